Source: an optimization exercise on an open RTL-to-GDS flow (aim: small area). Production flows keep margins and buffers that such runs may drop.
Function was checked by simulation only, so behaviour that the tests miss may differ from the original.
Runs are listed by start time; runs that overlapped did not see each other's results, and the first one shown may already differ from the original design.
The series may have gaps, and a smaller design here may also do less where the tests do not look.
No driver is modelled on the clock port, so clocking that relies on it looks cheaper here than on a real chip.

### design/flow/run.sh
#!/bin/bash
# synth_recipe.tcl (not shown) runs the flow's synth.tcl, then flattens the netlist and writes it again
# the make line also repeats each setting of config.mk as NAME=value (left out here)
make -C /OpenROAD-flow-scripts/flow DESIGN_CONFIG=/design/flow/config.mk WORK_HOME=/design/flow/orfs CLKGATE_MAP_FILE= SYNTH_SCRIPT=/design/flow/synth_recipe.tcl finish
### design/flow/config.mk
export PLATFORM = sky130hd
export DESIGN_NAME = drac
export DESIGN_NICKNAME = drac
export VERILOG_FILES = /design/flow/design.v
export SDC_FILE = /design/flow/constraint.sdc
export NUM_CORES = 4
export LEC_CHECK = 0
export CAP_MARGIN = 20
export CORE_MARGIN = 2
export CORE_UTILIZATION = 40
export SLEW_MARGIN = 20
### design/flow/constraint.sdc
create_clock -name core_clock -period 4.0 [get_ports {clk}]
set_input_delay 0.8000 -clock core_clock [delete_from_list [all_inputs] [get_ports {clk}]]
set_output_delay 0.8000 -clock core_clock [all_outputs]
set_load 0.01 [all_outputs]
### design/flow/design.v
module spi
	(
	input SCK,
	input CS,
	input MOSI,
	output MISO,
	input clk,
	input rst,
	input ready,
	input [7:0]datar,
	output [7:0]dataw,
	output reg valid
		);
	genvar i;
	reg [1:0]CS_sync;
	always @(posedge clk)begin
		CS_sync[0]<=CS;
		CS_sync[1]<=CS_sync[0];
	end
	reg [1:0]SCK_sync;
	always @(posedge clk)begin
		if(rst)
			SCK_sync<=0;  
		else
			SCK_sync[0]<=SCK;
			SCK_sync[1]<=SCK_sync[0];
	end
	reg late_SCK;
	always @(posedge clk)begin
		if(rst)
			late_SCK<=0;  
		else
			late_SCK<=SCK_sync[1];
	end
	wire SCK_RE;
	wire SCK_FE;
	assign SCK_RE=~late_SCK & SCK_sync[1] & ~CS_sync[1];
	assign SCK_FE= late_SCK &~SCK_sync[1] & ~CS_sync[1];
	reg [2:0]counter;
	always @(posedge clk)begin
		if(rst)
			counter<=0;
		else if(SCK_FE)
			counter<=counter+1;
	end
	always @(posedge clk)begin
		if(rst)
			valid <=0;
		else
		 	valid <= counter==7 & SCK_RE;
	end
	reg [1:0]MOSI_sync;
	always @(posedge clk)begin
		if(rst)
			MOSI_sync<=2'b11;  
		else
			MOSI_sync[0]<=MOSI;
			MOSI_sync[1]<=MOSI_sync[0];
	end
	reg [7:0] MOSI_SR;
	always @(posedge clk)begin
		if(rst)
			MOSI_SR<=8'hFF;  
		else if(SCK_RE) begin
			MOSI_SR[0]	<=MOSI_sync[1];
			MOSI_SR[7:1]<=MOSI_SR[6:0];
		end
	end
	assign dataw=MOSI_SR;
	reg [7:0] MISO_SR;
	reg sending;
	always @(posedge clk)begin
		if( CS_sync[1] | rst)begin
			MISO_SR<=8'hFF;  
			sending<=0;
		end
		else if( SCK_FE & ready & ~sending)begin
			MISO_SR<=datar;
			sending<=1;
		end
		else if( SCK_FE & ready & sending)
			MISO_SR[7:1]<=MISO_SR[6:0];		
	end
	assign MISO = MISO_SR[7];
endmodule
module access_controler #(parameter nregwr = 41,parameter nregr = 6)
	(
	input clk,
	input rst,
	output we,
	output reg [7:0]data_out,
	output reg [$clog2(nregwr+nregr)-1:0]addr,
	input [7:0]data_in,
	output reg ready,
	output reg [7:0]datar,
	input [7:0]dataw,
	input valid
		);
	localparam adrr_s=0;
	localparam write=1;
	localparam read=2;
	localparam burst=3;
	reg [$clog2(nregwr)-1:0]burst_cnt;
	reg [1:0] state;
	always @(posedge clk) begin
		if(rst)begin
			state<=adrr_s;
		end
		else if( state==adrr_s & dataw==8'hFF & valid)begin
			state<=burst;
		end
		else if( state==adrr_s & dataw[7] & valid)begin
			state<=write;
		end
		else if( state==adrr_s & ~dataw[7] & valid)begin
			state<=read;
		end
		else if( state==write & valid )begin
			state<=adrr_s;			
		end
		else if( state==read & valid )
			state<=adrr_s;
		else if( state==burst & burst_cnt==(nregwr+1) )
			state<=adrr_s;
	end
	reg single_we;
	reg burst_we;
	assign we = single_we | burst_we;
	always @(posedge clk) begin
		if(rst)
			addr<=0;
		else if( state==adrr_s & valid)
			addr<=dataw[$clog2(nregwr+nregr)-1:0];
		else if(state==burst)
			addr<=burst_cnt;
		if(rst)begin
			data_out<=0;
			single_we<=0;
		end
		else if(state==write & valid )begin
			single_we<=1;
			data_out<=dataw;
		end
		else 
			single_we<=0;
		if(rst)begin
			datar<=0;
			ready<=0;
		end 
		else if(state==read)begin
			datar<=data_in;
			ready<=1;
		end
		else
			ready<=0;
		if(rst | state==burst & burst_cnt==(nregwr+1) )begin
			burst_cnt<=0;
			data_out<=0;
			burst_we<=0;
		end
		else if(state==burst & valid )begin
			burst_cnt <= burst_cnt+1;
			burst_we  <= 1 ;
			data_out  <=dataw;
		end
		else 
			burst_we  <=0;
	end
endmodule
module registers(
  input        clk,
  input        rst,
  input        we,
  input  [7:0] dataw,
  input  [5:0] addr,
  output [7:0] datar,
  input  [3:0] regr_0,
  input  [6:0] regr_1,
  input  [7:0] regr_2,
  input  [7:0] regr_3,
  input  [7:0] regr_4,
  input  [7:0] regr_5,
  output [7:0] regwr_0,
  output [7:0] regwr_1,
  output [7:0] regwr_2,
  output [7:0] regwr_3,
  output [2:0] regwr_4,
  output [7:0] regwr_5,
  output [3:0] regwr_6,
  output [1:0] regwr_7,
  output [4:0] regwr_8,
  output [4:0] regwr_9,
  output [4:0] regwr_10,
  output [4:0] regwr_11,
  output       regwr_12,
  output       regwr_13,
  output       regwr_14,
  output [2:0] regwr_15,
  output [2:0] regwr_16,
  output [1:0] regwr_17,
  output [1:0] regwr_18,
  output       regwr_19,
  output       regwr_20,
  output [1:0] regwr_21,
  output       regwr_22,
  output [6:0] regwr_23,
  output       regwr_24,
  output       regwr_25,
  output       regwr_26,
  output [3:0] regwr_27,
  output [3:0] regwr_28,
  output       regwr_29,
  output       regwr_30,
  output       regwr_31,
  output [2:0] regwr_32,
  output [2:0] regwr_33,
  output [2:0] regwr_34,
  output       regwr_35,
  output       regwr_36,
  output       regwr_37,
  output       regwr_38,
  output       regwr_39,
  output [7:0] regwr_40,
  output [7:0] regwr_41
);
  reg [7:0] _T;  
  wire  _T_1 = addr == 6'h0;  
  wire  _T_2 = we & _T_1;  
  reg [7:0] _T_3;  
  wire  _T_4 = addr == 6'h1;  
  wire  _T_5 = we & _T_4;  
  reg [7:0] _T_6;  
  wire  _T_7 = addr == 6'h2;  
  wire  _T_8 = we & _T_7;  
  reg [7:0] _T_9;  
  wire  _T_10 = addr == 6'h3;  
  wire  _T_11 = we & _T_10;  
  reg [2:0] _T_12;  
  wire  _T_13 = addr == 6'h4;  
  wire  _T_14 = we & _T_13;  
  wire [7:0] _GEN_4 = _T_14 ? dataw : {{5'd0}, _T_12};  
  reg [7:0] _T_15;  
  wire  _T_16 = addr == 6'h5;  
  wire  _T_17 = we & _T_16;  
  reg [3:0] _T_18;  
  wire  _T_19 = addr == 6'h6;  
  wire  _T_20 = we & _T_19;  
  wire [7:0] _GEN_6 = _T_20 ? dataw : {{4'd0}, _T_18};  
  reg [1:0] _T_21;  
  wire  _T_22 = addr == 6'h7;  
  wire  _T_23 = we & _T_22;  
  wire [7:0] _GEN_7 = _T_23 ? dataw : {{6'd0}, _T_21};  
  reg [4:0] _T_24;  
  wire  _T_25 = addr == 6'h8;  
  wire  _T_26 = we & _T_25;  
  wire [7:0] _GEN_8 = _T_26 ? dataw : {{3'd0}, _T_24};  
  reg [4:0] _T_27;  
  wire  _T_28 = addr == 6'h9;  
  wire  _T_29 = we & _T_28;  
  wire [7:0] _GEN_9 = _T_29 ? dataw : {{3'd0}, _T_27};  
  reg [4:0] _T_30;  
  wire  _T_31 = addr == 6'ha;  
  wire  _T_32 = we & _T_31;  
  wire [7:0] _GEN_10 = _T_32 ? dataw : {{3'd0}, _T_30};  
  reg [4:0] _T_33;  
  wire  _T_34 = addr == 6'hb;  
  wire  _T_35 = we & _T_34;  
  wire [7:0] _GEN_11 = _T_35 ? dataw : {{3'd0}, _T_33};  
  reg  _T_36;  
  wire  _T_37 = addr == 6'hc;  
  wire  _T_38 = we & _T_37;  
  wire [7:0] _GEN_12 = _T_38 ? dataw : {{7'd0}, _T_36};  
  reg  _T_39;  
  wire  _T_40 = addr == 6'hd;  
  wire  _T_41 = we & _T_40;  
  wire [7:0] _GEN_13 = _T_41 ? dataw : {{7'd0}, _T_39};  
  reg  _T_42;  
  wire  _T_43 = addr == 6'he;  
  wire  _T_44 = we & _T_43;  
  wire [7:0] _GEN_14 = _T_44 ? dataw : {{7'd0}, _T_42};  
  reg [2:0] _T_45;  
  wire  _T_46 = addr == 6'hf;  
  wire  _T_47 = we & _T_46;  
  wire [7:0] _GEN_15 = _T_47 ? dataw : {{5'd0}, _T_45};  
  reg [2:0] _T_48;  
  wire  _T_49 = addr == 6'h10;  
  wire  _T_50 = we & _T_49;  
  wire [7:0] _GEN_16 = _T_50 ? dataw : {{5'd0}, _T_48};  
  reg [1:0] _T_51;  
  wire  _T_52 = addr == 6'h11;  
  wire  _T_53 = we & _T_52;  
  wire [7:0] _GEN_17 = _T_53 ? dataw : {{6'd0}, _T_51};  
  reg [1:0] _T_54;  
  wire  _T_55 = addr == 6'h12;  
  wire  _T_56 = we & _T_55;  
  wire [7:0] _GEN_18 = _T_56 ? dataw : {{6'd0}, _T_54};  
  reg  _T_57;  
  wire  _T_58 = addr == 6'h13;  
  wire  _T_59 = we & _T_58;  
  wire [7:0] _GEN_19 = _T_59 ? dataw : {{7'd0}, _T_57};  
  reg  _T_60;  
  wire  _T_61 = addr == 6'h14;  
  wire  _T_62 = we & _T_61;  
  wire [7:0] _GEN_20 = _T_62 ? dataw : {{7'd0}, _T_60};  
  reg [1:0] _T_63;  
  wire  _T_64 = addr == 6'h15;  
  wire  _T_65 = we & _T_64;  
  wire [7:0] _GEN_21 = _T_65 ? dataw : {{6'd0}, _T_63};  
  reg  _T_66;  
  wire  _T_67 = addr == 6'h16;  
  wire  _T_68 = we & _T_67;  
  wire [7:0] _GEN_22 = _T_68 ? dataw : {{7'd0}, _T_66};  
  reg [6:0] _T_69;  
  wire  _T_70 = addr == 6'h17;  
  wire  _T_71 = we & _T_70;  
  wire [7:0] _GEN_23 = _T_71 ? dataw : {{1'd0}, _T_69};  
  reg  _T_72;  
  wire  _T_73 = addr == 6'h18;  
  wire  _T_74 = we & _T_73;  
  wire [7:0] _GEN_24 = _T_74 ? dataw : {{7'd0}, _T_72};  
  reg  _T_75;  
  wire  _T_76 = addr == 6'h19;  
  wire  _T_77 = we & _T_76;  
  wire [7:0] _GEN_25 = _T_77 ? dataw : {{7'd0}, _T_75};  
  reg  _T_78;  
  wire  _T_79 = addr == 6'h1a;  
  wire  _T_80 = we & _T_79;  
  wire [7:0] _GEN_26 = _T_80 ? dataw : {{7'd0}, _T_78};  
  reg [3:0] _T_81;  
  wire  _T_82 = addr == 6'h1b;  
  wire  _T_83 = we & _T_82;  
  wire [7:0] _GEN_27 = _T_83 ? dataw : {{4'd0}, _T_81};  
  reg [3:0] _T_84;  
  wire  _T_85 = addr == 6'h1c;  
  wire  _T_86 = we & _T_85;  
  wire [7:0] _GEN_28 = _T_86 ? dataw : {{4'd0}, _T_84};  
  reg  _T_87;  
  wire  _T_88 = addr == 6'h1d;  
  wire  _T_89 = we & _T_88;  
  wire [7:0] _GEN_29 = _T_89 ? dataw : {{7'd0}, _T_87};  
  reg  _T_90;  
  wire  _T_91 = addr == 6'h1e;  
  wire  _T_92 = we & _T_91;  
  wire [7:0] _GEN_30 = _T_92 ? dataw : {{7'd0}, _T_90};  
  reg  _T_93;  
  wire  _T_94 = addr == 6'h1f;  
  wire  _T_95 = we & _T_94;  
  wire [7:0] _GEN_31 = _T_95 ? dataw : {{7'd0}, _T_93};  
  reg [2:0] _T_96;  
  wire  _T_97 = addr == 6'h20;  
  wire  _T_98 = we & _T_97;  
  wire [7:0] _GEN_32 = _T_98 ? dataw : {{5'd0}, _T_96};  
  reg [2:0] _T_99;  
  wire  _T_100 = addr == 6'h21;  
  wire  _T_101 = we & _T_100;  
  wire [7:0] _GEN_33 = _T_101 ? dataw : {{5'd0}, _T_99};  
  reg [2:0] _T_102;  
  wire  _T_103 = addr == 6'h22;  
  wire  _T_104 = we & _T_103;  
  wire [7:0] _GEN_34 = _T_104 ? dataw : {{5'd0}, _T_102};  
  reg  _T_105;  
  wire  _T_106 = addr == 6'h23;  
  wire  _T_107 = we & _T_106;  
  wire [7:0] _GEN_35 = _T_107 ? dataw : {{7'd0}, _T_105};  
  reg  _T_108;  
  wire  _T_109 = addr == 6'h24;  
  wire  _T_110 = we & _T_109;  
  wire [7:0] _GEN_36 = _T_110 ? dataw : {{7'd0}, _T_108};  
  reg  _T_111;  
  wire  _T_112 = addr == 6'h25;  
  wire  _T_113 = we & _T_112;  
  wire [7:0] _GEN_37 = _T_113 ? dataw : {{7'd0}, _T_111};  
  reg  _T_114;  
  wire  _T_115 = addr == 6'h26;  
  wire  _T_116 = we & _T_115;  
  wire [7:0] _GEN_38 = _T_116 ? dataw : {{7'd0}, _T_114};  
  reg  _T_117;  
  wire  _T_118 = addr == 6'h27;  
  wire  _T_119 = we & _T_118;  
  wire [7:0] _GEN_39 = _T_119 ? dataw : {{7'd0}, _T_117};  
  reg [7:0] _T_120;  
  wire  _T_121 = addr == 6'h28;  
  wire  _T_122 = we & _T_121;  
  reg [7:0] _T_123;  
  wire  _T_124 = addr == 6'h29;  
  wire  _T_125 = we & _T_124;  
  reg [7:0] _T_128_0;  
  reg [7:0] _T_128_1;  
  reg [7:0] _T_128_2;  
  reg [7:0] _T_128_3;  
  reg [7:0] _T_128_4;  
  reg [7:0] _T_128_5;  
  wire [7:0] _T_126_4 = {{5'd0}, _T_12};  
  wire [7:0] _T_126_6 = {{4'd0}, _T_18};  
  wire [7:0] _T_126_9 = {{3'd0}, _T_27};  
  wire [7:0] _T_126_8 = {{3'd0}, _T_24};  
  wire [7:0] _T_126_7 = {{6'd0}, _T_21};  
  wire [79:0] _T_143 = {_T_126_9,_T_126_8,_T_126_7,_T_126_6,_T_15,_T_126_4,_T_9,_T_6,_T_3,_T};  
  wire [7:0] _T_126_11 = {{3'd0}, _T_33};  
  wire [7:0] _T_126_10 = {{3'd0}, _T_30};  
  wire [7:0] _T_126_14 = {{7'd0}, _T_42};  
  wire [7:0] _T_126_13 = {{7'd0}, _T_39};  
  wire [7:0] _T_126_12 = {{7'd0}, _T_36};  
  wire [39:0] _T_147 = {_T_126_14,_T_126_13,_T_126_12,_T_126_11,_T_126_10};  
  wire [7:0] _T_126_17 = {{6'd0}, _T_51};  
  wire [7:0] _T_126_16 = {{5'd0}, _T_48};  
  wire [7:0] _T_126_15 = {{5'd0}, _T_45};  
  wire [7:0] _T_126_20 = {{7'd0}, _T_60};  
  wire [7:0] _T_126_19 = {{7'd0}, _T_57};  
  wire [7:0] _T_126_18 = {{6'd0}, _T_54};  
  wire [167:0] _T_154 = {_T_126_20,_T_126_19,_T_126_18,_T_126_17,_T_126_16,_T_126_15,_T_147,_T_143};  
  wire [7:0] _T_126_22 = {{7'd0}, _T_66};  
  wire [7:0] _T_126_21 = {{6'd0}, _T_63};  
  wire [7:0] _T_126_25 = {{7'd0}, _T_75};  
  wire [7:0] _T_126_24 = {{7'd0}, _T_72};  
  wire [7:0] _T_126_23 = {{1'd0}, _T_69};  
  wire [7:0] _T_126_27 = {{4'd0}, _T_81};  
  wire [7:0] _T_126_26 = {{7'd0}, _T_78};  
  wire [7:0] _T_126_30 = {{7'd0}, _T_90};  
  wire [7:0] _T_126_29 = {{7'd0}, _T_87};  
  wire [7:0] _T_126_28 = {{4'd0}, _T_84};  
  wire [79:0] _T_163 = {_T_126_30,_T_126_29,_T_126_28,_T_126_27,_T_126_26,_T_126_25,_T_126_24,_T_126_23,_T_126_22,_T_126_21};  
  wire [7:0] _T_126_32 = {{5'd0}, _T_96};  
  wire [7:0] _T_126_31 = {{7'd0}, _T_93};  
  wire [7:0] _T_126_35 = {{7'd0}, _T_105};  
  wire [7:0] _T_126_34 = {{5'd0}, _T_102};  
  wire [7:0] _T_126_33 = {{5'd0}, _T_99};  
  wire [39:0] _T_167 = {_T_126_35,_T_126_34,_T_126_33,_T_126_32,_T_126_31};  
  wire [7:0] _T_126_38 = {{7'd0}, _T_114};  
  wire [7:0] _T_126_37 = {{7'd0}, _T_111};  
  wire [7:0] _T_126_36 = {{7'd0}, _T_108};  
  wire [7:0] _T_126_39 = {{7'd0}, _T_117};  
  wire [335:0] _T_175 = {_T_123,_T_120,_T_126_39,_T_126_38,_T_126_37,_T_126_36,_T_167,_T_163,_T_154};  
  wire [383:0] _T_176 = {_T_128_5,_T_128_4,_T_128_3,_T_128_2,_T_128_1,_T_128_0,_T_175};  
  reg [7:0] _T_227;  
  assign datar = _T_227;  
  assign regwr_0 = _T;  
  assign regwr_1 = _T_3;  
  assign regwr_2 = _T_6;  
  assign regwr_3 = _T_9;  
  assign regwr_4 = _T_12;  
  assign regwr_5 = _T_15;  
  assign regwr_6 = _T_18;  
  assign regwr_7 = _T_21;  
  assign regwr_8 = _T_24;  
  assign regwr_9 = _T_27;  
  assign regwr_10 = _T_30;  
  assign regwr_11 = _T_33;  
  assign regwr_12 = _T_36;  
  assign regwr_13 = _T_39;  
  assign regwr_14 = _T_42;  
  assign regwr_15 = _T_45;  
  assign regwr_16 = _T_48;  
  assign regwr_17 = _T_51;  
  assign regwr_18 = _T_54;  
  assign regwr_19 = _T_57;  
  assign regwr_20 = _T_60;  
  assign regwr_21 = _T_63;  
  assign regwr_22 = _T_66;  
  assign regwr_23 = _T_69;  
  assign regwr_24 = _T_72;  
  assign regwr_25 = _T_75;  
  assign regwr_26 = _T_78;  
  assign regwr_27 = _T_81;  
  assign regwr_28 = _T_84;  
  assign regwr_29 = _T_87;  
  assign regwr_30 = _T_90;  
  assign regwr_31 = _T_93;  
  assign regwr_32 = _T_96;  
  assign regwr_33 = _T_99;  
  assign regwr_34 = _T_102;  
  assign regwr_35 = _T_105;  
  assign regwr_36 = _T_108;  
  assign regwr_37 = _T_111;  
  assign regwr_38 = _T_114;  
  assign regwr_39 = _T_117;  
  assign regwr_40 = _T_120;  
  assign regwr_41 = _T_123;  
  always @(posedge clk) begin
    if (6'h2f == addr) begin
      _T_227 <= _T_176[383:376];
    end else if (6'h2e == addr) begin
      _T_227 <= _T_176[375:368];
    end else if (6'h2d == addr) begin
      _T_227 <= _T_176[367:360];
    end else if (6'h2c == addr) begin
      _T_227 <= _T_176[359:352];
    end else if (6'h2b == addr) begin
      _T_227 <= _T_176[351:344];
    end else if (6'h2a == addr) begin
      _T_227 <= _T_176[343:336];
    end else if (6'h29 == addr) begin
      _T_227 <= _T_176[335:328];
    end else if (6'h28 == addr) begin
      _T_227 <= _T_176[327:320];
    end else if (6'h27 == addr) begin
      _T_227 <= _T_176[319:312];
    end else if (6'h26 == addr) begin
      _T_227 <= _T_176[311:304];
    end else if (6'h25 == addr) begin
      _T_227 <= _T_176[303:296];
    end else if (6'h24 == addr) begin
      _T_227 <= _T_176[295:288];
    end else if (6'h23 == addr) begin
      _T_227 <= _T_176[287:280];
    end else if (6'h22 == addr) begin
      _T_227 <= _T_176[279:272];
    end else if (6'h21 == addr) begin
      _T_227 <= _T_176[271:264];
    end else if (6'h20 == addr) begin
      _T_227 <= _T_176[263:256];
    end else if (6'h1f == addr) begin
      _T_227 <= _T_176[255:248];
    end else if (6'h1e == addr) begin
      _T_227 <= _T_176[247:240];
    end else if (6'h1d == addr) begin
      _T_227 <= _T_176[239:232];
    end else if (6'h1c == addr) begin
      _T_227 <= _T_176[231:224];
    end else if (6'h1b == addr) begin
      _T_227 <= _T_176[223:216];
    end else if (6'h1a == addr) begin
      _T_227 <= _T_176[215:208];
    end else if (6'h19 == addr) begin
      _T_227 <= _T_176[207:200];
    end else if (6'h18 == addr) begin
      _T_227 <= _T_176[199:192];
    end else if (6'h17 == addr) begin
      _T_227 <= _T_176[191:184];
    end else if (6'h16 == addr) begin
      _T_227 <= _T_176[183:176];
    end else if (6'h15 == addr) begin
      _T_227 <= _T_176[175:168];
    end else if (6'h14 == addr) begin
      _T_227 <= _T_176[167:160];
    end else if (6'h13 == addr) begin
      _T_227 <= _T_176[159:152];
    end else if (6'h12 == addr) begin
      _T_227 <= _T_176[151:144];
    end else if (6'h11 == addr) begin
      _T_227 <= _T_176[143:136];
    end else if (6'h10 == addr) begin
      _T_227 <= _T_176[135:128];
    end else if (6'hf == addr) begin
      _T_227 <= _T_176[127:120];
    end else if (6'he == addr) begin
      _T_227 <= _T_176[119:112];
    end else if (6'hd == addr) begin
      _T_227 <= _T_176[111:104];
    end else if (6'hc == addr) begin
      _T_227 <= _T_176[103:96];
    end else if (6'hb == addr) begin
      _T_227 <= _T_176[95:88];
    end else if (6'ha == addr) begin
      _T_227 <= _T_176[87:80];
    end else if (6'h9 == addr) begin
      _T_227 <= _T_176[79:72];
    end else if (6'h8 == addr) begin
      _T_227 <= _T_176[71:64];
    end else if (6'h7 == addr) begin
      _T_227 <= _T_176[63:56];
    end else if (6'h6 == addr) begin
      _T_227 <= _T_176[55:48];
    end else if (6'h5 == addr) begin
      _T_227 <= _T_176[47:40];
    end else if (6'h4 == addr) begin
      _T_227 <= _T_176[39:32];
    end else if (6'h3 == addr) begin
      _T_227 <= _T_176[31:24];
    end else if (6'h2 == addr) begin
      _T_227 <= _T_176[23:16];
    end else if (6'h1 == addr) begin
      _T_227 <= _T_176[15:8];
    end else begin
      _T_227 <= _T_176[7:0];
    end
  end
  always @(posedge clk or posedge rst) begin
    if (rst) begin
      _T <= 8'h81;
    end else if (_T_2) begin
      _T <= dataw;
    end
  end
  always @(posedge clk or posedge rst) begin
    if (rst) begin
      _T_3 <= 8'hff;
    end else if (_T_5) begin
      _T_3 <= dataw;
    end
  end
  always @(posedge clk or posedge rst) begin
    if (rst) begin
      _T_6 <= 8'h0;
    end else if (_T_8) begin
      _T_6 <= dataw;
    end
  end
  always @(posedge clk or posedge rst) begin
    if (rst) begin
      _T_9 <= 8'h0;
    end else if (_T_11) begin
      _T_9 <= dataw;
    end
  end
  always @(posedge clk or posedge rst) begin
    if (rst) begin
      _T_12 <= 3'h4;
    end else begin
      _T_12 <= _GEN_4[2:0];
    end
  end
  always @(posedge clk or posedge rst) begin
    if (rst) begin
      _T_15 <= 8'hff;
    end else if (_T_17) begin
      _T_15 <= dataw;
    end
  end
  always @(posedge clk or posedge rst) begin
    if (rst) begin
      _T_18 <= 4'h0;
    end else begin
      _T_18 <= _GEN_6[3:0];
    end
  end
  always @(posedge clk or posedge rst) begin
    if (rst) begin
      _T_21 <= 2'h0;
    end else begin
      _T_21 <= _GEN_7[1:0];
    end
  end
  always @(posedge clk or posedge rst) begin
    if (rst) begin
      _T_24 <= 5'hb;
    end else begin
      _T_24 <= _GEN_8[4:0];
    end
  end
  always @(posedge clk or posedge rst) begin
    if (rst) begin
      _T_27 <= 5'h2;
    end else begin
      _T_27 <= _GEN_9[4:0];
    end
  end
  always @(posedge clk or posedge rst) begin
    if (rst) begin
      _T_30 <= 5'h0;
    end else begin
      _T_30 <= _GEN_10[4:0];
    end
  end
  always @(posedge clk or posedge rst) begin
    if (rst) begin
      _T_33 <= 5'h0;
    end else begin
      _T_33 <= _GEN_11[4:0];
    end
  end
  always @(posedge clk or posedge rst) begin
    if (rst) begin
      _T_36 <= 1'h0;
    end else begin
      _T_36 <= _GEN_12[0];
    end
  end
  always @(posedge clk or posedge rst) begin
    if (rst) begin
      _T_39 <= 1'h0;
    end else begin
      _T_39 <= _GEN_13[0];
    end
  end
  always @(posedge clk or posedge rst) begin
    if (rst) begin
      _T_42 <= 1'h1;
    end else begin
      _T_42 <= _GEN_14[0];
    end
  end
  always @(posedge clk or posedge rst) begin
    if (rst) begin
      _T_45 <= 3'h3;
    end else begin
      _T_45 <= _GEN_15[2:0];
    end
  end
  always @(posedge clk or posedge rst) begin
    if (rst) begin
      _T_48 <= 3'h1;
    end else begin
      _T_48 <= _GEN_16[2:0];
    end
  end
  always @(posedge clk or posedge rst) begin
    if (rst) begin
      _T_51 <= 2'h1;
    end else begin
      _T_51 <= _GEN_17[1:0];
    end
  end
  always @(posedge clk or posedge rst) begin
    if (rst) begin
      _T_54 <= 2'h1;
    end else begin
      _T_54 <= _GEN_18[1:0];
    end
  end
  always @(posedge clk or posedge rst) begin
    if (rst) begin
      _T_57 <= 1'h0;
    end else begin
      _T_57 <= _GEN_19[0];
    end
  end
  always @(posedge clk or posedge rst) begin
    if (rst) begin
      _T_60 <= 1'h0;
    end else begin
      _T_60 <= _GEN_20[0];
    end
  end
  always @(posedge clk or posedge rst) begin
    if (rst) begin
      _T_63 <= 2'h0;
    end else begin
      _T_63 <= _GEN_21[1:0];
    end
  end
  always @(posedge clk or posedge rst) begin
    if (rst) begin
      _T_66 <= 1'h1;
    end else begin
      _T_66 <= _GEN_22[0];
    end
  end
  always @(posedge clk or posedge rst) begin
    if (rst) begin
      _T_69 <= 7'h0;
    end else begin
      _T_69 <= _GEN_23[6:0];
    end
  end
  always @(posedge clk or posedge rst) begin
    if (rst) begin
      _T_72 <= 1'h0;
    end else begin
      _T_72 <= _GEN_24[0];
    end
  end
  always @(posedge clk or posedge rst) begin
    if (rst) begin
      _T_75 <= 1'h0;
    end else begin
      _T_75 <= _GEN_25[0];
    end
  end
  always @(posedge clk or posedge rst) begin
    if (rst) begin
      _T_78 <= 1'h0;
    end else begin
      _T_78 <= _GEN_26[0];
    end
  end
  always @(posedge clk or posedge rst) begin
    if (rst) begin
      _T_81 <= 4'h0;
    end else begin
      _T_81 <= _GEN_27[3:0];
    end
  end
  always @(posedge clk or posedge rst) begin
    if (rst) begin
      _T_84 <= 4'h8;
    end else begin
      _T_84 <= _GEN_28[3:0];
    end
  end
  always @(posedge clk or posedge rst) begin
    if (rst) begin
      _T_87 <= 1'h0;
    end else begin
      _T_87 <= _GEN_29[0];
    end
  end
  always @(posedge clk or posedge rst) begin
    if (rst) begin
      _T_90 <= 1'h0;
    end else begin
      _T_90 <= _GEN_30[0];
    end
  end
  always @(posedge clk or posedge rst) begin
    if (rst) begin
      _T_93 <= 1'h0;
    end else begin
      _T_93 <= _GEN_31[0];
    end
  end
  always @(posedge clk or posedge rst) begin
    if (rst) begin
      _T_96 <= 3'h0;
    end else begin
      _T_96 <= _GEN_32[2:0];
    end
  end
  always @(posedge clk or posedge rst) begin
    if (rst) begin
      _T_99 <= 3'h0;
    end else begin
      _T_99 <= _GEN_33[2:0];
    end
  end
  always @(posedge clk or posedge rst) begin
    if (rst) begin
      _T_102 <= 3'h0;
    end else begin
      _T_102 <= _GEN_34[2:0];
    end
  end
  always @(posedge clk or posedge rst) begin
    if (rst) begin
      _T_105 <= 1'h1;
    end else begin
      _T_105 <= _GEN_35[0];
    end
  end
  always @(posedge clk or posedge rst) begin
    if (rst) begin
      _T_108 <= 1'h1;
    end else begin
      _T_108 <= _GEN_36[0];
    end
  end
  always @(posedge clk or posedge rst) begin
    if (rst) begin
      _T_111 <= 1'h1;
    end else begin
      _T_111 <= _GEN_37[0];
    end
  end
  always @(posedge clk or posedge rst) begin
    if (rst) begin
      _T_114 <= 1'h0;
    end else begin
      _T_114 <= _GEN_38[0];
    end
  end
  always @(posedge clk or posedge rst) begin
    if (rst) begin
      _T_117 <= 1'h0;
    end else begin
      _T_117 <= _GEN_39[0];
    end
  end
  always @(posedge clk or posedge rst) begin
    if (rst) begin
      _T_120 <= 8'h0;
    end else if (_T_122) begin
      _T_120 <= dataw;
    end
  end
  always @(posedge clk or posedge rst) begin
    if (rst) begin
      _T_123 <= 8'h0;
    end else if (_T_125) begin
      _T_123 <= dataw;
    end
  end
  always @(posedge clk or posedge rst) begin
    if (rst) begin
      _T_128_0 <= 8'h0;
    end else begin
      _T_128_0 <= {{4'd0}, regr_0};
    end
  end
  always @(posedge clk or posedge rst) begin
    if (rst) begin
      _T_128_1 <= 8'h0;
    end else begin
      _T_128_1 <= {{1'd0}, regr_1};
    end
  end
  always @(posedge clk or posedge rst) begin
    if (rst) begin
      _T_128_2 <= 8'h0;
    end else begin
      _T_128_2 <= regr_2;
    end
  end
  always @(posedge clk or posedge rst) begin
    if (rst) begin
      _T_128_3 <= 8'h0;
    end else begin
      _T_128_3 <= regr_3;
    end
  end
  always @(posedge clk or posedge rst) begin
    if (rst) begin
      _T_128_4 <= 8'h0;
    end else begin
      _T_128_4 <= regr_4;
    end
  end
  always @(posedge clk or posedge rst) begin
    if (rst) begin
      _T_128_5 <= 8'h0;
    end else begin
      _T_128_5 <= regr_5;
    end
  end
endmodule
module drac
	(
	input SCK,
	input CS,
	input MOSI,
	output MISO,
	input clk,
	input rst,
  input  [3:0] regr_0,
  input  [6:0] regr_1,
  input  [7:0] regr_2,
  input  [7:0] regr_3,
  input  [7:0] regr_4,
  input  [7:0] regr_5,
  output [7:0] regwr_0,
  output [7:0] regwr_1,
  output [7:0] regwr_2,
  output [7:0] regwr_3,
  output [2:0] regwr_4,
  output [7:0] regwr_5,
  output [3:0] regwr_6,
  output [1:0] regwr_7,
  output [4:0] regwr_8,
  output [4:0] regwr_9,
  output [4:0] regwr_10,
  output [4:0] regwr_11,
  output       regwr_12,
  output       regwr_13,
  output       regwr_14,
  output [2:0] regwr_15,
  output [2:0] regwr_16,
  output [1:0] regwr_17,
  output [1:0] regwr_18,
  output       regwr_19,
  output       regwr_20,
  output [1:0] regwr_21,
  output       regwr_22,
  output [6:0] regwr_23,
  output       regwr_24,
  output       regwr_25,
  output       regwr_26,
  output [3:0] regwr_27,
  output [3:0] regwr_28,
  output       regwr_29,
  output       regwr_30,
  output       regwr_31,
  output [2:0] regwr_32,
  output [2:0] regwr_33,
  output [2:0] regwr_34,
  output       regwr_35,
  output       regwr_36,
  output       regwr_37,
  output       regwr_38,
  output       regwr_39,
  output [7:0] regwr_40,
  output [7:0] regwr_41
		);
	wire ready;
	wire [7:0]datar;
	wire [7:0]dataw;
	wire valid;
	spi SPI(
	.SCK(SCK),
	.MOSI(MOSI),
	.MISO(MISO),
	.CS(CS),
	.ready(ready),
	.datar(datar),
	.dataw(dataw),
	.valid(valid),
	.rst(rst),
	.clk(clk)
	);
localparam nregwr =41; 
localparam nregr =6; 
wire we;
wire [7:0] data_out;
wire [7:0] data_in;
wire [$clog2(nregwr+nregr)-1:0] addr;
access_controler#(nregwr,nregr) CONTROL(
	.we(we),
	.data_out(data_out),
	.addr(addr),
	.data_in(data_in),
	.ready(ready),
	.datar(datar),
	.dataw(dataw),
	.valid(valid),
	.rst(rst),
	.clk(clk)
		);
registers REGS	(
	.we(we),
	.dataw(data_out),
	.addr(addr),
	.datar(data_in),
	.rst(rst),
	.clk(clk),
	.regr_0(regr_0),
	.regr_1(regr_1),
	.regr_2(regr_2),
	.regr_3(regr_3),
	.regr_4(regr_4),
	.regr_5(regr_5),
	.regwr_0(regwr_0),
	.regwr_1(regwr_1),
	.regwr_2(regwr_2),
	.regwr_3(regwr_3),
	.regwr_4(regwr_4),
	.regwr_5(regwr_5),
	.regwr_6(regwr_6),
	.regwr_7(regwr_7),
	.regwr_8(regwr_8),
	.regwr_9(regwr_9),
	.regwr_10(regwr_10),
	.regwr_11(regwr_11),
	.regwr_12(regwr_12),
	.regwr_13(regwr_13),
	.regwr_14(regwr_14),
	.regwr_15(regwr_15),
	.regwr_16(regwr_16),
	.regwr_17(regwr_17),
	.regwr_18(regwr_18),
	.regwr_19(regwr_19),
	.regwr_20(regwr_20),
	.regwr_21(regwr_21),
	.regwr_22(regwr_22),
	.regwr_23(regwr_23),
	.regwr_24(regwr_24),
	.regwr_25(regwr_25),
	.regwr_26(regwr_26),
	.regwr_27(regwr_27),
	.regwr_28(regwr_28),
	.regwr_29(regwr_29),
	.regwr_30(regwr_30),
	.regwr_31(regwr_31),
	.regwr_32(regwr_32),
	.regwr_33(regwr_33),
	.regwr_34(regwr_34),
	.regwr_35(regwr_35),
	.regwr_36(regwr_36),
	.regwr_37(regwr_37),
	.regwr_38(regwr_38),
	.regwr_39(regwr_39),
	.regwr_40(regwr_40),
	.regwr_41(regwr_41)		
		);
endmodule
==> results of run 1 <==
-- final cells by class --
type,instances,area (sq um),share of cell area
timing repair buffer,203,1990,0.136
clock buffer,35,736,0.0503
sequential,250,5960,0.408
multi-input combinational,734,5240,0.358
clock inverter,14,178,0.0121
tap,384,480,0.0328
inverter,10,42.5,0.00291
-- cells in the mapped netlist (all sizes together) (4+ instances only) --
cell type / number / area (sq um)
dfrtp: 147 / 3680
mux2: 136 / 1530
nor2: 102 / 420
nand2: 92 / 345
dfxtp: 69 / 1380
o21ai: 61 / 305
a21oi: 55 / 275
buf: 51 / 282
mux2i: 37 / 370
dfstp: 34 / 893
clkbuf: 27 / 101
nand3: 22 / 110
a22oi: 21 / 158
a31oi: 16 / 100
nor2b: 15 / 96.3
o22ai: 12 / 81.3
nor3: 11 / 55.1
o211ai: 11 / 82.6
nand2b: 10 / 62.6
a221oi: 9 / 91.3
inv: 9 / 33.8
a211oi: 8 / 60.1
o221ai: 8 / 70.1
nand4: 7 / 43.8
a21o: 5 / 37.5
and3: 5 / 31.3
nor3b: 5 / 37.5
a31o: 4 / 35.0
ha: 4 / 50.1
mux4: 4 / 90.1
o2111ai: 4 / 35.0
o21a: 4 / 30.0
-- worst max-delay path, stage by stage (launching register included) --
cell,delay (ns)
dfxtp_1,0.87
nor2b_1,0.52
nand3_1,0.43
o311ai_0,0.78
a21oi_1,0.12
a21boi_2,0.18
-- per-layer routing --
metal	vias up	part of all wire	global-route usage
met5	-	0	0
met2	376	0.46	0.379
met1	4622	0.44	0.330
met4	0	0.029	0.0658
met3	70	0.065	0.0411
li1	4213	-	-
-- cells by family after synthesis --
logic type,after synthesis,share of synthesized area
and+or+nand+nor,298,0.128
DFF,250,0.513
AOI/OAI and AO/OA,249,0.142
muxes,177,0.172
buffers and inverters,88,0.0362
xor gates and xnor gates,6,0.00453
adders and majority gates,4,0.00431
-- metrics by stage --
step | util | area, sq um
after global placement | 0.479 | 13700
after global routing | 0.511 | 14600
after detailed placement | 0.479 | 13700
after CTS | 0.511 | 14600
after floorplan | - | 11600
final | 0.511 | 14600
-- worst paths after layout --
| path | from | endpoint | slack (ns) |
|---|---|---|---|
| worst max register to register | CONTROL.addr[5] | REGS._T_227[0] | 0.95 |
| worst min register to register | SPI.MOSI_sync[0] | SPI.MOSI_sync[1] | 0.33 |
| worst max-delay path | CONTROL.addr[5] | REGS._T_227[0] | 0.95 |
| worst min-delay path | SPI.MOSI_sync[0] | SPI.MOSI_sync[1] | 0.33 |
| max in group asynchronous | rst | REGS._T_57 | 2.00 |
| min in group asynchronous | rst | REGS._T_6[3] | 1.20 |
-- cell usage in the layout (no fill, tap or decap), types with 10 or more instances in the layout --
cell	instances
clkbuf_16	27
nand2b_1	10
o22ai_1	11
nand2_1	92
clkdlybuf4s50_1	186
mux2_2	136
a31oi_1	16
nor3_1	11
o21ai_0	53
dfrtp_1	147
mux2i_1	37
dfstp_2	34
dfxtp_1	65
nand3_1	22
o211ai_1	11
buf_4	17
a22oi_1	21
nor2b_1	14
nor2_1	91
a21oi_1	55
==> results.txt, run 1 <==
Starting Density - 0.406
number of flops mapped to enable cells by yosys - 0
CTS tree - built
outcome - complete, no violations
placed instance count - 1581
post-DR wirelength/cell - 22.4 um
Final Skew - 0.0126 ns
Core Footprint - 0.0286 sq mm
area of the mapped netlist - 0.0116 sq mm
final slew viol count - 0
Reg2Reg Depth - 5
number of routed nets with antenna violations - 0
Min Clock Period, post-route - 3.05 ns
final-stage net count - 1278
DRT Wirelength - 36500 um
crit path DAT - 3.44 ns
count of cell types in the netlist - 83
via/cell ratio - 5.69
PostCTS Resize Cnt - 0
worst min-delay path category - register to register
Skew-Pair Late Insertion Delay - 0.53 ns
number of buffers created by CTS - 27
share of layout cells above drive strength 1 - 0.219
Iteration-0 DRC Markers - 878
Overflow after GRT - 0
H-tree lvl count - 1
Worst Slack Setup Final - 0.949 ns
ys flop type - dfrtp_1
Remaining DRCs - 0
RSZ-0062 raised after global routing - no
total number of vias - 9281
Max-cap violations - 0
FILL cells - 2607
Final Hold Viols - 0
WHS - 0.325 ns
Total Die Area - 0.0304 sq mm
ant diodes - 0
Max clock buf depth - 3
CP max FO - 23
die height - 174 um
First-pass DRT Iterations - 5
GP Congestion - 0.927
Hold Buf Count CTS - 0
Synth Instances - 1072
Startpoint Class - register
clk sinks - 250
vias in the first global route - 9163
Hold Crit Depth - 0
fraction of the cycle the final worst path needs - 0.763
Placement Rows - 62
Worst EP required - 4.39 ns
setup TNS - 0 ns
IO Pins - 187
initial antenna violation count - 0
Clock transition at path regs - 0.07 ns
Mapped Avg Cell Area - 10.8 sq um
GRT Util Overall - 0.236
DPL Wire Length - 25400 um
first-pass GRT wire length - 55900 um
Area growth, synth to finish - 26.0%
Post-CTS Setup Repair Bufs - 0
largest net degree at the start of global routing - 80
DIE WIDTH - 174 um
warning count from the yosys run - 3
non-filler cells in the finished layout - 1630
Buffers on Ports - 186
Final setup viols - 0
post-place setup slack - 1.02 ns
CTS root buf - clkbuf_16
Worst-Margin Slew - 1.15 ns
Worst Setup End Kind - register
Max Clk Rate - 328 MHz
flops & latches, synth - 250
critical path class - register to register
Async S/R FF share, synth - 0.724
post-synthesis sequential area ratio - 0.513
Worst slew margin - 0.234
Power of run 1 is not shown: the default activity estimate is doubtful for this run.
==> inputs of run 2 (changes only) <==
==> design/flow/design.v (replaced) <==
module drac (
  input SCK,
  input CS,
  input MOSI,
  output MISO,
  input clk,
  input rst,
  input [3:0] regr_0,
  input [6:0] regr_1,
  input [7:0] regr_2,
  input [7:0] regr_3,
  input [7:0] regr_4,
  input [7:0] regr_5,
  output [7:0] regwr_0,
  output [7:0] regwr_1,
  output [7:0] regwr_2,
  output [7:0] regwr_3,
  output [2:0] regwr_4,
  output [7:0] regwr_5,
  output [3:0] regwr_6,
  output [1:0] regwr_7,
  output [4:0] regwr_8,
  output [4:0] regwr_9,
  output [4:0] regwr_10,
  output [4:0] regwr_11,
  output regwr_12,
  output regwr_13,
  output regwr_14,
  output [2:0] regwr_15,
  output [2:0] regwr_16,
  output [1:0] regwr_17,
  output [1:0] regwr_18,
  output regwr_19,
  output regwr_20,
  output [1:0] regwr_21,
  output regwr_22,
  output [6:0] regwr_23,
  output regwr_24,
  output regwr_25,
  output regwr_26,
  output [3:0] regwr_27,
  output [3:0] regwr_28,
  output regwr_29,
  output regwr_30,
  output regwr_31,
  output [2:0] regwr_32,
  output [2:0] regwr_33,
  output [2:0] regwr_34,
  output regwr_35,
  output regwr_36,
  output regwr_37,
  output regwr_38,
  output regwr_39,
  output [7:0] regwr_40,
  output [7:0] regwr_41
);
  reg cs0, cs1, sck0, sck1, sck2, mo0, mo1;
  always @(posedge clk) begin
    cs0 <= CS;   cs1 <= cs0;
    sck0 <= SCK; sck1 <= sck0; sck2 <= sck1;
    mo0 <= MOSI; mo1 <= mo0;
  end
  wire re = sck1 & ~sck2 & ~cs1;    
  localparam CMD = 2'd0, WR = 2'd1, RD = 2'd2, BURST = 2'd3;
  reg [1:0] st;
  reg [7:0] sr;
  reg [5:0] addr;
  wire done = re & sr[7];
  wire [7:0] byte_in = {sr[6:0], mo1};
  wire is_ff = &byte_in;
  always @(posedge clk) begin
    if (cs1)
      sr <= 8'd1;
    else if (re)
      sr <= sr[7] ? 8'd1 : {sr[6:0], mo1 & (st != RD)};
  end
  always @(posedge clk) begin
    if (cs1)
      st <= CMD;
    else if (done)
      case (st)
        CMD:   st <= is_ff ? BURST : (byte_in[7] ? WR : RD);
        BURST: if (addr == 6'd41) st <= CMD;
        default: st <= CMD;
      endcase
  end
  always @(posedge clk) begin
    if (done) begin
      if (st == CMD)
        addr <= byte_in[5:0] & {6{~is_ff}};
      else if (st == BURST)
        addr <= addr + 6'd1;
    end
  end
  wire wr = done & st[0];             
  wire [7:0] bus0 = byte_in & {8{~rst}};   
  wire [7:0] bus1 = byte_in | {8{rst}};    
  wire [7:0] wlo; wire [5:0] whi;
  assign wlo[0] = rst | (addr[2:0] == 3'd0);
  assign wlo[1] = rst | (addr[2:0] == 3'd1);
  assign wlo[2] = rst | (addr[2:0] == 3'd2);
  assign wlo[3] = rst | (addr[2:0] == 3'd3);
  assign wlo[4] = rst | (addr[2:0] == 3'd4);
  assign wlo[5] = rst | (addr[2:0] == 3'd5);
  assign wlo[6] = rst | (addr[2:0] == 3'd6);
  assign wlo[7] = rst | (addr[2:0] == 3'd7);
  assign whi[0] = rst | (wr & (addr[5:3] == 3'd0));
  assign whi[1] = rst | (wr & (addr[5:3] == 3'd1));
  assign whi[2] = rst | (wr & (addr[5:3] == 3'd2));
  assign whi[3] = rst | (wr & (addr[5:3] == 3'd3));
  assign whi[4] = rst | (wr & (addr[5:3] == 3'd4));
  assign whi[5] = rst | (wr & (addr[5:3] == 3'd5));
  reg [7:0] r0;
  always @(posedge clk) if (whi[0] & wlo[0]) r0 <= {bus1[7], bus0[6], bus0[5], bus0[4], bus0[3], bus0[2], bus0[1], bus1[0]};
  assign regwr_0 = r0;
  reg [7:0] r1;
  always @(posedge clk) if (whi[0] & wlo[1]) r1 <= {bus1[7], bus1[6], bus1[5], bus1[4], bus1[3], bus1[2], bus1[1], bus1[0]};
  assign regwr_1 = r1;
  reg [7:0] r2;
  always @(posedge clk) if (whi[0] & wlo[2]) r2 <= {bus0[7], bus0[6], bus0[5], bus0[4], bus0[3], bus0[2], bus0[1], bus0[0]};
  assign regwr_2 = r2;
  reg [7:0] r3;
  always @(posedge clk) if (whi[0] & wlo[3]) r3 <= {bus0[7], bus0[6], bus0[5], bus0[4], bus0[3], bus0[2], bus0[1], bus0[0]};
  assign regwr_3 = r3;
  reg [2:0] r4;
  always @(posedge clk) if (whi[0] & wlo[4]) r4 <= {bus1[2], bus0[1], bus0[0]};
  assign regwr_4 = r4;
  reg [7:0] r5;
  always @(posedge clk) if (whi[0] & wlo[5]) r5 <= {bus1[7], bus1[6], bus1[5], bus1[4], bus1[3], bus1[2], bus1[1], bus1[0]};
  assign regwr_5 = r5;
  reg [3:0] r6;
  always @(posedge clk) if (whi[0] & wlo[6]) r6 <= {bus0[3], bus0[2], bus0[1], bus0[0]};
  assign regwr_6 = r6;
  reg [1:0] r7;
  always @(posedge clk) if (whi[0] & wlo[7]) r7 <= {bus0[1], bus0[0]};
  assign regwr_7 = r7;
  reg [4:0] r8;
  always @(posedge clk) if (whi[1] & wlo[0]) r8 <= {bus0[4], bus1[3], bus0[2], bus1[1], bus1[0]};
  assign regwr_8 = r8;
  reg [4:0] r9;
  always @(posedge clk) if (whi[1] & wlo[1]) r9 <= {bus0[4], bus0[3], bus0[2], bus1[1], bus0[0]};
  assign regwr_9 = r9;
  reg [4:0] r10;
  always @(posedge clk) if (whi[1] & wlo[2]) r10 <= {bus0[4], bus0[3], bus0[2], bus0[1], bus0[0]};
  assign regwr_10 = r10;
  reg [4:0] r11;
  always @(posedge clk) if (whi[1] & wlo[3]) r11 <= {bus0[4], bus0[3], bus0[2], bus0[1], bus0[0]};
  assign regwr_11 = r11;
  reg r12;
  always @(posedge clk) if (whi[1] & wlo[4]) r12 <= {bus0[0]};
  assign regwr_12 = r12;
  reg r13;
  always @(posedge clk) if (whi[1] & wlo[5]) r13 <= {bus0[0]};
  assign regwr_13 = r13;
  reg r14;
  always @(posedge clk) if (whi[1] & wlo[6]) r14 <= {bus1[0]};
  assign regwr_14 = r14;
  reg [2:0] r15;
  always @(posedge clk) if (whi[1] & wlo[7]) r15 <= {bus0[2], bus1[1], bus1[0]};
  assign regwr_15 = r15;
  reg [2:0] r16;
  always @(posedge clk) if (whi[2] & wlo[0]) r16 <= {bus0[2], bus0[1], bus1[0]};
  assign regwr_16 = r16;
  reg [1:0] r17;
  always @(posedge clk) if (whi[2] & wlo[1]) r17 <= {bus0[1], bus1[0]};
  assign regwr_17 = r17;
  reg [1:0] r18;
  always @(posedge clk) if (whi[2] & wlo[2]) r18 <= {bus0[1], bus1[0]};
  assign regwr_18 = r18;
  reg r19;
  always @(posedge clk) if (whi[2] & wlo[3]) r19 <= {bus0[0]};
  assign regwr_19 = r19;
  reg r20;
  always @(posedge clk) if (whi[2] & wlo[4]) r20 <= {bus0[0]};
  assign regwr_20 = r20;
  reg [1:0] r21;
  always @(posedge clk) if (whi[2] & wlo[5]) r21 <= {bus0[1], bus0[0]};
  assign regwr_21 = r21;
  reg r22;
  always @(posedge clk) if (whi[2] & wlo[6]) r22 <= {bus1[0]};
  assign regwr_22 = r22;
  reg [6:0] r23;
  always @(posedge clk) if (whi[2] & wlo[7]) r23 <= {bus0[6], bus0[5], bus0[4], bus0[3], bus0[2], bus0[1], bus0[0]};
  assign regwr_23 = r23;
  reg r24;
  always @(posedge clk) if (whi[3] & wlo[0]) r24 <= {bus0[0]};
  assign regwr_24 = r24;
  reg r25;
  always @(posedge clk) if (whi[3] & wlo[1]) r25 <= {bus0[0]};
  assign regwr_25 = r25;
  reg r26;
  always @(posedge clk) if (whi[3] & wlo[2]) r26 <= {bus0[0]};
  assign regwr_26 = r26;
  reg [3:0] r27;
  always @(posedge clk) if (whi[3] & wlo[3]) r27 <= {bus0[3], bus0[2], bus0[1], bus0[0]};
  assign regwr_27 = r27;
  reg [3:0] r28;
  always @(posedge clk) if (whi[3] & wlo[4]) r28 <= {bus1[3], bus0[2], bus0[1], bus0[0]};
  assign regwr_28 = r28;
  reg r29;
  always @(posedge clk) if (whi[3] & wlo[5]) r29 <= {bus0[0]};
  assign regwr_29 = r29;
  reg r30;
  always @(posedge clk) if (whi[3] & wlo[6]) r30 <= {bus0[0]};
  assign regwr_30 = r30;
  reg r31;
  always @(posedge clk) if (whi[3] & wlo[7]) r31 <= {bus0[0]};
  assign regwr_31 = r31;
  reg [2:0] r32;
  always @(posedge clk) if (whi[4] & wlo[0]) r32 <= {bus0[2], bus0[1], bus0[0]};
  assign regwr_32 = r32;
  reg [2:0] r33;
  always @(posedge clk) if (whi[4] & wlo[1]) r33 <= {bus0[2], bus0[1], bus0[0]};
  assign regwr_33 = r33;
  reg [2:0] r34;
  always @(posedge clk) if (whi[4] & wlo[2]) r34 <= {bus0[2], bus0[1], bus0[0]};
  assign regwr_34 = r34;
  reg r35;
  always @(posedge clk) if (whi[4] & wlo[3]) r35 <= {bus1[0]};
  assign regwr_35 = r35;
  reg r36;
  always @(posedge clk) if (whi[4] & wlo[4]) r36 <= {bus1[0]};
  assign regwr_36 = r36;
  reg r37;
  always @(posedge clk) if (whi[4] & wlo[5]) r37 <= {bus1[0]};
  assign regwr_37 = r37;
  reg r38;
  always @(posedge clk) if (whi[4] & wlo[6]) r38 <= {bus0[0]};
  assign regwr_38 = r38;
  reg r39;
  always @(posedge clk) if (whi[4] & wlo[7]) r39 <= {bus0[0]};
  assign regwr_39 = r39;
  reg [7:0] r40;
  always @(posedge clk) if (whi[5] & wlo[0]) r40 <= {bus0[7], bus0[6], bus0[5], bus0[4], bus0[3], bus0[2], bus0[1], bus0[0]};
  assign regwr_40 = r40;
  reg [7:0] r41;
  always @(posedge clk) if (whi[5] & wlo[1]) r41 <= {bus0[7], bus0[6], bus0[5], bus0[4], bus0[3], bus0[2], bus0[1], bus0[0]};
  assign regwr_41 = r41;
  wire [7:0] rlo; wire [5:0] rhi;
  assign rlo[0] = addr[2:0] == 3'd0;
  assign rlo[1] = addr[2:0] == 3'd1;
  assign rlo[2] = addr[2:0] == 3'd2;
  assign rlo[3] = addr[2:0] == 3'd3;
  assign rlo[4] = addr[2:0] == 3'd4;
  assign rlo[5] = addr[2:0] == 3'd5;
  assign rlo[6] = addr[2:0] == 3'd6;
  assign rlo[7] = addr[2:0] == 3'd7;
  assign rhi[0] = addr[5:3] == 3'd0;
  assign rhi[1] = addr[5:3] == 3'd1;
  assign rhi[2] = addr[5:3] == 3'd2;
  assign rhi[3] = addr[5:3] == 3'd3;
  assign rhi[4] = addr[5:3] == 3'd4;
  assign rhi[5] = addr[5:3] == 3'd5;
  wire [7:0] bsel = {sr[0], sr[1], sr[2], sr[3], sr[4], sr[5], sr[6], sr[7]};
  wire [47:0] bits;
  assign bits[0] = |(bsel[7:0] & r0);
  assign bits[1] = |(bsel[7:0] & r1);
  assign bits[2] = |(bsel[7:0] & r2);
  assign bits[3] = |(bsel[7:0] & r3);
  assign bits[4] = |(bsel[2:0] & r4);
  assign bits[5] = |(bsel[7:0] & r5);
  assign bits[6] = |(bsel[3:0] & r6);
  assign bits[7] = |(bsel[1:0] & r7);
  assign bits[8] = |(bsel[4:0] & r8);
  assign bits[9] = |(bsel[4:0] & r9);
  assign bits[10] = |(bsel[4:0] & r10);
  assign bits[11] = |(bsel[4:0] & r11);
  assign bits[12] = |(bsel[0:0] & r12);
  assign bits[13] = |(bsel[0:0] & r13);
  assign bits[14] = |(bsel[0:0] & r14);
  assign bits[15] = |(bsel[2:0] & r15);
  assign bits[16] = |(bsel[2:0] & r16);
  assign bits[17] = |(bsel[1:0] & r17);
  assign bits[18] = |(bsel[1:0] & r18);
  assign bits[19] = |(bsel[0:0] & r19);
  assign bits[20] = |(bsel[0:0] & r20);
  assign bits[21] = |(bsel[1:0] & r21);
  assign bits[22] = |(bsel[0:0] & r22);
  assign bits[23] = |(bsel[6:0] & r23);
  assign bits[24] = |(bsel[0:0] & r24);
  assign bits[25] = |(bsel[0:0] & r25);
  assign bits[26] = |(bsel[0:0] & r26);
  assign bits[27] = |(bsel[3:0] & r27);
  assign bits[28] = |(bsel[3:0] & r28);
  assign bits[29] = |(bsel[0:0] & r29);
  assign bits[30] = |(bsel[0:0] & r30);
  assign bits[31] = |(bsel[0:0] & r31);
  assign bits[32] = |(bsel[2:0] & r32);
  assign bits[33] = |(bsel[2:0] & r33);
  assign bits[34] = |(bsel[2:0] & r34);
  assign bits[35] = |(bsel[0:0] & r35);
  assign bits[36] = |(bsel[0:0] & r36);
  assign bits[37] = |(bsel[0:0] & r37);
  assign bits[38] = |(bsel[0:0] & r38);
  assign bits[39] = |(bsel[0:0] & r39);
  assign bits[40] = |(bsel[7:0] & r40);
  assign bits[41] = |(bsel[7:0] & r41);
  assign bits[42] = |(bsel[3:0] & regr_0);
  assign bits[43] = |(bsel[6:0] & regr_1);
  assign bits[44] = |(bsel[7:0] & regr_2);
  assign bits[45] = |(bsel[7:0] & regr_3);
  assign bits[46] = |(bsel[7:0] & regr_4);
  assign bits[47] = |(bsel[7:0] & regr_5);
  wire g0 = |(rlo & bits[7:0]);
  wire g1 = |(rlo & bits[15:8]);
  wire g2 = |(rlo & bits[23:16]);
  wire g3 = |(rlo & bits[31:24]);
  wire g4 = |(rlo & bits[39:32]);
  wire g5 = |(rlo & bits[47:40]);
  assign MISO = (rhi[0] & g0) | (rhi[1] & g1) | (rhi[2] & g2) | (rhi[3] & g3) | (rhi[4] & g4) | (rhi[5] & g5);
endmodule
==> design/flow/flow/run.sh (new file) <==
#!/bin/bash
# Standard ORFS layout (standard.sh), except: ports are buffered with buf_1
# cells, and CTS uses small clock buffers without dummy loads.
set -euo pipefail
bash standard.sh synth > synth.log 2>&1
bash standard.sh \
  "BUFFER_PORTS_ARGS=-buffer_cell sky130_fd_sc_hd__buf_1" \
  "CTS_ARGS=-sink_clustering_enable -repair_clock_nets -dont_use_dummy_load -buf_list {sky130_fd_sc_hd__clkbuf_4 sky130_fd_sc_hd__clkbuf_8}" \
  REMOVE_ABC_BUFFERS=1 RECOVER_POWER=100 \
  finish > layout.log 2>&1
==> design/flow/standard.sh (new file) <==
#!/bin/bash
# synth_recipe.tcl (not shown) runs the flow's synth.tcl, then flattens the netlist and writes it again
# the make line also repeats each setting of config.mk as NAME=value (left out here)
make -C /OpenROAD-flow-scripts/flow DESIGN_CONFIG=/design/flow/config.mk WORK_HOME=/design/flow/orfs CLKGATE_MAP_FILE= SYNTH_SCRIPT=/design/flow/synth_recipe.tcl "${@:-finish}"
--- a/design/flow/config.mk
+++ b/design/flow/config.mk
@@ -8,4 +8,5 @@
 export CAP_MARGIN = 20
 export CORE_MARGIN = 2
 export CORE_UTILIZATION = 40
+export GPL_TIMING_DRIVEN = 0
 export SLEW_MARGIN = 20
removed: design/flow/run.sh
==> run 2 against run 1 <==
Compared with the run above:
- now fails the layout checks on capacitance limit, slew limit
- setup slack worse by 0.71 ns
- register-to-register slack better by 0.14 ns
- synthesized area down 42%
- via count down 43%
- global-route usage up 0.54 points
- wire length down 39%
- hold slack better by 0.014 ns
- sequential cell count down 89
- critical path type is now register to primary output
- largest cell class unchanged
- highest routed layer unchanged
==> results.txt, run 2 <==
Worst EP required - 3.20 ns (-1.19 ns)
Final Util - 0.475 (-0.0363)
most common cell after layout, fill and taps aside - buf_1
GP Congestion - 0.920 (-0.79%)
initial antenna violation count - 0 (unchanged)
Mapped Avg Cell Area - 13.5 sq um (+24%)
fraction of the cycle the final worst path needs - 0.940 (+0.178)
Min Clock Period, post-route - 3.76 ns (+0.710 ns)
Max clock buf depth - 2 (-1)
failed layout checks - capacitance limit, slew limit
Synth Instances - 502 (-53%)
Core Footprint - 0.0166 sq mm (-42%)
total number of vias - 5304 (-43%)
die height - 134 um (-23%)
non-filler cells in the finished layout - 897 (-45%)
worst min-delay path category - register to register
Overflow after GRT - 0 (unchanged)
Startpoint Class - register
commonest non-fill, non-tap cells in the layout - buf_1, edfxtp_1, a22oi_1
CTS tree - built
Clock transition at path regs - 0.07 ns (about the same)
sequential cell area - 0.00467 sq mm (-22%)
Area contributors post-synth - edfxtp_1, a22oi_1, dfxtp_1
Async S/R FF share, synth - 0 (-0.724)
warning count from the yosys run - 1 (-2)
Buffers on Ports - 186 (unchanged)
setup TNS - 0 ns (unchanged)
Area growth, synth to finish - 16.4%
Worst-Margin Slew - 2.35 ns (+1.20 ns)
Placement Rows - 47 (-24%)
Remaining DRCs - 0 (unchanged)
clk sinks - 161 (-36%)
final slew viol count - 30 (+30)
list of most frequent post-synthesis cells - edfxtp_1, a22oi_1, nor2_1, a21oi_1, nand2_1
RSZ-0062 raised after global routing - no
Max-cap violations - 1 (+1)
ant diodes - 0 (unchanged)
Max Clk Rate - 266 MHz (-19%)
post-DR wirelength/cell - 24.8 um (+11%)
multi-input combinational cell area - 0.00187 sq mm (-64%)
Skew-Pair Late Insertion Delay - 0.46 ns (-0.07 ns)
largest net degree at the start of global routing - 32 (-60%)
final-stage net count - 736 (-42%)
post-synthesis sequential area ratio - 0.690 (+0.177)
Iteration-0 DRC Markers - 740 (-16%)
number of buffers created by CTS - 17 (-37%)
share of the synthesized area in the top cell type - 0.639 (+0.323)
Final Hold Viols - 0 (unchanged)
number of flops mapped to enable cells by yosys - 144 (+144)
H-tree lvl count - 4 (+3)
Worst slew margin - -0.572 (-0.805)
Worst Setup End Kind - primary output
CP max FO - 12 (-48%)
crit path DAT - 2.96 ns (-0.48 ns)
share of layout cells above drive strength 1 - 0.0502 (-0.169)
DIE WIDTH - 134 um (-23%)
CTS root buf - clkbuf_8
placed instance count - 879 (-44%)
outcome - complete, but fails checks
via/cell ratio - 5.91 (+3.8%)
flops & latches, synth - 161 (-36%)
DRT Wirelength - 22200 um (-39%)
count of cell types in the netlist - 40 (-52%)
Final Skew - 0.0325 ns (+0.0199 ns)
FILL cells - 1572 (-40%)
DPL Wire Length - 15100 um (-41%)
Starting Density - 0.408 (+0.00213)
largest area contributor in the netlist - edfxtp_1
Hold Buf Count CTS - 0 (unchanged)
GRT Util Overall - 0.242 (+0.00540)
critical path class - register to primary output
area of the mapped netlist - 0.00676 sq mm (-42%)
most frequent cell after synthesis - edfxtp_1
number of routed nets with antenna violations - 0 (unchanged)
vias in the first global route - 5064 (-45%)
first-pass GRT wire length - 31600 um (-43%)
First-pass DRT Iterations - 6 (+1)
Total Die Area - 0.0180 sq mm (-41%)
IO Pins - 187 (unchanged)
ys flop type - edfxtp_1
Final setup viols - 0 (unchanged)
[run 2: changes by cell type in the layout (fill, tap and decap cells not counted), moves of 39 or more]
cell,delta
a22oi_1,+40
buf_1,+185
clkdlybuf4s50_1,-186
dfrtp_1,-147
dfxtp_1,-53
edfxtp_1,+144
mux2_2,-136
nand2_1,-66
nor2_1,-39
o21ai_0,-48
[run 2: area by class of cell]
cell class,instances,area share
flip-flops and latches,161,0.593
multi-input cells,296,0.237
repair buffers,193,0.100
well taps,220,0.0350
clock buffers,17,0.0297
inverters,10,0.00477
[run 2: path summary, 6_finish.rpt]
check	cells after the start	from	end	slack, ns
setup / recovery	9	addr[1]	MISO	0.24
hold / removal	0	sck0	sck1	0.34
setup reg to reg	5	sck1	r1[2]	1.09
hold reg to reg	0	sck0	sck1	0.34
[run 2: critical path, stage by stage (launching register included)]
cell and delay (ns):
edfxtp_1 0.43, inv_1 0.11, ha_1 0.51, nand2b_1 0.38, a41oi_1 0.37, a21oi_1 0.11
nand4_1 0.15, a21oi_1 0.08, o21ai_1 0.18, buf_1 0.19
[run 2: routing by layer]
metal  wire (um)  global-route usage
met5           0                   0
met3        2260              0.0676
met2       10400               0.385
met4         444              0.0649
met1        9100               0.329
[run 2: repair_timing]
item / 4_1_cts / 5_1_grt
gates resized for setup: 0 / 0
setup endpoints to repair: 1 / 0
buffers inserted: 1 / 0
[run 2: logic make-up (layout without fill, tap and decap cells)]
logic type      count (synthesis)  after routing  synth area share
compound gates                142            142             0.153
flops                         161            161             0.690
simple gates                  138            138            0.0986
mux                             4              4           0.00592
fa+ha+maj                       9              9            0.0167
xor+xnor                        3              3           0.00389
buf+inv                        45            220            0.0322
[run 2: metrics by stage]
step | worst slack (ns) | instance area, sq um | hold WS, ns
6_report | 0.238 | 7880 | 0.340
5_1_grt | 0.108 | 7880 | 0.352
4_1_cts | 0.220 | 7920 | 0.343
3_5_place_dp | 0.493 | 7670 | 0.312
3_3_place_gp | 0.139 | 7560 | 0.325
2_1_floorplan | 0.975 | 6580 | 0.310
Power of run 2 is not shown: the default activity estimate is doubtful for this run.
==> inputs of run 3 (changes only) <==
--- a/design/flow/design.v
+++ b/design/flow/design.v
@@ -307,5 +307,7 @@
   wire g3 = |(rlo & bits[31:24]);
   wire g4 = |(rlo & bits[39:32]);
   wire g5 = |(rlo & bits[47:40]);
-  assign MISO = (rhi[0] & g0) | (rhi[1] & g1) | (rhi[2] & g2) | (rhi[3] & g3) | (rhi[4] & g4) | (rhi[5] & g5);
+  reg miso_q;
+  always @(posedge clk) miso_q <= (rhi[0] & g0) | (rhi[1] & g1) | (rhi[2] & g2) | (rhi[3] & g3) | (rhi[4] & g4) | (rhi[5] & g5);
+  assign MISO = miso_q;
 endmodule
--- a/design/flow/flow/run.sh
+++ b/design/flow/flow/run.sh
@@ -6,5 +6,5 @@
 bash standard.sh \
   "BUFFER_PORTS_ARGS=-buffer_cell sky130_fd_sc_hd__buf_1" \
   "CTS_ARGS=-sink_clustering_enable -repair_clock_nets -dont_use_dummy_load -buf_list {sky130_fd_sc_hd__clkbuf_4 sky130_fd_sc_hd__clkbuf_8}" \
-  REMOVE_ABC_BUFFERS=1 RECOVER_POWER=100 \
+  REMOVE_ABC_BUFFERS=1 \
   finish > layout.log 2>&1
==> run 3 against run 2 <==
Compared with the run above:
- now clean on timing, DRC and antenna
- first-iteration DRC count shrank 17%
- sequential share of layout area shrank 0.25 points
- global-route usage grew 0.32 points
- setup slack gained 0.93 ns
- synthesized area grew 0.30%
==> results.txt, run 3 <==
GRT met3 Usage - 0.0646 (-0.00302)
ys flop type - edfxtp_1
largest delay contributor family on the critical path - simple AND/OR/NAND/NOR gates
share of layout cells above drive strength 1 - 0.0665 (+0.0162)
Max clock buf depth - 2 (unchanged)
Overflow after GRT - 0 (unchanged)
Worst EP required - 4.07 ns (+0.87 ns)
count of cell types in the netlist - 40 (unchanged)
area of the mapped netlist - 0.00678 sq mm (+0.30%)
flops & latches, synth - 162 (+0.62%)
DRT Wirelength - 22600 um (+1.4%)
Skew-Pair Late Insertion Delay - 0.46 ns (about the same)
share of the synthesized area in the top cell type - 0.638 (-0.00189)
Synth Instances - 503 (+0.20%)
most common cell after layout, fill and taps aside - buf_1
largest area contributor in the netlist - edfxtp_1
Clock transition at path regs - 0.06 ns (about the same)
First-pass DRT Iterations - 6 (unchanged)
ant diodes - 0 (unchanged)
Async S/R FF share, synth - 0 (unchanged)
Final Skew - 0.0196 ns (-0.0129 ns)
Hold Buf Count CTS - 0 (unchanged)
via/cell ratio - 5.95 (+0.55%)
total number of vias - 5333 (+0.55%)
number of flops mapped to enable cells by yosys - 144 (unchanged)
most frequent cell after synthesis - edfxtp_1
Iteration-0 DRC Markers - 614 (-17%)
Final setup viols - 0 (unchanged)
Mapped Avg Cell Area - 13.5 sq um (about the same)
Slowest Stage Delay on Critical Path - 0.64 ns (+0.13 ns)
cells along the critical path - nor2b_1, nand3b_2, nor3_1, a21oi_2, nor2_1
post-synthesis sequential area ratio - 0.691 (+0.000916)
Worst Setup End Kind - register
Core Footprint - 0.0166 sq mm (unchanged)
Starting Density - 0.409 (+0.00121)
number of routed nets with antenna violations - 0 (unchanged)
worst path buffer plus inverter count - 0 (-2)
largest net degree at the start of global routing - 32 (unchanged)
CTS tree - built
die height - 134 um (+0.15%)
Area contributors post-synth - edfxtp_1, a22oi_1, dfxtp_1
Max-cap violations - 0 (-1)
Worst slew margin - 0.309 (+0.881)
Min Clock Period, post-route - 2.83 ns (-0.928 ns)
final-stage net count - 736 (unchanged)
setup TNS - 0 ns (unchanged)
Total Die Area - 0.0180 sq mm (+0.29%)
IO Pins - 187 (unchanged)
Area growth, synth to finish - 17.1%
commonest non-fill, non-tap cells in the layout - buf_1, edfxtp_1, a22oi_1
RSZ-0062 raised after global routing - no
H-tree lvl count - 4 (unchanged)
PostCTS Resize Cnt - 0 (unchanged)
Startpoint Class - register
outcome - complete, no violations
list of most frequent post-synthesis cells - edfxtp_1, a22oi_1, nor2_1, a21oi_1, nand2_1
Max Clk Rate - 353 MHz (+33%)
vias in the first global route - 5197 (+2.6%)
CTS root buf - clkbuf_8
Final Hold Viols - 0 (unchanged)
Worst R2R Setup Slack - 1.17 ns (+0.08 ns)
crit path DAT - 2.91 ns (-0.05 ns)
first-pass GRT wire length - 32200 um (+1.7%)
GRT Util Overall - 0.245 (+0.00317)
Post-CTS Setup Repair Bufs - 0 (-1)
clk sinks - 162 (+0.62%)
met1 usage - 0.325 (-0.00390)
GP Congestion - 0.874 (-5.0%)
warning count from the yosys run - 1 (unchanged)
Placement Rows - 47 (unchanged)
post-DR wirelength/cell - 25.1 um (+1.4%)
number of buffers created by CTS - 17 (unchanged)
CP max FO - 8 (-4)
fraction of the cycle the final worst path needs - 0.709 (-0.232)
Worst-Margin Slew - 1.03 ns (-1.32 ns)
final slew viol count - 0 (-100%)
Remaining DRCs - 0 (unchanged)
met2 Usage GRT - 0.399 (+0.0139)
Buffers on Ports - 186 (unchanged)
critical path class - register to register
initial antenna violation count - 0 (unchanged)
DPL Wire Length - 15000 um (-0.63%)
worst min-delay path category - register to register
GR peak layer - met2
critical path's slowest cell - nor2_1
DIE WIDTH - 134 um (+0.15%)
run 3: changes by cell type in the layout (fill, tap and decap cells not counted), sizes merged:
cell	before	now
buf	190	192
clkbuf	20	17
dfxtp	17	18
run 3: final timing paths:
| kind | startpoint | endpoint | depth (start not counted) |
|---|---|---|---|
| max | sck1 | r5[1] | 5 |
| min | cs0 | cs1 | 0 |
| max reg2reg | sck1 | r5[1] | 5 |
| min reg2reg | cs0 | cs1 | 0 |
run 3: area by class of cell:
cell class / instances / area [sq um]
tap: 220 / 275
inverter: 10 / 37.5
clock buffer: 17 / 234
timing repair buffer: 192 / 812
multi-input combinational: 296 / 1890
fill: 1514 / 8640
sequential: 162 / 4690
run 3: per-stage QoR:
| stage | cells | hold slack, ns | util | area (sq um) | setup slack [ns] |
|---|---|---|---|---|---|
| floorplan | 468 | 0.310 | - | 6600 | 1.63 |
| global placement | 874 | 0.319 | 0.457 | 7580 | 0.0699 |
| detailed placement | 880 | 0.314 | 0.465 | 7710 | 1.16 |
| CTS | 897 | 0.330 | 0.479 | 7940 | 1.14 |
| global route | 897 | 0.336 | 0.479 | 7940 | 0.963 |
| finish | 897 | 0.328 | 0.479 | 7940 | 1.17 |
run 3: metal layers:
metal / routed length, um / up-vias
met1: 9180 / 2634
met5: 0 / -
met2: 10800 / 359
li1: - / 2307
met4: 289 / 0
met3: 2270 / 33
run 3: cells by family after synthesis:
| kind of cell | share of synthesized area |
|---|---|
| flip-flops | 0.691 |
| AO/OA/AOI/OAI | 0.153 |
| AND/OR/NAND/NOR | 0.0983 |
| buffers and inverters | 0.0321 |
| adder cells (fa/ha/maj) | 0.0166 |
| multiplexers | 0.00590 |
| XOR/XNOR | 0.00387 |
Power of run 3 is not shown: the default activity estimate is doubtful for this run.
==> inputs of run 4 (changes only) <==
==> design/flow/flow/run.sh (replaced) <==
#!/bin/bash
# Standard ORFS layout (standard.sh), except: ports are buffered with buf_1
# cells, and CTS uses small clock buffers without dummy loads.
set -euo pipefail
bash standard.sh synth > synth.log 2>&1
bash standard.sh \
  "BUFFER_PORTS_ARGS=-buffer_cell sky130_fd_sc_hd__buf_1" \
  "CTS_ARGS=-sink_clustering_enable -repair_clock_nets -dont_use_dummy_load -buf_list sky130_fd_sc_hd__clkbuf_4" \
  REMOVE_ABC_BUFFERS=1 "POST_CTS_TCL=$(pwd)/flow/post_cts.tcl" \
  finish > layout.log 2>&1
==> design/flow/flow/post_cts.tcl (new file) <==
# After CTS: upsize each clkbuf_4 whose loads see a slow clock edge to clkbuf_8,
# then legalize the placement again.
estimate_parasitics -placement
set n 0
foreach inst [get_cells -filter "ref_name == sky130_fd_sc_hd__clkbuf_4"] {
  set worst 0
  set net [get_nets -of_objects [get_pins [get_full_name $inst]/X]]
  foreach pin [get_pins -of_objects $net -filter "direction == input"] {
    set s [get_property $pin slew_max]
    if {$s > $worst} { set worst $s }
  }
  if {$worst > 0.112} {
    replace_cell $inst sky130_fd_sc_hd__clkbuf_8
    incr n
  }
}
puts "post_cts: upsized $n clock buffers"
estimate_parasitics -placement
detailed_placement
check_placement -verbose
==> design/flow/config.mk (replaced) <==
export PLATFORM = sky130hd
export DESIGN_NAME = drac
export DESIGN_NICKNAME = drac
export VERILOG_FILES = /design/flow/design.v
export SDC_FILE = /design/flow/constraint.sdc
export NUM_CORES = 4
export LEC_CHECK = 0
export CAP_MARGIN = 0
export CORE_MARGIN = 2
export CORE_UTILIZATION = 60
export GPL_TIMING_DRIVEN = 0
export PLACE_DENSITY = 0.75
export SLEW_MARGIN = 0
==> run 4 against run 3 <==
Compared with the run above:
- still clean
- global-route usage rose by 9.6 points
- via count up 0.84%
- fmax down 9.3%
- die area shrank 32%
- sequential cell count stayed put
- cell area down 3.1%
- non-clock buffer count decreased by 3
- first-iteration DRC count up 24%
- clock skew is 0.0094 ns higher
- hold slack improved by 0.010 ns
- register-to-register slack lost 0.29 ns
- largest cell class unchanged
==> results.txt, run 4 <==
Worst EP required - 4.33 ns (+0.26 ns)
most frequent cell after synthesis - edfxtp_1
crit path DAT - 3.46 ns (+0.55 ns)
fraction of the cycle the final worst path needs - 0.781 (+0.0725)
list of most frequent post-synthesis cells - edfxtp_1, a22oi_1, nor2_1, a21oi_1, nand2_1
DRT Wirelength - 20300 um (-10%)
multi-input combinational cell area - 0.00189 sq mm (-0.26%)
vias in the first global route - 5165 (-0.62%)
Core Footprint - 0.0109 sq mm (-34%)
Crit. Startpoint - addr[2]
Total Die Area - 0.0122 sq mm (-32%)
largest area contributor in the netlist - edfxtp_1
area of the mapped netlist - 0.00678 sq mm (unchanged)
Area growth, synth to finish - 13.5%
post-synthesis sequential area ratio - 0.691 (unchanged)
Synth Instances - 503 (unchanged)
ys flop type - edfxtp_1
total number of vias - 5378 (+0.84%)
largest delay contributor family on the critical path - flip-flops
Worst slew margin - 0.0541 (-0.255)
First-pass DRT Iterations - 6 (unchanged)
Worst-Margin Slew - 1.42 ns (+0.383 ns)
clk sinks - 162 (unchanged)
warning count from the yosys run - 1 (unchanged)
Startpoint Class - register
largest net degree at the start of global routing - 41 (+28%)
Iteration-0 DRC Markers - 761 (+24%)
first-pass GRT wire length - 29300 um (-8.9%)
share of layout cells above drive strength 1 - 0.0593 (-0.00712)
Final Skew - 0.0290 ns (+0.00943 ns)
DIE WIDTH - 110 um (-18%)
Min Clock Period, post-route - 3.12 ns (+0.290 ns)
DPL Wire Length - 13400 um (-10%)
Crit Reg-Reg Startpoint - addr[2]
commonest non-fill, non-tap cells in the layout - buf_1, edfxtp_1, a22oi_1
WHS - 0.338 ns (+0.0102 ns)
hold path start - sck0
CTS tree - built
Slowest Stage Delay on Critical Path - 1.12 ns (+0.48 ns)
flops & latches, synth - 162 (unchanged)
IO Pins - 187 (unchanged)
GP Congestion - 0.908 (+3.9%)
GRT Util Overall - 0.341 (+0.0961)
Final Hold Viols - 0 (unchanged)
Max-cap violations - 0 (unchanged)
Area contributors post-synth - edfxtp_1, a22oi_1, dfxtp_1
worst min-delay path category - register to register
via/cell ratio - 6.61 (+11%)
Starting Density - 0.620 (+0.211)
post-DR wirelength/cell - 24.9 um (-0.84%)
Placement Rows - 38 (-19%)
Buffers on Ports - 186 (unchanged)
initial antenna violation count - 0 (unchanged)
CP max FO - 30 (+22)
Remaining DRCs - 0 (unchanged)
count of cell types in the netlist - 40 (unchanged)
final-stage net count - 733 (-0.41%)
Clock transition at path regs - 0.10 ns (+0.04 ns)
sequential cell area - 0.00469 sq mm (about the same)
Max Clk Rate - 320 MHz (-9.3%)
Skew-Pair Late Insertion Delay - 0.44 ns (-0.02 ns)
most common cell after layout, fill and taps aside - buf_1
RSZ-0062 raised after global routing - no
die height - 110 um (-18%)
outcome - complete, no violations
critical path's slowest cell - edfxtp_1
number of routed nets with antenna violations - 0 (unchanged)
Final Cell Area - 0.00770 sq mm (-3.1%)
Overflow after GRT - 0 (unchanged)
Mapped Avg Cell Area - 13.5 sq um (unchanged)
share of the synthesized area in the top cell type - 0.638 (unchanged)
Placed Area - 0.00754 sq mm (-2.1%)
cells along the critical path - inv_1, ha_1, a22oi_1, o221ai_1, a211o_1, a21oi_1, o211a_1, o21ai_1
worst path buffer plus inverter count - 1 (+1)
Worst Setup End Kind - register
Async S/R FF share, synth - 0 (unchanged)
Final setup viols - 0 (unchanged)
final slew viol count - 0 (unchanged)
setup TNS - 0 ns (unchanged)
critical path class - register to register
FILL cells - 803 (-47%)
ant diodes - 0 (unchanged)
number of flops mapped to enable cells by yosys - 144 (unchanged)
==> run 4: cell families (layout without fill, tap and decap cells) <==
kind of cell	Yosys count	after routing	synth area share
buffers and inverters	45	216	0.0321
flip-flops	162	162	0.691
AND/OR/NAND/NOR	138	138	0.0983
AO/OA/AOI/OAI	142	142	0.153
multiplexers	4	4	0.00590
XOR/XNOR	3	3	0.00387
adder cells (fa/ha/maj)	9	9	0.0166
==> run 4: final cells by class <==
type / count / area share
timing repair buffer: 189 / 0.0983
sequential: 162 / 0.609
tap: 140 / 0.0228
multi-input combinational: 296 / 0.245
inverter: 10 / 0.00488
clock buffer: 17 / 0.0198
==> run 4: per-layer routing <==
layer | global-route usage | vias up | wire length (um)
met2 | 0.529 | 419 | 9740
met4 | 0.132 | 0 | 552
met5 | 0 | - | 0
met1 | 0.455 | 2604 | 7400
met3 | 0.107 | 52 | 2600
li1 | - | 2303 | -
==> run 4: through the flow <==
stage | worst slack [ns] | utilization | std cells
floorplan | 1.63 | - | 468
global placement | 0.247 | 0.684 | 794
detailed placement | 1.01 | 0.690 | 797
global route | 0.710 | 0.704 | 814
finish | 0.876 | 0.704 | 814
==> run 4: final timing paths <==
check	to	slack [ns]	cells past startpoint
worst min register to register	sck1	0.34	0
worst min-delay path	sck1	0.34	0
worst max register to register	miso_q	0.88	8
worst max-delay path	miso_q	0.88	8
Power of run 4 is not shown: the default activity estimate is doubtful for this run.
==> inputs of run 5 (changes only) <==
--- a/design/flow/design.v
+++ b/design/flow/design.v
@@ -61,7 +61,7 @@
     mo0 <= MOSI; mo1 <= mo0;
   end
   wire re = sck1 & ~sck2 & ~cs1;    
-  localparam CMD = 2'd0, WR = 2'd1, RD = 2'd2, BURST = 2'd3;
+  localparam CMD = 2'd0, WR = 2'd2, RD = 2'd1, BURST = 2'd3;
   reg [1:0] st;
   reg [7:0] sr;
   reg [5:0] addr;
@@ -84,15 +84,10 @@
         default: st <= CMD;
       endcase
   end
-  always @(posedge clk) begin
-    if (done) begin
-      if (st == CMD)
-        addr <= byte_in[5:0] & {6{~is_ff}};
-      else if (st == BURST)
-        addr <= addr + 6'd1;
-    end
-  end
-  wire wr = done & st[0];             
+  always @(posedge clk)
+    if (done)
+      addr <= (st == CMD) ? (byte_in[5:0] & {6{~is_ff}}) : addr + 6'd1;
+  wire wr = done & st[1];             
   wire [7:0] bus0 = byte_in & {8{~rst}};   
   wire [7:0] bus1 = byte_in | {8{rst}};    
   wire [7:0] wlo; wire [5:0] whi;
==> run 5 against run 4 <==
Compared with the run above:
- critical path type unchanged
- register-to-register slack better by 0.11 ns
- non-clock buffer count stayed put
- global-route usage fell by 1.3 points
- clock skew barely moved
- synthesized area fell by 1.6%
- via count fell by 0.86%
- first-iteration DRC count increased by 7.8%
- wire length down 4.3%
- largest cell class unchanged
- sequential share of layout area increased by 0.84 points
==> results.txt, run 5 <==
outcome - complete, no violations
most common cell after layout, fill and taps aside - buf_1
commonest non-fill, non-tap cells in the layout - buf_1, edfxtp_1, nor2_1, a22oi_1, nand2_1
Buffers on Ports - 186 (unchanged)
number of routed nets with antenna violations - 0 (unchanged)
initial antenna violation count - 0 (unchanged)
Core Footprint - 0.0108 sq mm (-0.87%)
Crit Reg-Reg Startpoint - addr[2]
post-synthesis sequential area ratio - 0.702 (+0.0113)
multi-input combinational cell area - 0.00178 sq mm (-5.9%)
flops & latches, synth - 162 (unchanged)
Async S/R FF share, synth - 0 (unchanged)
Synth Area in XOR/XNOR - 0.00394 (+0.0000632)
DRT Wirelength - 19400 um (-4.3%)
mux share of post-synthesis cell area - 0.00300 (-0.00290)
ant diodes - 0 (unchanged)
share of layout cells above drive strength 1 - 0.0559 (-0.00346)
warning count from the yosys run - 1 (unchanged)
Area growth, synth to finish - 13.8%
crit path DAT - 3.29 ns (-0.17 ns)
Worst-Margin Slew - 1.19 ns (-0.227 ns)
post-DR wirelength/cell - 24.2 um (-2.9%)
die height - 109 um (-0.78%)
count of cell types in the netlist - 43 (+7.5%)
RR Endpoint - miso_q
number of flops mapped to enable cells by yosys - 144 (unchanged)
list of most frequent post-synthesis cells - edfxtp_1, a22oi_1, nor2_1, nand2_1, clkbuf_1
IO Pins - 187 (unchanged)
Area contributors post-synth - edfxtp_1, a22oi_1, dfxtp_1
DIE WIDTH - 109 um (-0.78%)
Iteration-0 DRC Markers - 820 (+7.8%)
Final setup viols - 0 (unchanged)
CP max FO - 23 (-23%)
first-pass GRT wire length - 28200 um (-3.6%)
Starting Density - 0.616 (-0.00460)
clk sinks - 162 (unchanged)
Worst Setup End Kind - register
CTS tree - built
adder-cell share of the synthesized area - 0.0112 (-0.00535)
GP Congestion - 0.934 (+2.9%)
RSZ-0062 raised after global routing - no
Max-cap violations - 0 (unchanged)
Overflow after GRT - 0 (unchanged)
Placement Rows - 38 (unchanged)
Reg2Reg Depth - 8 (unchanged)
fraction of the cycle the final worst path needs - 0.754 (-0.0272)
Final Hold Viols - 0 (unchanged)
GRT Util Overall - 0.328 (-0.0131)
Min Clock Period, post-route - 3.02 ns (-0.109 ns)
vias in the first global route - 4998 (-3.2%)
Worst R2R Setup Slack - 0.98 ns (+0.11 ns)
Mapped Avg Cell Area - 13.6 sq um (+0.60%)
area of the mapped netlist - 0.00667 sq mm (-1.6%)
Hold Crit Depth - 0 (unchanged)
Worst EP required - 4.28 ns (-0.05 ns)
Startpoint Class - register
worst min-delay path category - register to register
FILL cells - 814 (+1.4%)
ys flop type - edfxtp_1
Final Skew - 0.0294 ns (+0.000329 ns)
Total Die Area - 0.0120 sq mm (-1.6%)
DPL Wire Length - 13400 um (-0.61%)
Worst slew margin - 0.206 (+0.152)
sequential cell area - 0.00469 sq mm (unchanged)
hold path start - mo0
Clock transition at path regs - 0.11 ns (about the same)
final-stage net count - 718 (-2.0%)
largest family of logic cells by synthesized area - compound AO/OA/AOI/OAI gates
largest net degree at the start of global routing - 38 (-7.3%)
final slew viol count - 0 (unchanged)
First-pass DRT Iterations - 8 (+2)
Hold Path End - mo1
Max Clk Rate - 332 MHz (+3.6%)
compound-cell area share of the yosys netlist - 0.156 (+0.00361)
via/cell ratio - 6.65 (+0.63%)
share of the synthesized area in the top cell type - 0.648 (+0.0104)
Synth Area in Simple Gates - 0.0907 (-0.00758)
Skew-Pair Late Insertion Delay - 0.44 ns (about the same)
setup TNS - 0 ns (unchanged)
largest area contributor in the netlist - edfxtp_1
Synth Instances - 492 (-2.2%)
most frequent cell after synthesis - edfxtp_1
total number of vias - 5332 (-0.86%)
critical path class - register to register
Remaining DRCs - 0 (unchanged)
[run 5: cell types whose count changed after synthesis, sizes merged, moves of 6 or more]
cell	delta
clkbuf	+12
buf	-11
a221oi	+7
a21oi	-13
a22oi	-8
a31oi	+6
nand2b	-6
nand3b	-8
[run 5: cell type report]
cell class / count / share of cell area
clock buffer: 17 / 0.0209
inverter: 12 / 0.00593
tap: 140 / 0.0231
sequential: 162 / 0.617
timing repair buffer: 189 / 0.0987
multi-input combinational: 282 / 0.234
[run 5: cell families after synthesis]
family                     Yosys count
xor gates and xnor gates             3
muxes                                2
and+or+nand+nor                    131
AOI/OAI and AO/OA                  140
DFF                                162
adders and majority gates            6
buffers and inverters               48
[run 5: how the worst max path moves through the flow]
stage	startpoint	to	slack, ns	depth (start not counted)
final	addr[2]	miso_q	0.98	8
after global placement	rst	r32[0]	0.30	2
after global routing	cs1	r0[0]	0.82	6
after detailed placement	rst	r41[2]	0.61	3
after floorplan	cs1	r5[0]	1.44	5
[run 5: routing by layer]
| metal | track usage | up-vias | share of wire |
|---|---|---|---|
| met4 | 0.122 | 0 | 0.025 |
| met5 | 0 | - | 0 |
| met1 | 0.448 | 2591 | 0.39 |
| li1 | - | 2280 | - |
| met3 | 0.0889 | 47 | 0.11 |
| met2 | 0.510 | 414 | 0.47 |
[run 5: critical path, stage by stage (launching register included)]
cell      delay [ns]
edfxtp_1        0.99
inv_1           0.40
ha_1            0.46
a31oi_1         0.22
o21ai_0         0.13
a21oi_1         0.16
o211ai_1        0.11
a32oi_1         0.23
o221ai_1        0.16
[run 5: per-stage QoR]
step | hold WS, ns | setup slack (ns) | instances | area [sq um] | util
2_1_floorplan | 0.310 | 1.44 | 456 | 6500 | -
3_3_place_gp | 0.314 | 0.296 | 782 | 7370 | 0.680
3_5_place_dp | 0.312 | 0.614 | 784 | 7420 | 0.685
5_1_grt | 0.325 | 0.823 | 802 | 7590 | 0.700
6_report | 0.316 | 0.985 | 802 | 7590 | 0.700
Power of run 5 is not shown: the default activity estimate is doubtful for this run.
==> inputs of run 6 (changes only) <==
--- a/design/flow/design.v
+++ b/design/flow/design.v
@@ -60,7 +60,7 @@
     sck0 <= SCK; sck1 <= sck0; sck2 <= sck1;
     mo0 <= MOSI; mo1 <= mo0;
   end
-  wire re = sck1 & ~sck2 & ~cs1;    
+  wire re = sck1 & ~sck2;
   localparam CMD = 2'd0, WR = 2'd2, RD = 2'd1, BURST = 2'd3;
   reg [1:0] st;
   reg [7:0] sr;
@@ -80,7 +80,7 @@
     else if (done)
       case (st)
         CMD:   st <= is_ff ? BURST : (byte_in[7] ? WR : RD);
-        BURST: if (addr == 6'd41) st <= CMD;
+        BURST: if (addr[5] & addr[3] & addr[0]) st <= CMD;
         default: st <= CMD;
       endcase
   end
==> run 6 against run 5 <==
Compared with the run above:
- critical path depth is 3 lower
- global-route usage is 0.54 points higher
- sequential cell count stayed put
- via count is 0.92% higher
- clock skew is 0.00098 ns higher
- non-clock buffer count is 1 lower
- fmax is 2.5% lower
- register-to-register slack worse by 0.08 ns
- die area is 0.31% higher
- hold slack better by 0.020 ns
- clock-buffer cell count stayed put
- setup slack worse by 0.077 ns
- highest routed layer unchanged
==> results.txt, run 6 <==
share of the synthesized area in the top cell type - 0.646 (-0.00206)
area of the mapped netlist - 0.00670 sq mm (+0.32%)
Crit Reg-Reg Startpoint - sr[7]
GP Congestion - 0.907 (-2.9%)
crit path DAT - 3.16 ns (-0.13 ns)
post-place setup slack - 0.585 ns (-0.0290 ns)
setup TNS - 0 ns (unchanged)
final slew viol count - 0 (unchanged)
Core Footprint - 0.0108 sq mm (unchanged)
Total Die Area - 0.0120 sq mm (+0.31%)
Placement Rows - 38 (unchanged)
warning count from the yosys run - 1 (unchanged)
Async S/R FF share, synth - 0 (unchanged)
GRT Util Overall - 0.334 (+0.00544)
Worst Slack Setup Final - 0.908 ns (-0.0769 ns)
CTS tree - built
Worst-Margin Slew - 1.24 ns (+0.0541 ns)
list of most frequent post-synthesis cells - edfxtp_1, a22oi_1, nor2_1, clkbuf_1, nand2_1
worst path buffer plus inverter count - 0 (-1)
FILL cells - 811 (-0.37%)
CP max FO - 41 (+78%)
number of routed nets with antenna violations - 0 (unchanged)
final-stage net count - 723 (+0.70%)
Worst R2R Setup Slack - 0.91 ns (-0.08 ns)
WHS - 0.336 ns (+0.0202 ns)
hold path start - mo0
Final Util - 0.702 (+0.00150)
most used cell, CP - nor2_1
die height - 110 um (+0.16%)
First-pass DRT Iterations - 6 (-2)
worst min-delay path category - register to register
Synth Instances - 500 (+1.6%)
Reg2Reg Depth - 5 (-3)
Clock transition at path regs - 0.10 ns (about the same)
post-DR wirelength/cell - 24.3 um (+0.56%)
initial antenna violation count - 0 (unchanged)
vias in the first global route - 5060 (+1.2%)
post-synthesis sequential area ratio - 0.700 (-0.00223)
Max-cap violations - 0 (unchanged)
flops & latches, synth - 162 (unchanged)
Area growth, synth to finish - 13.7%
share of layout cells above drive strength 1 - 0.0570 (+0.00108)
ant diodes - 0 (unchanged)
critical path's slowest cell - dfxtp_2
Final setup viols - 0 (unchanged)
Max Clk Rate - 323 MHz (-2.5%)
most frequent cell after synthesis - edfxtp_1
clk sinks - 162 (unchanged)
cells along the critical path - and2_1, nand2_1, nor2_1, a21oi_1, nor2_1
critical path class - register to register
RSZ-0062 raised after global routing - no
Buffers on Ports - 186 (unchanged)
count of cell types in the netlist - 42 (-2.3%)
Hold Crit Depth - 0 (unchanged)
Starting Density - 0.618 (+0.00196)
via/cell ratio - 6.67 (+0.29%)
Final Hold Viols - 0 (unchanged)
Iteration-0 DRC Markers - 643 (-22%)
IO Pins - 187 (unchanged)
Startpoint Class - register
Area contributors post-synth - edfxtp_1, a22oi_1, dfxtp_1
DPL Wire Length - 13000 um (-2.8%)
RR Endpoint - r5[2]
Hold Path End - mo1
commonest non-fill, non-tap cells in the layout - buf_1, edfxtp_1, a22oi_1
Worst EP required - 4.07 ns (-0.21 ns)
fraction of the cycle the final worst path needs - 0.773 (+0.0192)
Skew-Pair Late Insertion Delay - 0.45 ns (about the same)
Worst slew margin - 0.170 (-0.0361)
Min Clock Period, post-route - 3.09 ns (+0.0769 ns)
Final Skew - 0.0303 ns (+0.000975 ns)
largest delay contributor family on the critical path - simple AND/OR/NAND/NOR gates
DIE WIDTH - 110 um (+0.16%)
Mapped Avg Cell Area - 13.4 sq um (-1.3%)
outcome - complete, no violations
largest net degree at the start of global routing - 42 (+11%)
Crit. Startpoint - sr[7]
Worst Setup End Kind - register
ys flop type - edfxtp_1
DRT Wirelength - 19600 um (+1.2%)
Overflow after GRT - 0 (unchanged)
total number of vias - 5381 (+0.92%)
largest area contributor in the netlist - edfxtp_1
first-pass GRT wire length - 28400 um (+0.64%)
number of flops mapped to enable cells by yosys - 144 (unchanged)
Slowest Stage Delay on Critical Path - 0.91 ns (-0.08 ns)
most common cell after layout, fill and taps aside - buf_1
Remaining DRCs - 0 (unchanged)
-- run 6: cell types whose count changed after synthesis, sizes merged, moves of 4 or more --
cell and change:
nor2 +4, a21oi +4, a31oi -5, clkbuf +7, nand3b +8, a221oi -7, buf -5, a22oi +15
nand4 +6, nand3 -7
-- run 6: worst reg2reg max path: cells and delay by family (launching register included) --
family	cells	cell delay (ns)
simple gates	4	1.52
flops	1	0.91
compound gates	1	0.30
-- run 6: metal layers --
metal  part of all wire  GRT usage
met4              0.039      0.165
met2               0.47      0.509
met3               0.13     0.0854
met1               0.37      0.449
met5                  0          0
-- run 6: how the worst max path moves through the flow --
stage,endpoint,slack [ns],cells past startpoint
after floorplan,r5[0],1.51,5
after global placement,r40[0],0.34,2
after detailed placement,r5[6],0.58,3
after global routing,r1[0],0.72,6
final,r5[2],0.91,5
-- run 6: area by class of cell --
| cell class | count | area [sq um] | area share |
|---|---|---|---|
| multi-input cells | 292 | 1830 | 0.241 |
| flip-flops and latches | 162 | 4690 | 0.616 |
| inverters | 8 | 30.0 | 0.00395 |
| clock buffers | 17 | 153 | 0.0201 |
| repair buffers | 188 | 729 | 0.0959 |
| well taps | 140 | 175 | 0.0230 |
-- run 6: through the flow --
step,instances,cell area (sq um)
2_1_floorplan,462,6540
6_report,807,7610
3_5_place_dp,790,7450
3_3_place_gp,788,7410
5_1_grt,807,7610
-- run 6: cell families (layout without fill, tap and decap cells) --
| family | Yosys count | in the layout | share of synthesized area |
|---|---|---|---|
| adders and majority gates | 6 | 6 | 0.0112 |
| AOI/OAI and AO/OA | 138 | 138 | 0.151 |
| xor gates and xnor gates | 3 | 3 | 0.00393 |
| buffers and inverters | 46 | 213 | 0.0275 |
| DFF | 162 | 162 | 0.700 |
| muxes | 4 | 4 | 0.00673 |
| and+or+nand+nor | 141 | 141 | 0.100 |
Power of run 6 is not shown: the default activity estimate is doubtful for this run.

## separate check: timing with driven ports
No port has a modelled driver above. Below, the same layouts with a new extraction and two added sets of constraints.
Step 1, drivers: a clkbuf_16 drives clk and a buf_2 each remaining input, both assumed.
Step 2 moves the port delays by t, midway between the first and last clock arrival at a register: inputs arrive t later, outputs are due t later. That takes back most of the time a late clock gives input paths.
Three values: no drivers, after step 1, after step 2; two values: the first two.
run	t (ns)	setup WS [ns]	worst hold slack (ns)	worst setup path at the end	worst register clock-pin slew, ns
run 1	0.581	0.949 / 0.949 / 0.949	0.325 / 0.325 / 0.325	register to register	0.07 / 0.07
run 2	0.476	0.238 / 0.205 / 0.081	0.340 / 0.340 / 0.340	input to register	0.09 / 0.09
run 3	0.480	1.166 / 1.166 / 1.166	0.328 / 0.328 / 0.328	register to register	0.08 / 0.08
run 4	0.465	0.876 / 0.876 / 0.876	0.338 / 0.338 / 0.338	register to register	0.12 / 0.12
run 5	0.458	0.985 / 0.985 / 0.985	0.316 / 0.316 / 0.316	register to register	0.11 / 0.11
run 6	0.469	0.908 / 0.908 / 0.908	0.336 / 0.336 / 0.336	register to register	0.11 / 0.11
For run 2, which loses most, drivers alone change the setup slack by -0.033 ns; drivers and shift together by -0.157 ns.
